Context: an optimization exercise on an open-source flow, tuned for small area. The choices shown serve that exercise and are no tape-out recipe. RTL that was checked went through simulation tests only; none was proved equivalent to the original. Runs are listed by start time; runs that overlapped did not see each other's results, and the first one shown may already differ from the original design. Not every run is shown, and edits may drop behaviour that the tests do not exercise. The RTL of run 11 was laid out without a check of its function. The flow treats the clock pin as an ideal source, which a real chip does not have.

[flow/run.sh]
#!/bin/bash
# synth_recipe.tcl (not shown) runs the flow's synth.tcl, then flattens the netlist and writes it again
# the make line also repeats each setting of config.mk as NAME=value (left out here)
make -C /OpenROAD-flow-scripts/flow DESIGN_CONFIG=/design/flow/config.mk WORK_HOME=/design/flow/orfs CLKGATE_MAP_FILE= SYNTH_SCRIPT=/design/flow/synth_recipe.tcl finish
[flow/config.mk]
export PLATFORM = sky130hd
export DESIGN_NAME = top
export DESIGN_NICKNAME = top
export VERILOG_FILES = /design/flow/design.v
export SDC_FILE = /design/flow/constraint.sdc
export NUM_CORES = 4
export LEC_CHECK = 0
export CAP_MARGIN = 20
export CORE_MARGIN = 2
export CORE_UTILIZATION = 40
export SLEW_MARGIN = 20
[flow/constraint.sdc]
create_clock -name core_clock -period 40.0 [get_ports {clk}]
set_input_delay 8.0000 -clock core_clock [delete_from_list [all_inputs] [get_ports {clk}]]
set_output_delay 8.0000 -clock core_clock [all_outputs]
set_load 0.01 [all_outputs]
[flow/design.v]
module HorizontalCnt(vga_clk, reset, HcntValue, VcntEnable);
input vga_clk, reset;
output reg [9:0] HcntValue;
output reg VcntEnable;
always @(posedge vga_clk or posedge reset)
begin
	if (reset)
	begin
		HcntValue <= 0;
		VcntEnable <= 0;
	end
	else
		begin
			 if(HcntValue < 800)  
			 begin
				  HcntValue <= HcntValue + 1;
				  VcntEnable <= 0;
			 end
			 else
			 begin
				  HcntValue <= 0;
				  VcntEnable <=1;
			 end
		end
end
endmodule
module VerticalCnt(vga_clk, reset, VcntEnable, VcntValue);
input vga_clk, reset, VcntEnable;
output reg [8:0] VcntValue;
always @(posedge vga_clk or posedge reset) 
begin
	if (reset) 
	begin
	VcntValue <= 0;
	end
	else
		begin
		 if(VcntEnable == 1'b1)
			  begin
				if(VcntValue < 449)  
					begin
					 VcntValue <= VcntValue + 1;
					end
				else
					begin
					 VcntValue <= 0;
					end
				end
		end
end
endmodule
module kbd_protocol (reset, clk, ps2clk, ps2data, scancode, found);
  input        reset, clk, ps2clk, ps2data;
  output [7:0] scancode;
  output found;
  reg    [7:0] scancode;
  reg    [7:0] ps2clksamples;  
  reg found;
  always @(posedge clk or posedge reset)
    if (reset) ps2clksamples <= 8'd0;
      else ps2clksamples <= {ps2clksamples[7:0], ps2clk};
  wire fall_edge;  
  assign fall_edge = (ps2clksamples[7:4] == 4'hF) & (ps2clksamples[3:0] == 4'h0);
  reg    [9:0] shift;    
  reg    [3:0] cnt;      
  reg          f0;       
  always @(posedge clk or posedge reset)
    begin
    if (reset) 
      begin
        cnt      <= 4'd0;
        scancode <= 8'd0;
        shift    <= 10'd0;
        f0       <= 1'b0;
        found    <= 1'd0;
      end  
     else begin
      found <= 1'd0;
      if (fall_edge)
         begin
           if (cnt == 4'd10)  
             begin
               cnt <= 0;
               if ((shift[0] == 0) && (ps2data == 1) && (^shift[9:1]==1))  
                 begin
                   if (f0)  
                     begin
                       scancode <= shift[8:1];
                       f0       <= 0;
                       found    <= 1;
                     end
                    else if (shift[8:1] == 8'hF0) f0 <= 1'b1;
                 end  
             end
            else
             begin
               shift <= {ps2data, shift[9:1]};  
               cnt <= cnt+1;
             end
         end
      end
    end
endmodule
module vgasync(reset, clk25, HcntValue, VcntValue, hsync, vsync, red, green, blue, scancode, found);
input clk25, found, reset;
input [7:0] scancode;
input [9:0] HcntValue;
input [8:0] VcntValue;
output hsync, vsync;
output [2:0] red, green, blue;
integer counter;
wire [3:0] section;
reg [8:0] r_rgb1, r_rgb2, r_rgb3, r_rgb4, r_rgb5, r_rgb6, r_rgb7, r_rgb8, r_rgb9;
reg [4:0] zone;
reg flag;
assign hsync = (HcntValue > 15 && HcntValue < 112) ? 0:1;  
assign vsync = (VcntValue > 11 && VcntValue < 14) ? 1:0;  
assign section =	 ((HcntValue > 160 && HcntValue <= 373) && (VcntValue >  48 && VcntValue <= 182)) ? 4'd1 :																	
					 ((HcntValue > 373 && HcntValue <= 586) && (VcntValue >  48 && VcntValue <= 182)) ? 4'd2 : 
					 ((HcntValue > 586 && HcntValue <= 799) && (VcntValue >  48 && VcntValue <= 182)) ? 4'd3 : 
					 ((HcntValue > 160 && HcntValue <= 373) && (VcntValue > 182 && VcntValue <= 315)) ? 4'd4 : 
                	 ((HcntValue > 373 && HcntValue <= 586) && (VcntValue > 182 && VcntValue <= 315)) ? 4'd5 : 
					 ((HcntValue > 586 && HcntValue <= 799) && (VcntValue > 182 && VcntValue <= 315)) ? 4'd6 : 
					 ((HcntValue > 160 && HcntValue <= 373) && (VcntValue > 315 && VcntValue <= 448)) ? 4'd7 : 
					 ((HcntValue > 373 && HcntValue <= 586) && (VcntValue > 315 && VcntValue <= 448)) ? 4'd8 :
					 ((HcntValue > 586 && HcntValue <= 799) && (VcntValue > 315 && VcntValue <= 448)) ? 4'd9 : 4'd0;
always @(posedge clk25 or posedge reset) 
begin
	if(reset)
		begin
			zone<=0;
			flag<=1;
			counter=0;
			r_rgb1<=0; r_rgb2<=0; r_rgb3<=0;
			r_rgb4<=0; r_rgb5<=0; r_rgb6<=0;
			r_rgb7<=0; r_rgb8<=0; r_rgb9<=0;
		end
	else if(found)
	begin
		zone <=	 (scancode == 8'h15) ? 4'd0 :  
				 (scancode == 8'h16) ? 4'd1 :  
				 (scancode == 8'h1E) ? 4'd2 :  
				 (scancode == 8'h26) ? 4'd3 :  
				 (scancode == 8'h25) ? 4'd4 :  
				 (scancode == 8'h2E) ? 4'd5 :  
				 (scancode == 8'h36) ? 4'd6 :  
				 (scancode == 8'h3D) ? 4'd7 :  
				 (scancode == 8'h3E) ? 4'd8 :  
				 (scancode == 8'h46) ? 4'd9 :  
				 (scancode == 8'h35) ? 4'd10 :  
				 (scancode == 8'h3C) ? 4'd11 :  
				 (scancode == 8'h4B) ? 4'd12 : zone; 
		if(zone==1)
			begin
			r_rgb1<= 	(scancode == 8'h2d) ? 9'b111000000 :  
						(scancode == 8'h34) ? 9'b000111000 :  
						(scancode == 8'h24) ? 9'b000111111 :  
						(scancode == 8'h1D) ? 9'b111111111 :  
						(scancode == 8'h32) ? 9'b000000111 : r_rgb1;  
			end
		if(zone==2)
			begin
			r_rgb2<= 	(scancode == 8'h2d) ? 9'b111000000 :
						(scancode == 8'h34) ? 9'b000111000 :
						(scancode == 8'h24) ? 9'b000111111 :
						(scancode == 8'h1D) ? 9'b111111111 :
						(scancode == 8'h32) ? 9'b000000111 : r_rgb2;
			end
		if(zone==3) 
			begin
			r_rgb3<= 	(scancode == 8'h2d) ? 9'b111000000 :
						(scancode == 8'h34) ? 9'b000111000 :
						(scancode == 8'h24) ? 9'b000111111 :
						(scancode == 8'h1D) ? 9'b111111111 :
						(scancode == 8'h32) ? 9'b000000111 : r_rgb3;
			end
		if(zone==4) 
			begin
			r_rgb4<= 	(scancode == 8'h2d) ? 9'b111000000 :
						(scancode == 8'h34) ? 9'b000111000 :
						(scancode == 8'h24) ? 9'b000111111 :
						(scancode == 8'h1D) ? 9'b111111111 :
						(scancode == 8'h32) ? 9'b000000111 : r_rgb4;
			end
		if(zone==5) 
			begin
			r_rgb5<= 	(scancode == 8'h2d) ? 9'b111000000 :
						(scancode == 8'h34) ? 9'b000111000 :
						(scancode == 8'h24) ? 9'b000111111 :
						(scancode == 8'h1D) ? 9'b111111111 :
						(scancode == 8'h32) ? 9'b000000111 : r_rgb5;
			end
		if(zone==6) 
			begin
			r_rgb6<= 	(scancode == 8'h2d) ? 9'b111000000 :
						(scancode == 8'h34) ? 9'b000111000 :
						(scancode == 8'h24) ? 9'b000111111 :
						(scancode == 8'h1D) ? 9'b111111111 :
						(scancode == 8'h32) ? 9'b000000111 : r_rgb6;
			end
		if(zone==7) 
			begin
			r_rgb7<= 	(scancode == 8'h2d) ? 9'b111000000 :
						(scancode == 8'h34) ? 9'b000111000 :
						(scancode == 8'h24) ? 9'b000111111 :
						(scancode == 8'h1D) ? 9'b111111111 :
						(scancode == 8'h32) ? 9'b000000111 : r_rgb7;
			end
		if(zone==8) 
			begin
			r_rgb8<= 	(scancode == 8'h2d) ? 9'b111000000 :
						(scancode == 8'h34) ? 9'b000111000 :
						(scancode == 8'h24) ? 9'b000111111 :
						(scancode == 8'h1D) ? 9'b111111111 :
						(scancode == 8'h32) ? 9'b000000111 : r_rgb8;
			end
		if(zone==9) 
			begin
			r_rgb9<= 	(scancode == 8'h2d) ? 9'b111000000 :
						(scancode == 8'h34) ? 9'b000111000 :
						(scancode == 8'h24) ? 9'b000111111 :
						(scancode == 8'h1D) ? 9'b111111111 :
						(scancode == 8'h32) ? 9'b000000111 : r_rgb9;
			end
		if(zone == 0)  
			begin
				r_rgb1 <= 9'b000000000;
				r_rgb2 <= 9'b000000000;
				r_rgb3 <= 9'b000000000;
				r_rgb4 <= 9'b000000000;
				r_rgb5 <= 9'b000000000;
				r_rgb6 <= 9'b000000000;
				r_rgb7 <= 9'b000000000;
				r_rgb8 <= 9'b000000000;
				r_rgb9 <= 9'b000000000;
				flag <= 1;
			end
		if(zone == 10)  
			begin
				r_rgb1 <= 9'b111111111;
				r_rgb3 <= 9'b111111111;
				r_rgb7 <= 9'b111111111;
				r_rgb9 <= 9'b111111111;
				r_rgb2 <= 9'b000111111;
				r_rgb4 <= 9'b000111111;
				r_rgb5 <= 9'b000111111;
				r_rgb6 <= 9'b000111111;
				r_rgb8 <= 9'b000111111;
			end
		if(zone == 12)  
			begin
				flag <= 0;
			end
		if(zone == 11)  
		begin
				r_rgb1 <= 9'b111000000;
				r_rgb2 <= 9'b110000000;
				r_rgb3 <= 9'b101000000;
				r_rgb6 <= 9'b100000000;
				r_rgb9 <= 9'b011000000;
				r_rgb8 <= 9'b010000000;
				r_rgb7 <= 9'b001000000;
				r_rgb4 <= 9'b000000000;
		end
	end
		else if(flag==0)
					begin
					if(counter == 5499999)  
					begin
						counter = 0;  
						r_rgb1 <= r_rgb2;
						r_rgb2 <= r_rgb3;
						r_rgb3 <= r_rgb6;
						r_rgb6 <= r_rgb9;
						r_rgb9 <= r_rgb8;
						r_rgb8 <= r_rgb7;
						r_rgb7 <= r_rgb4;
						r_rgb4 <= r_rgb1;
					end
					else
					begin
						counter = counter + 1;
					end
					end
end
assign {red, green, blue} = 		 (section == 4'd1) ? r_rgb1 :
									 (section == 4'd2) ? r_rgb2 :
									 (section == 4'd3) ? r_rgb3 :
									 (section == 4'd4) ? r_rgb4 :
									 (section == 4'd5) ? r_rgb5 :
									 (section == 4'd6) ? r_rgb6 :
									 (section == 4'd7) ? r_rgb7 :
									 (section == 4'd8) ? r_rgb8 :
									 (section == 4'd9) ? r_rgb9 : {3'h0, 3'h0, 3'h0};
endmodule
module top(reset, clk, ps2clk, ps2data, hsync, vsync, red, green, blue);
input reset, clk;
input ps2clk, ps2data;
output hsync, vsync;
output [2:0] red, green, blue;
wire [9:0] Hcount;
wire [8:0] Vcount;
wire found;
wire Venable;
wire [7:0]scancode;
HorizontalCnt hcnt(clk, reset, Hcount, Venable);
VerticalCnt vcnt(clk, reset, Venable, Vcount);
kbd_protocol kbdp (reset, clk, ps2clk, ps2data, scancode, found);
vgasync vga(reset, clk, Hcount, Vcount, hsync, vsync, red, green, blue, scancode, found);
endmodule
==> summary.txt, run 1 <==
Final layout
  • Most common library cell in the layout ignoring fill and taps: dfrtp_1
  • Fraction of layout cells with a size suffix above 1: 0.0962
  • Nets: roughly 940
  • Ant diodes: 0
  • Commonest non-fill, non-tap cells in the layout: dfrtp_1 (162), nor2_1 (105), nand2b_1 (72), nand2_1 (72), a31oi_1 (53)
  • P&R area growth vs syn: 9.53%

STA
  • RSZ-0062 raised after global routing: false
  • Final setup TNS: 0 ns
  • Post-route setup slack: 28.15 ns
  • Slew Limit Fails: 0
  • FMAX: between 80 and 90 MHz
  • Post-layout minimum cycle time: about 12 ns
  • Setup violations, final: 0
  • Slew @ Worst Pin: 1.12 ns
  • Endpoints failing hold: 0
  • Relative slew slack: 0.253
  • Layout Skew: ~0.011 ns
  • Final Cycle Share: 0.296

Setup path
  • Worst-path fanout max: 9
  • Setup Crit Path Kind: reg -> out
  • Worst setup EP type: primary output
  • WP data required: 32.00 ns
  • Startpoint Class: register
  • Worst R2R Path Depth: 6
  • End of the worst register-to-register path: vga.r_rgb1[4]
  • Critical path arrival: 3.85 ns
  • Worst Setup SP: vcnt.VcntValue[0]
  • Worst R2R Start: kbdp.scancode[5]
  • FF-to-FF setup slack: 36.59 ns

Clocking
  • CTS-repair resized insts: 0
  • Clock insertion delay at the later pin of the skew report: roughly 0.43 ns
  • CTS clk-pin slew, worst paths: 0.07 ns
  • CTS Buf Count: 17
  • Worst-case clock buffer depth: 2
  • H-tree depth: 4
  • Hold_buf cts: 0
  • Postcts setup bufs: 0
  • CTS root buf: clkbuf_16
  • CTS tree: yes
  • Clk sink count: 164

Hold path
  • Hold path depth: 0
  • Worst hold path type: reg -> reg
  • Hold Path End: kbdp.ps2clksamples[6]
  • Worst Hold Launch: kbdp.ps2clksamples[5]

Yosys
  • EDFF count, synth: 0
  • Predominant post-synthesis flop cell: dfrtp_1
  • Share of the synthesized area in the top cell type: 0.461
  • Mean Syn Cell Area: 9.43 sq um
  • Post-synth top area cell: dfrtp_1
  • Post-Syn Instances: 939
  • Post-synthesis sequential area ratio: 0.464
  • Synth Cell Area: just under 9000 sq um
  • Synth cell types: 79
  • Asr flop ratio synth: 1.00
  • Syn nets: 953
  • Synth Register Bits: 164
  • Synth top area cells: dfrtp_1 (46%), nand2b_1 (5.1%), nor2_1 (4.5%), a31oi_1 (3.7%), mux2_2 (3.6%)
  • Yosys warns: 4

Global route
  • Tot GR Track Use: 0.178
  • Vias in the first global route: roughly 6,600
  • Initial antenna violation count: 0
  • Grt total ovfl: 0
  • Largest net degree at the start of global routing: 96
  • First-pass GRT wire length: 34.2 mm

Run status
  • Status: finished clean

Run
  • Max Cap Violations: 0

Die
  • I/O pin cnt: 15
  • Initial Util: 0.407
  • Rows: 54
  • Core ar.: 21,800 sq um
  • Die width: 153 um
  • Chip height: 153 um
  • Die area: around 23,000 sq um

Routing
  • DR vias/cell: 5.63
  • DRT Pass-1 Iters: 6
  • Final ANT Viol Nets: 0
  • DRC Markers: 0
  • Initial DRC count: 474
  • WL/cell: 16.3 um
  • Vias: 6,851
  • Routed wire length: 19.9 mm

Placement
  • Pre-CTS setup slack: between 20 and 30 ns
  • Routability cong.: 0.820
  • Final HPWL DP: 12.8 mm
  • Buffers on Ports: 14
==> cells by family after synthesis <==
group	Yosys count	share of synthesized area
flops	164	0.464
fa+ha+maj	10	0.0141
simple gates	374	0.219
mux	30	0.0379
compound gates	238	0.183
xor+xnor	44	0.0435
buf+inv	79	0.0383
==> critical path, stage by stage, from the launching register on <==
cell,delay (ns)
dfrtp_1,0.43
ha_1,0.27
nand3b_1,0.17
a221oi_1,0.44
or2b_1,0.32
nor2_2,0.42
a221oi_1,0.16
a2111o_1,0.41
a41oi_1,0.23
clkdlybuf4s50_1,0.57
==> worst max-delay path by stage <==
stage | to | cells past startpoint | slack, ns
floorplan | hcnt.HcntValue[0] | 1 | 27.57
global placement | blue[1] | 9 | 28.68
detailed placement | blue[1] | 9 | 28.59
CTS | blue[1] | 9 | 28.15
global route | blue[1] | 9 | 27.86
finish | blue[1] | 9 | 28.15
==> layer usage <==
layer	wire [um]	vias to the layer above	part of all wire	GRT usage
li1	-	3344	-	-
met1	9450	3345	0.48	0.257
met2	9130	140	0.46	0.275
met3	989	22	0.050	0.0350
met4	299	0	0.015	0.0467
met5	0	-	0	0
==> flip-flops by register name, indices dropped and copies added (netlist names), 3 cells and up <==
register,count
vga.r_rgb4,9
vga.r_rgb8,9
vga.r_rgb1,9
vcnt.VcntValue,9
hcnt.HcntValue,10
vga.counter,32
kbdp.ps2clksamples,8
vga.r_rgb6,9
vga.r_rgb2,9
vga.r_rgb5,3
kbdp.shift,10
vga.r_rgb7,9
kbdp.scancode,8
kbdp.cnt,4
vga.r_rgb9,9
vga.r_rgb3,9
vga.zone,4
==> stage by stage <==
step	cell area (sq um)	std cells	hold slack [ns]	utilization
floorplan	8850	939	0.347	-
global placement	9150	1184	0.353	0.420
detailed placement	9150	1184	0.359	0.420
CTS	9700	1216	0.380	0.446
global route	9700	1216	0.383	0.446
finish	9700	1216	0.375	0.446
==> synth_stat cells (4+ instances only) <==
cell type and n:
inv_1 24, nor2b_1 11, nor4_1 5, nor3_1 11
nand2_1 72, o21ai_0 50, ha_1 10, clkbuf_1 29
nor2_1 105, and2_1 9, a21o_1 20, a21oi_1 31
and4_1 5, buf_2 18, xor2_1 18, or3_1 7
o22ai_1 6, xnor2_1 26, nor4b_1 8, mux2_2 28
dfrtp_1 163, o211ai_1 6, or2_2 4, a211o_1 5
nand4_1 13, and3_1 5, a222oi_1 8, a221oi_1 11
o31ai_1 4, nand2b_1 72, nand3_1 25, a31oi_1 53
==> layout make-up <==
class                   count  area [sq um]
clock buffers              18           429
flip-flops and latches    164          4110
clock inverters            14           119
repair buffers             19           178
multi-input cells         696          4410
well taps                 280           350
fillers                  2101         12100
inverters                  25          98.8
Power of run 1 is not shown: the default activity estimate is doubtful for this run.
==> inputs of run 2 (changes only) <==
==> flow/design.v (replaced) <==
module top(reset, clk, ps2clk, ps2data, hsync, vsync, red, green, blue);
input reset, clk;
input ps2clk, ps2data;
output hsync, vsync;
output [2:0] red, green, blue;
reg [1:0] hs;
reg [7:0] hb;
reg [8:0] V;       
reg       ven;     
wire      hw = &hb;
always @(posedge clk or posedge reset)
  if (reset) begin
    hs <= 2'd0; hb <= 8'd95; ven <= 1'b0; V <= 9'd0;
  end else begin
    hb <= hw ? ((hs == 2'd3) ? 8'd94 : 8'd43) : hb + 8'd1;
    if (hw) hs <= hs + 2'd1;
    ven <= (hs == 2'd0) && (hb == 8'd94);
    if (ven) V <= (V == 9'd449) ? 9'd0 : V + 9'd1;
  end
assign hsync = ~(hs == 2'd0 && hb >= 8'd111 && hb <= 8'd206);    
assign vsync = (V == 9'd12) || (V == 9'd13);
wire r1 = V > 9'd48  && V <= 9'd182;
wire r2 = V > 9'd182 && V <= 9'd315;
wire r3 = V > 9'd315 && V <= 9'd448;
reg [3:0] ps;
wire fe = (ps == 4'd8);
always @(posedge clk or posedge reset)
  if (reset) ps <= 4'd0;
  else if (ps2clk) ps <= (ps < 4'd4) ? ps + 4'd1 : (ps == 4'd4) ? 4'd4 : 4'd1;
  else ps <= (ps >= 4'd4 && ps < 4'd8) ? ps + 4'd1 : 4'd0;
reg [8:0] shift;
reg [3:0] cnt;
reg       f0, found, p;
wire      stop = cnt == 4'd10;
wire      good = ~shift[0] & ps2data & p;
wire [7:0] code = shift[8:1];
always @(posedge clk)
  if (fe && cnt < 4'd9) shift <= {ps2data, shift[8:1]};
always @(posedge clk or posedge reset)
  if (reset) begin
    cnt <= 4'd0; f0 <= 1'b0; found <= 1'b0; p <= 1'b0;
  end else begin
    found <= 1'b0;
    if (fe) begin
      p <= stop ? 1'b0 : p ^ ps2data;
      if (stop) begin
        cnt <= 4'd0;
        if (good) begin
          if (f0) begin f0 <= 1'b0; found <= 1'b1; end
          else if (code == 8'hF0) f0 <= 1'b1;
        end
      end else cnt <= cnt + 4'd1;
    end
  end
reg [3:0] zone;
reg       flag;
reg [22:0] counter;
reg [2:0] k;
reg [2:0] s0, s1, s2, s3, s4, s5, s6, s7, cc;
reg       zk;
reg [3:0] zv;
always @* begin
  zk = 1'b1;
  case (code)
    8'h15: zv = 4'b1000;
    8'h16: zv = 4'b0000;
    8'h1E: zv = 4'b0001;
    8'h26: zv = 4'b0010;
    8'h25: zv = 4'b0111;
    8'h2E: zv = 4'b1001;
    8'h36: zv = 4'b0011;
    8'h3D: zv = 4'b0110;
    8'h3E: zv = 4'b0101;
    8'h46: zv = 4'b0100;
    8'h35: zv = 4'b1010;
    8'h3C: zv = 4'b1011;
    8'h4B: zv = 4'b1100;
    default: begin zv = 4'bxxxx; zk = 1'b0; end
  endcase
end
reg       hit;
reg [2:0] ncol;
always @*
  case (code)
    8'h2D: begin hit = 1'b1; ncol = 3'b100; end
    8'h34: begin hit = 1'b1; ncol = 3'b010; end
    8'h24: begin hit = 1'b1; ncol = 3'b011; end
    8'h1D: begin hit = 1'b1; ncol = 3'b111; end
    8'h32: begin hit = 1'b1; ncol = 3'b001; end
    default: begin hit = 1'b0; ncol = 3'bxxx; end
  endcase
wire zQ = zone == 4'b1000;
wire zC = zone == 4'b1001;
wire zY = zone == 4'b1010;
wire zU = zone == 4'b1011;
wire zL = zone == 4'b1100;
wire [2:0] wslot = zone[2:0] + k;
wire       wr    = found & hit & ~zone[3];
wire       ldall = found & (zQ | zY | zU);
wire [7:0] ld    = ({8{wr}} & (8'd1 << wslot)) | {8{ldall}};
wire [2:0] dE    = zQ ? 3'b000 : zY ? 3'b111 : zU ? 3'b101 : ncol;
wire [2:0] dO    = zQ ? 3'b000 : zY ? 3'b011 : zU ? 3'b101 : ncol;
wire       ldc   = found & (zQ | zY | (zC & hit));
wire [2:0] dc    = zQ ? 3'b000 : zY ? 3'b011 : ncol;
wire        en    = !found && !flag;
wire        step  = en && (counter == 23'h4691b0);
wire [22:0] cnext = {counter[21:0], ~(counter[22] ^ counter[17])};
always @(posedge clk or posedge reset)
  if (reset) begin
    zone <= 4'b1000; flag <= 1'b1; counter <= 23'd0; k <= 3'd0;
    s0 <= 3'd0; s1 <= 3'd0; s2 <= 3'd0; s3 <= 3'd0;
    s4 <= 3'd0; s5 <= 3'd0; s6 <= 3'd0; s7 <= 3'd0; cc <= 3'd0;
  end else begin
    if (found & zk) zone <= zv;
    if (found & zQ) flag <= 1'b1;
    if (found & zL) flag <= 1'b0;
    if (en) counter <= step ? 23'd0 : cnext;
    if (found & (zY | zU)) k <= 3'd0;
    else if (step) k <= k + 3'd1;
    if (ld[0]) s0 <= dE;
    if (ld[1]) s1 <= dO;
    if (ld[2]) s2 <= dE;
    if (ld[3]) s3 <= dO;
    if (ld[4]) s4 <= dE;
    if (ld[5]) s5 <= dO;
    if (ld[6]) s6 <= dE;
    if (ld[7]) s7 <= dO;
    if (ldc) cc <= dc;
  end
reg [2:0] rpos;    
always @*
  case ({r1, r2, r3, hs})
    5'b10001: rpos = 3'd0;
    5'b10010: rpos = 3'd1;
    5'b10011: rpos = 3'd2;
    5'b01011: rpos = 3'd3;
    5'b00111: rpos = 3'd4;
    5'b00110: rpos = 3'd5;
    5'b00101: rpos = 3'd6;
    default:  rpos = 3'd7;
  endcase
wire inarea = (r1 | r2 | r3) & (hs != 2'd0);
wire centre = r2 & (hs == 2'd2);
wire [2:0] rslot = rpos + k;
reg  [2:0] rc;
always @*
  case (rslot)
    3'd0: rc = s0; 3'd1: rc = s1; 3'd2: rc = s2; 3'd3: rc = s3;
    3'd4: rc = s4; 3'd5: rc = s5; 3'd6: rc = s6; default: rc = s7;
  endcase
wire [2:0] col = !inarea ? 3'd0 : centre ? cc : rc;
wire snake = col == 3'b101;
assign red   = snake ? ~rslot : {3{col[2]}};
assign green = {3{col[1]}};
assign blue  = {3{col[0] & ~snake}};
endmodule
--- a/flow/config.mk
+++ b/flow/config.mk
@@ -7,5 +7,6 @@
 export LEC_CHECK = 0
 export CAP_MARGIN = 20
 export CORE_MARGIN = 2
-export CORE_UTILIZATION = 40
+export CORE_UTILIZATION = 70
+export CTS_BUF_LIST = sky130_fd_sc_hd__clkbuf_4 sky130_fd_sc_hd__clkbuf_8
 export SLEW_MARGIN = 20
==> summary.txt, run 2 <==
Run status
  • Status: finished clean

Yosys
  • Syn nets: between 500 and 600
  • Synth Cell Area: 5440 sq um
  • Synth top area cells: dfrtp_1 (37%), nand2_1 (7.7%), mux2_2 (5.2%), edfxtp_1 (5.0%), dfstp_2 (3.9%)
  • Mean Syn Cell Area: 9.82 sq um
  • Predominant post-synthesis flop cell: dfrtp_1
  • EDFF count, synth: 9
  • Post-synthesis sequential area ratio: 0.461
  • Post-synth top area cell: dfrtp_1
  • Synth Register Bits: 98
  • Yosys warns: 1
  • Count leader, synth: nand2_1
  • Asr flop ratio synth: 0.908
  • Synth cell types: 70
  • Top cells by count, synth: nand2_1 (111), dfrtp_1 (81), nor2_1 (33), inv_1 (25), mux2_2 (25)
  • Post-Syn Instances: about 550
  • Share of the synthesized area in the top cell type: 0.372

STA
  • Post-layout minimum cycle time: 13.09 ns
  • Relative slew slack: 0.442
  • Slew Limit Fails: 0
  • Layout Skew: 0.0159 ns
  • RSZ-0062 raised after global routing: false
  • Setup violations, final: 0
  • Endpoints failing hold: 0
  • Final setup TNS: 0 ns
  • Slew @ Worst Pin: 0.835 ns
  • Final Cycle Share: 0.327
  • FMAX: 76.4 MHz

Setup path
  • Setup Crit Path Kind: reg -> out
  • Worst setup EP type: primary output
  • Critical path arrival: 5.09 ns
  • WP data required: between 30 and 40 ns
  • Startpoint Class: register
  • Worst-path fanout max: 10

Routing
  • DR vias/cell: 6.04
  • Final ANT Viol Nets: 0
  • Vias: 3,995
  • Initial DRC count: 195
  • WL/cell: 15.1 um
  • DRT Pass-1 Iters: 4
  • Routed wire length: around 10 mm
  • DRC Markers: 0

Final layout
  • Nets: about 570
  • Commonest non-fill, non-tap cells in the layout: nand2_1 (111), dfrtp_1 (81), nor2_1 (33), mux2_2 (25)
  • Most common library cell in the layout ignoring fill and taps: nand2_1
  • Number of flip-flops in the largest register: 23
  • Fraction of layout cells with a size suffix above 1: 0.134
  • Ant diodes: 0
  • P&R area growth vs syn: 6.18%

Global route
  • First-pass GRT wire length: 17.5 mm
  • Largest net degree at the start of global routing: 51
  • Tot GR Track Use: 0.258
  • Vias in the first global route: between 3,000 and 4,000
  • Initial antenna violation count: 0
  • Grt total ovfl: 0

Die
  • Initial Util: 0.712
  • Die area: 8500 sq um
  • Chip height: 92.2 um
  • Die width: 92.2 um
  • Rows: 32
  • Core ar.: 7650 sq um
  • I/O pin cnt: 15

Clocking
  • CTS clk-pin slew, worst paths: 0.09 ns
  • H-tree depth: 3
  • Postcts setup bufs: 0
  • CTS-repair resized insts: 0
  • Clk sink count: 98
  • CTS root buf: clkbuf_8
  • CTS Buf Count: 9
  • Clock insertion delay at the later pin of the skew report: 0.38 ns
  • Worst-case clock buffer depth: 2
  • CTS tree: yes
  • Hold_buf cts: 0

Placement
  • Final HPWL DP: around 7.1 mm
  • Buffers on Ports: 14
  • Routability cong.: 0.911

Hold path
  • Worst hold path type: reg -> reg

Run
  • Max Cap Violations: 0
[run 2: changes by cell type after synthesis, moves of 15 or more]
cell / before / now
o21ai_0: 50 / 24
a21o_1: 20 / 4
clkbuf_1: 29 / 14
dfrtp_1: 163 / 81
nand3_1: 25 / 10
nand2b_1: 72 / 8
a31oi_1: 53 / 18
nand2_1: 72 / 111
nor2_1: 105 / 33
[run 2: cells by family (layout without fill, tap and decap cells)]
family | Yosys count | after routing | synth area share
flops | 98 | 98 | 0.461
buf+inv | 53 | 58 | 0.0446
xor+xnor | 18 | 18 | 0.0290
simple gates | 228 | 228 | 0.206
mux | 38 | 38 | 0.0897
fa+ha+maj | 16 | 16 | 0.0395
compound gates | 103 | 103 | 0.131
[run 2: final timing paths]
kind,startpoint,end,slack [ns],cells after the start
max,V[2],blue[2],26.91,12
min,p,p,0.50,1
max reg2reg,shift[2],cc[0],37.32,7
min reg2reg,p,p,0.50,1
max in group asynchronous,reset,k[1],30.93,3
min in group asynchronous,reset,counter[7],8.01,2
[run 2: area by class of cell]
cell class              instances  area (sq um)
clock buffers                  11           151
flip-flops and latches         98          2510
repair buffers                 17           163
multi-input cells             403          2690
inverters                      25          95.1
well taps                     102           128
fillers                       529          1870
clock inverters                 5          42.5
[run 2: stage by stage]
step / utilization / area (sq um) / worst slack (ns) / hold slack [ns] / cells
5_1_grt: 0.756 / 5780 / 26.56 / 0.524 / 661
2_1_floorplan: - / 5440 / 28.00 / 0.435 / 554
6_report: 0.756 / 5780 / 26.91 / 0.499 / 661
3_5_place_dp: 0.730 / 5590 / 27.33 / 0.477 / 645
4_1_cts: 0.756 / 5780 / 26.90 / 0.504 / 661
3_3_place_gp: 0.730 / 5590 / 27.49 / 0.465 / 645
[run 2: worst max-delay path: stages, from the launching register on]
cell	delay [ns]
dfrtp_1	0.49
or4_1	0.60
or3_1	0.33
a31oi_1	0.23
nand2b_1	0.17
o21ai_0	0.10
a211oi_1	0.27
fa_1	0.65
mux4_2	0.51
and3_1	0.20
o31ai_2	0.39
o211a_1	0.22
clkdlybuf4s50_1	0.55
[run 2: layer usage]
metal / GRT usage / share of wire / up-vias
met5: 0 / 0 / -
met4: 0.0983 / 0.021 / 0
met1: 0.368 / 0.48 / 1935
li1: - / - / 1951
met2: 0.393 / 0.46 / 89
met3: 0.0534 / 0.043 / 20
Power of run 2 is not shown: the default activity estimate is doubtful for this run.
==> inputs of run 3 (changes only) <==
==> flow/flow/run.sh (new file) <==
#!/bin/bash
# Own layout flow: the standard flow with
#  - an area-oriented ABC script in synthesis (flow/synth.tcl, flow/area.abc),
#  - the smallest buffer on every port,
#  - clock tree synthesis without dummy loads.
set -euo pipefail
W=$PWD
export AREA_ABC_SCRIPT=$W/flow/area.abc
export FLOW_SYNTH_TCL=$W/synth_recipe.tcl
export BUFFER_PORTS_ARGS="-buffer_cell sky130_fd_sc_hd__buf_1"
export CTS_ARGS="-sink_clustering_enable -repair_clock_nets -dont_use_dummy_load -buf_list sky130_fd_sc_hd__clkbuf_8 -sink_clustering_size 25 -sink_clustering_max_diameter 60"
bash standard.sh SYNTH_SCRIPT=$W/flow/synth.tcl synth > $W/synth.log 2>&1
bash standard.sh SYNTH_SCRIPT=$W/flow/synth.tcl finish > $W/layout.log 2>&1
==> flow/flow/area.abc (new file) <==
strash
&get -n
&fraig -x
&put
scorr
dc2
strash
&get -n
&deepsyn -T 30
&put
strash
&get -n
&dch -f
&nf -a
&put
topo
dnsize
==> flow/flow/synth.tcl (new file) <==
# synth_recipe.tcl with an area-oriented ABC script for the technology mapping.
proc abc {args} {
  set new {}
  set i 0
  while {$i < [llength $args]} {
    set a [lindex $args $i]
    if {$a eq "-script"} {
      lappend new -script $::env(AREA_ABC_SCRIPT)
      incr i 2
    } elseif {$a eq "-D"} {
      lappend new -D 40000
      incr i 2
    } else {
      lappend new $a
      incr i
    }
  }
  yosys abc {*}$new
}
source $::env(FLOW_SYNTH_TCL)
==> flow/standard.sh (new file) <==
#!/bin/bash
# synth_recipe.tcl (not shown) runs the flow's synth.tcl, then flattens the netlist and writes it again
# the make line also repeats each setting of config.mk as NAME=value (left out here)
make -C /OpenROAD-flow-scripts/flow DESIGN_CONFIG=/design/flow/config.mk WORK_HOME=/design/flow/orfs CLKGATE_MAP_FILE= SYNTH_SCRIPT=/design/flow/synth_recipe.tcl "${@:-finish}"
--- a/flow/config.mk
+++ b/flow/config.mk
@@ -8,5 +8,4 @@
 export CAP_MARGIN = 20
 export CORE_MARGIN = 2
 export CORE_UTILIZATION = 70
-export CTS_BUF_LIST = sky130_fd_sc_hd__clkbuf_4 sky130_fd_sc_hd__clkbuf_8
 export SLEW_MARGIN = 20
removed: flow/run.sh
==> summary.txt, run 3 <==
Routing
  • Routed wire length: 8.76 mm
  • Vias: 3,452
  • Final ANT Viol Nets: 0
  • WL/cell: 15.7 um
  • DR vias/cell: 6.19
  • Initial DRC count: 192
  • DRT Pass-1 Iters: 4
  • DRC Markers: 0

Final layout
  • Most common library cell in the layout ignoring fill and taps: dfrtp_1
  • Nets: 500
  • Commonest non-fill, non-tap cells in the layout: dfrtp_1 (81), nor2_1 (66), nand2_1 (41), a21oi_1 (31), mux2_1 (30)
  • Final Non-Filler Cells: between 500 and 600
  • Ant diodes: 0
  • Number of flip-flops in the largest register: 23
  • Fraction of layout cells with a size suffix above 1: 0.0565
  • P&R area growth vs syn: 5.56%

Global route
  • Largest net degree at the start of global routing: 90
  • First-pass GRT wire length: 15.4 mm
  • Vias in the first global route: about 3,300
  • Tot GR Track Use: 0.257
  • Grt total ovfl: 0
  • Initial antenna violation count: 0

STA
  • RSZ-0062 raised after global routing: false
  • FMAX: 78.2 MHz
  • Post-route setup slack: 27.22 ns
  • Hold_ws: 0.487 ns
  • Slew @ Worst Pin: 0.947 ns
  • Final Cycle Share: 0.320
  • Relative slew slack: 0.366
  • Post-layout minimum cycle time: between 10 and 15 ns
  • Final setup TNS: 0 ns
  • Slew Limit Fails: 0
  • Endpoints failing hold: 0
  • Layout Skew: ~0.026 ns
  • Setup violations, final: 0

Setup path
  • Worst Setup SP: V[2]
  • Setup Crit Path Kind: reg -> out
  • End of the worst register-to-register path: s3[2]
  • Worst setup EP type: primary output
  • Worst-path fanout max: 7
  • CP Cell Sequence: and3_1 > a311o_1 > a311o_1 > a21oi_1 > nor2_1 > o21ai_0 > ha_1 > clkinv_1 > fa_1 > mux4_2 > mux2i_1 > a211oi_1 > a211oi_1 > a31o_1 > buf_1
  • Startpoint Class: register
  • WP data required: ~32 ns
  • CP Buf/Inv Count: 2
  • FF-to-FF setup slack: approximately 37 ns
  • Cell family with most CP delay: compound AO/OA/AOI/OAI gates
  • Slowest-stage cell, CP: fa_1
  • Critical path arrival: 4.78 ns
  • Worst R2R Start: shift[6]
  • Worst path max stage delay: 0.79 ns
  • Worst R2R Path Depth: 9

Die
  • Rows: 30
  • I/O pin cnt: 15
  • Core ar.: 6760 sq um
  • Die width: 87.5 um
  • Chip height: 87.5 um
  • Die area: 7660 sq um
  • Initial Util: 0.723

Yosys
  • Mean Syn Cell Area: 10.7 sq um
  • Post-synthesis sequential area ratio: 0.514
  • Post-synthesis xor/xnor area fraction: 0.0305
  • Share of the synthesized area in the top cell type: 0.415
  • Post-synth top area cell: dfrtp_1
  • Asr flop ratio synth: 0.908
  • Synth Area in Simple Gates: 0.179
  • Compound-Gate Fraction of Synth Area: 0.108
  • Mux share of post-synthesis cell area: 0.107
  • Yosys warns: 1
  • Largest family of logic cells by synthesized area: simple AND/OR/NAND/NOR gates
  • Syn nets: about 480
  • Count leader, synth: dfrtp_1
  • Synth top area cells: dfrtp_1 (42%), mux2_1 (6.9%), edfxtp_1 (5.5%), nor2_1 (5.1%), dfstp_2 (4.3%)
  • Post-Syn Instances: 457
  • Synth Cell Area: 4880 sq um
  • Post-Synth Adder-Cell Area: 0.0441
  • EDFF count, synth: 9
  • Synth Register Bits: 98
  • Synth cell types: 48
  • Top cells by count, synth: dfrtp_1 (81), nor2_1 (66), nand2_1 (41), a21oi_1 (31), mux2_1 (30)
  • Predominant post-synthesis flop cell: dfrtp_1

Placement
  • Placed cell count: 549
  • Final HPWL DP: about 6.3 mm
  • Pre-CTS setup slack: 27.65 ns
  • Buffers on Ports: 14
  • Routability cong.: 0.847

Run
  • Max Cap Violations: 0

Clocking
  • Clk sink count: 98
  • CTS clk-pin slew, worst paths: 0.09 ns
  • H-tree depth: 3
  • Postcts setup bufs: 0
  • CTS-repair resized insts: 0
  • Hold_buf cts: 0
  • CTS tree: yes
  • Clock insertion delay at the later pin of the skew report: around 0.37 ns
  • CTS root buf: clkbuf_8
  • Worst-case clock buffer depth: 2
  • CTS Buf Count: 9

Run status
  • Status: finished clean

Hold path
  • Worst hold path type: reg -> reg
  • Hold path depth: 2
  • Hold Path End: flag
  • Worst Hold Launch: flag
## run 3: worst max-delay path by stage
| stage | end | depth (start not counted) |
|---|---|---|
| global placement | red[1] | 15 |
| CTS | red[2] | 15 |
| global route | red[0] | 15 |
| finish | red[2] | 15 |
| floorplan | red[0] | 14 |
| detailed placement | red[2] | 15 |
## run 3: worst min-delay path: stages, from the launching register on
cell and delay [ns]:
dfstp_2 0.37, nand2_1 0.04, o21ai_0 0.07
## run 3: kinds of logic after synthesis
family                     count (synthesis)
and+or+nand+nor                          182
DFF                                       98
AOI/OAI and AO/OA                         83
muxes                                     41
buffers and inverters                     20
xor gates and xnor gates                  17
adders and majority gates                 16
## run 3: through the flow
stage,util,cell area (sq um)
2_1_floorplan,-,4880
3_3_place_gp,0.743,5020
3_5_place_dp,0.743,5020
4_1_cts,0.761,5140
5_1_grt,0.763,5150
6_report,0.763,5150
## run 3: layout make-up
class	count	area [sq um]
multi-input cells	339	2290
repair buffers	16	71.3
fillers	460	1600
well taps	80	100
flip-flops and latches	98	2510
inverters	16	61.3
clock buffers	9	124
## run 3: routing by layer
metal	track usage	vias to the layer above	wire (um)
li1	-	1675	-
met1	0.378	1692	4160
met2	0.393	72	4160
met3	0.0398	13	286
met4	0.0979	0	157
met5	0	-	0
Power of run 3 is not shown: the default activity estimate is doubtful for this run.
==> inputs of run 4 (changes only) <==
==> flow/flow/run.sh (replaced) <==
#!/bin/bash
# Own layout flow: the standard flow with
#  - an area-oriented ABC script in synthesis (flow/synth.tcl, flow/area.abc),
#  - the smallest buffer on every port,
#  - clock tree synthesis without dummy loads.
set -euo pipefail
W=$PWD
export AREA_ABC_SCRIPT=$W/flow/area.abc
export FLOW_SYNTH_TCL=$W/synth_recipe.tcl
export BUFFER_PORTS_ARGS="-buffer_cell sky130_fd_sc_hd__buf_1"
export CTS_ARGS="-sink_clustering_enable -repair_clock_nets -dont_use_dummy_load -buf_list sky130_fd_sc_hd__clkbuf_8 -sink_clustering_size 50 -sink_clustering_max_diameter 200"
bash standard.sh SYNTH_SCRIPT=$W/flow/synth.tcl synth > $W/synth.log 2>&1
bash standard.sh SYNTH_SCRIPT=$W/flow/synth.tcl finish > $W/layout.log 2>&1
==> summary.txt, run 4 <==
Clocking
  • Hold_buf cts: 0
  • CTS clk-pin slew, worst paths: 0.09 ns
  • Clock insertion delay at the later pin of the skew report: 0.37 ns
  • H-tree depth: 3
  • Postcts setup bufs: 0
  • CTS-repair resized insts: 0
  • CTS Buf Count: 9
  • Worst-case clock buffer depth: 2
  • CTS root buf: clkbuf_8
  • Clk sink count: 98
  • CTS tree: yes

Final layout
  • Most common library cell in the layout ignoring fill and taps: dfrtp_1
  • Post-route cell area: 5150 sq um
  • Fraction of layout cells with a size suffix above 1: 0.0565
  • P&R area growth vs syn: 5.56%
  • Nets: 500
  • Number of flip-flops in the largest register: 23
  • Fillers: 460
  • Commonest non-fill, non-tap cells in the layout: dfrtp_1 (81), nor2_1 (66), nand2_1 (41), a21oi_1 (31), mux2_1 (30)
  • Ant diodes: 0

Yosys
  • Predominant post-synthesis flop cell: dfrtp_1
  • Synth Register Bits: a little under 100
  • Syn nets: 477
  • Post-Syn Instances: ~460
  • Post-synth top area cell: dfrtp_1
  • Share of the synthesized area in the top cell type: 0.415
  • Synth cell types: 48
  • Synth Cell Area: 4880 sq um
  • Mean Syn Cell Area: 10.7 sq um
  • Yosys warns: 1
  • EDFF count, synth: 9
  • Top cells by count, synth: dfrtp_1 (81), nor2_1 (66), nand2_1 (41), a21oi_1 (31), mux2_1 (30)
  • Post-synthesis sequential area ratio: 0.514
  • Asr flop ratio synth: 0.908
  • Count leader, synth: dfrtp_1
  • Synth top area cells: dfrtp_1 (42%), mux2_1 (6.9%), edfxtp_1 (5.5%), nor2_1 (5.1%), dfstp_2 (4.3%)

STA
  • Endpoints failing hold: 0
  • Slew @ Worst Pin: 0.947 ns
  • Layout Skew: 0.0255 ns
  • Hold_ws: just under 0.5 ns
  • Post-layout minimum cycle time: between 10 and 15 ns
  • FMAX: slightly below 80 MHz
  • Slew Limit Fails: 0
  • Setup violations, final: 0
  • Final setup TNS: 0 ns
  • RSZ-0062 raised after global routing: false
  • Relative slew slack: 0.366
  • Final Cycle Share: 0.320

Setup path
  • Worst R2R Path Depth: 9
  • Worst R2R Start: shift[6]
  • Startpoint Class: register
  • FF-to-FF setup slack: 37.34 ns
  • Critical path arrival: 4.78 ns
  • WP data required: 32.00 ns
  • Setup Crit Path Kind: reg -> out
  • End of the worst register-to-register path: s3[2]
  • Worst Setup SP: V[2]
  • Worst setup EP type: primary output
  • Worst-path fanout max: 7

Hold path
  • Worst Hold Launch: flag
  • Hold path depth: 2
  • Hold Path End: flag
  • Worst hold path type: reg -> reg

Global route
  • Vias in the first global route: 3,303
  • Tot GR Track Use: 0.257
  • First-pass GRT wire length: 15.4 mm
  • Grt total ovfl: 0
  • Largest net degree at the start of global routing: 90
  • Initial antenna violation count: 0

Die
  • I/O pin cnt: 15
  • Core ar.: 6760 sq um
  • Die area: 7660 sq um
  • Initial Util: 0.723
  • Die width: about 90 um
  • Rows: 30
  • Chip height: between 80 and 90 um

Placement
  • Final HPWL DP: 6.26 mm
  • Routability cong.: roughly 0.85
  • Buffers on Ports: 14
  • DP Area: 5020 sq um

Routing
  • WL/cell: approximately 16 um
  • Routed wire length: 8.76 mm
  • Final ANT Viol Nets: 0
  • DR vias/cell: ~6.2
  • DRT Pass-1 Iters: 4
  • Initial DRC count: 192
  • DRC Markers: 0
  • Vias: 3,452

Run status
  • Status: finished clean

Run
  • Max Cap Violations: 0
==> run 4: cell counts after synthesis <==
Identical to the previous run, type by type.
==> run 4: logic make-up after synthesis <==
group	count (synthesis)	synth area share
AND/OR/NAND/NOR	182	0.179
AO/OA/AOI/OAI	83	0.108
buffers and inverters	20	0.0185
flip-flops	98	0.514
XOR/XNOR	17	0.0305
adder cells (fa/ha/maj)	16	0.0441
multiplexers	41	0.107
==> run 4: how the worst max path moves through the flow <==
stage                         to  cells after the start  slack (ns)
after global routing      red[0]                     15       26.93
after floorplan           red[0]                     14       28.13
after CTS                 red[2]                     15       27.25
final                     red[2]                     15       27.22
after detailed placement  red[2]                     15       27.65
after global placement    red[1]                     15       27.83
==> run 4: area by class of cell <==
class                      count  area, sq um  share of cell area
multi-input combinational    339         2290               0.444
sequential                    98         2510               0.487
inverter                      16         61.3              0.0119
tap                           80          100              0.0194
clock buffer                   9          124              0.0240
timing repair buffer          16         71.3              0.0138
==> run 4: stage by stage <==
stage	util	instances	worst slack [ns]
global route	0.763	558	26.93
floorplan	-	457	28.13
finish	0.763	558	27.22
CTS	0.761	558	27.25
detailed placement	0.743	549	27.65
global placement	0.743	549	27.83
==> run 4: critical path, cell delays in order (launching register included) <==
cell	delay [ns]
dfrtp_1	0.44
and3_1	0.25
a311o_1	0.38
a311o_1	0.37
a21oi_1	0.22
nor2_1	0.05
o21ai_0	0.08
ha_1	0.18
clkinv_1	0.07
fa_1	0.79
mux4_2	0.56
mux2i_1	0.16
a211oi_1	0.15
a211oi_1	0.42
a31o_1	0.16
buf_1	0.15
==> run 4: routing by layer <==
| layer | routed length (um) | track usage | part of all wire | up-vias |
|---|---|---|---|---|
| met5 | 0 | 0 | 0 | - |
| met4 | 157 | 0.0979 | 0.018 | 0 |
| met3 | 286 | 0.0398 | 0.033 | 13 |
| met2 | 4160 | 0.393 | 0.47 | 72 |
| met1 | 4160 | 0.378 | 0.47 | 1692 |
| li1 | - | - | - | 1675 |
Power of run 4 is not shown: the default activity estimate is doubtful for this run.
==> inputs of run 5 (changes only) <==
--- a/flow/design.v
+++ b/flow/design.v
@@ -5,23 +5,26 @@
 output [2:0] red, green, blue;
 reg [1:0] hs;
 reg [7:0] hb;
-reg [8:0] V;       
-reg       ven;     
+reg [1:0] vs;
+reg [7:0] vb;
 wire      hw = &hb;
+wire      vw = &vb;
 always @(posedge clk or posedge reset)
   if (reset) begin
-    hs <= 2'd0; hb <= 8'd95; ven <= 1'b0; V <= 9'd0;
+    hs <= 2'd0; hb <= 8'd95; vs <= 2'd0; vb <= 8'd206;
   end else begin
     hb <= hw ? ((hs == 2'd3) ? 8'd94 : 8'd43) : hb + 8'd1;
     if (hw) hs <= hs + 2'd1;
-    ven <= (hs == 2'd0) && (hb == 8'd94);
-    if (ven) V <= (V == 9'd449) ? 9'd0 : V + 9'd1;
+    if (hs == 2'd0 && hb == 8'd95) begin
+      vb <= vw ? ((vs == 2'd3) ? 8'd206 : (vs == 2'd0) ? 8'd122 : 8'd123) : vb + 8'd1;
+      if (vw) vs <= vs + 2'd1;
+    end
   end
-assign hsync = ~(hs == 2'd0 && hb >= 8'd111 && hb <= 8'd206);    
-assign vsync = (V == 9'd12) || (V == 9'd13);
-wire r1 = V > 9'd48  && V <= 9'd182;
-wire r2 = V > 9'd182 && V <= 9'd315;
-wire r3 = V > 9'd315 && V <= 9'd448;
+assign hsync = ~(hs == 2'd0 && hb >= 8'd111 && hb <= 8'd206);
+assign vsync = (vs == 2'd0) && (vb == 8'd219 || vb == 8'd220);
+wire r1 = vs == 2'd1;
+wire r2 = vs == 2'd2;
+wire r3 = vs == 2'd3;
 reg [3:0] ps;
 wire fe = (ps == 4'd8);
 always @(posedge clk or posedge reset)
@@ -30,7 +33,8 @@
   else ps <= (ps >= 4'd4 && ps < 4'd8) ? ps + 4'd1 : 4'd0;
 reg [8:0] shift;
 reg [3:0] cnt;
-reg       f0, found, p;
+reg       f0, p;
+wire      found = cnt == 4'd11;    
 wire      stop = cnt == 4'd10;
 wire      good = ~shift[0] & ps2data & p;
 wire [7:0] code = shift[8:1];
@@ -38,15 +42,15 @@
   if (fe && cnt < 4'd9) shift <= {ps2data, shift[8:1]};
 always @(posedge clk or posedge reset)
   if (reset) begin
-    cnt <= 4'd0; f0 <= 1'b0; found <= 1'b0; p <= 1'b0;
+    cnt <= 4'd0; f0 <= 1'b0; p <= 1'b0;
   end else begin
-    found <= 1'b0;
+    if (found) cnt <= 4'd0;
     if (fe) begin
       p <= stop ? 1'b0 : p ^ ps2data;
       if (stop) begin
         cnt <= 4'd0;
         if (good) begin
-          if (f0) begin f0 <= 1'b0; found <= 1'b1; end
+          if (f0) begin f0 <= 1'b0; cnt <= 4'd11; end
           else if (code == 8'hF0) f0 <= 1'b1;
         end
       end else cnt <= cnt + 4'd1;
==> flow/flow/run.sh (replaced) <==
#!/bin/bash
# Own layout flow: the standard flow with
#  - an area-oriented ABC script in synthesis (flow/synth.tcl, flow/area.abc),
#  - the smallest buffer on every port,
#  - clock tree synthesis without dummy loads.
set -euo pipefail
W=$PWD
export AREA_ABC_SCRIPT=$W/flow/area.abc
export FLOW_SYNTH_TCL=$W/synth_recipe.tcl
export BUFFER_PORTS_ARGS="-buffer_cell sky130_fd_sc_hd__buf_1"
export CTS_ARGS="-sink_clustering_enable -repair_clock_nets -dont_use_dummy_load -buf_list sky130_fd_sc_hd__clkbuf_8 -sink_clustering_size 25 -sink_clustering_max_diameter 60"
bash standard.sh SYNTH_SCRIPT=$W/flow/synth.tcl synth > $W/synth.log 2>&1
bash standard.sh SYNTH_SCRIPT=$W/flow/synth.tcl finish > $W/layout.log 2>&1
==> summary.txt, run 5 <==
Run status
  • Status: finished clean

Setup path
  • CP Cell Sequence: clkinv_1 > ha_1 > or3_1 > o21ai_0 > nor2_1 > o21ai_0 > ha_1 > clkinv_1 > fa_1 > xnor2_1 > xor2_1 > nand3_1 > nand4_1 > a31o_1 > nor2_1 > nor3_1 > buf_1
  • Setup Crit Path Kind: reg -> out
  • Critical path arrival: 4.50 ns
  • Worst path max stage delay: roughly 0.74 ns
  • Cell family with most CP delay: simple AND/OR/NAND/NOR gates
  • WP data required: 32.00 ns
  • Startpoint Class: register
  • Worst setup EP type: primary output
  • Worst-path fanout max: 13
  • CP Buf/Inv Count: 3
  • Slowest-stage cell, CP: xor2_1

Yosys
  • Post-synthesis sequential area ratio: 0.494
  • Share of the synthesized area in the top cell type: 0.373
  • Post-synth top area cell: dfrtp_1
  • Asr flop ratio synth: 0.907
  • Predominant post-synthesis flop cell: dfrtp_1
  • Synth Register Bits: 97
  • Mean Syn Cell Area: roughly 10 sq um
  • Count leader, synth: nand2_1
  • Synth Cell Area: 5040 sq um
  • Synth top area cells: dfrtp_1 (37%), dfstp_2 (6.8%), nand2_1 (6.6%), mux2_1 (5.8%), ha_1 (5.5%)
  • EDFF count, synth: 9
  • Post-Syn Instances: around 500
  • Yosys warns: 1
  • Synth cell types: 50
  • Top cells by count, synth: nand2_1 (88), dfrtp_1 (75), nor2_1 (33), a21oi_1 (31), nand3_1 (27)
  • Syn nets: 540

Final layout
  • Number of flip-flops in the largest register: 23
  • Fraction of layout cells with a size suffix above 1: 0.0469
  • P&R area growth vs syn: 5.64%
  • Nets: 563
  • Fillers: 455
  • Ant diodes: 0
  • Commonest non-fill, non-tap cells in the layout: nand2_1 (88), dfrtp_1 (75), nor2_1 (33), a21oi_1 (31), nand3_1 (27)
  • Multi-input logic area: 2430 sq um
  • Most common library cell in the layout ignoring fill and taps: nand2_1
  • Register area: between 2000 and 2500 sq um

Routing
  • Final ANT Viol Nets: 0
  • DRC Markers: 0
  • Top Layer Used: met4
  • Initial DRC count: 177
  • Routed wire length: around 9.5 mm
  • Vias: about 3,800
  • DRT Pass-1 Iters: 4
  • Routed met3 length: 293 um
  • WL/cell: between 15 and 20 um
  • DR vias/cell: 6.04
  • Met1 Wirelength: around 4.4 mm
  • Routed wl met2: approximately 4.6 mm

Clocking
  • Hold_buf cts: 0
  • Clock insertion delay at the later pin of the skew report: 0.36 ns
  • CTS-repair resized insts: 0
  • H-tree depth: 3
  • CTS Buf Count: 9
  • Clk sink count: 97
  • CTS tree: yes
  • CTS clk-pin slew, worst paths: ~0.060 ns
  • Postcts setup bufs: 0
  • Worst-case clock buffer depth: 2
  • CTS root buf: clkbuf_8

Global route
  • Largest net degree at the start of global routing: 89
  • Vias in the first global route: ~3,500
  • Initial antenna violation count: 0
  • First-pass GRT wire length: 16.0 mm
  • Tot GR Track Use: 0.261
  • Grt total ovfl: 0

STA
  • Final Cycle Share: 0.313
  • Relative slew slack: 0.309
  • Layout Skew: 0.0282 ns
  • Slew @ Worst Pin: 1.03 ns
  • FMAX: 80.0 MHz
  • Slew Limit Fails: 0
  • Endpoints failing hold: 0
  • Final setup TNS: 0 ns
  • Post-layout minimum cycle time: 12.50 ns
  • RSZ-0062 raised after global routing: false
  • Setup violations, final: 0

Die
  • Core ar.: around 6900 sq um
  • Initial Util: 0.733
  • Die width: slightly below 90 um
  • Die area: 7890 sq um
  • Chip height: 88.8 um
  • I/O pin cnt: 15
  • Rows: 30

Hold path
  • Worst hold path type: reg -> reg

Placement
  • Routability cong.: around 0.87
  • Buffers on Ports: 14
  • Final HPWL DP: 6.81 mm

Run
  • Max Cap Violations: 0
-- run 5: cell count changes in the layout (fill, tap and decap cells not counted), sizes merged, moves of 8 or more --
cell and delta:
clkinv +8, ha +8, nand2 +47, nand3 +12
nor2 -33, o21ai +8
-- run 5: final timing paths --
check,from,endpoint,slack (ns),depth (start not counted)
min in group asynchronous,reset,counter[4],7.79,3
max in group asynchronous,reset,s1[1],31.60,3
worst max register to register,shift[4],s5[1],37.12,8
worst min register to register,cc[2],cc[2],0.48,2
worst min-delay path,cc[2],cc[2],0.48,2
worst max-delay path,hs[0],blue[1],27.50,17
-- run 5: logic make-up (layout without fill, tap and decap cells) --
kind of cell    count (synthesis)  count (layout)  synth area share
simple gates                  229             229             0.224
flops                          97              97             0.494
compound gates                 90              90             0.107
buf+inv                        28              49            0.0238
mux                            26              26            0.0581
fa+ha+maj                      24              24            0.0626
xor+xnor                       18              18            0.0313
-- run 5: area by class of cell --
type	count	area share
Multi-Input combinational cell	387	0.456
Tap cell	96	0.0226
Timing Repair Buffer	16	0.0129
Clock buffer	9	0.0233
Sequential cell	97	0.468
Inverter	24	0.0172
-- run 5: per-stage QoR --
| step | cell area [sq um] | worst slack [ns] | util | hold slack [ns] | cells |
|---|---|---|---|---|---|
| 5_1_grt | 5320 | 27.13 | 0.775 | 0.510 | 629 |
| 6_report | 5320 | 27.50 | 0.775 | 0.480 | 629 |
| 3_5_place_dp | 5190 | 27.89 | 0.755 | 0.463 | 619 |
| 4_1_cts | 5310 | 27.52 | 0.773 | 0.483 | 628 |
| 2_1_floorplan | 5040 | 28.27 | - | 0.440 | 512 |
| 3_3_place_gp | 5190 | 28.17 | 0.755 | 0.454 | 619 |
-- run 5: layer usage --
| metal | vias up | global-route usage |
|---|---|---|
| li1 | 1856 | - |
| met2 | 73 | 0.424 |
| met1 | 1850 | 0.359 |
| met4 | 0 | 0.103 |
| met3 | 19 | 0.0373 |
| met5 | - | 0 |
-- run 5: tightest hold or removal path, delay by kind of cell (launching register included) --
kind             cells  cell delay [ns]
DFF                  1             0.35
and+or+nand+nor      2             0.10
Power of run 5 is not shown: the default activity estimate is doubtful for this run.
==> inputs of run 6 (changes only) <==
==> flow/flow/run.sh (replaced) <==
#!/bin/bash
# Own layout flow: the standard flow with
#  - an area-oriented ABC script in synthesis (flow/synth.tcl, flow/area.abc),
#    with adders left to ABC (no ORFS adder or Kogge-Stone carry mapping),
#  - the smallest buffer on every port,
#  - clock tree synthesis without dummy loads.
set -euo pipefail
W=$PWD
export AREA_ABC_SCRIPT=$W/flow/area.abc
export FLOW_SYNTH_TCL=$W/synth_recipe.tcl
export SYNTH_OPERATIONS_ARGS="-noshare"
export BUFFER_PORTS_ARGS="-buffer_cell sky130_fd_sc_hd__buf_1"
export CTS_ARGS="-sink_clustering_enable -repair_clock_nets -dont_use_dummy_load -buf_list sky130_fd_sc_hd__clkbuf_8 -sink_clustering_size 25 -sink_clustering_max_diameter 60"
bash standard.sh SYNTH_SCRIPT=$W/flow/synth.tcl ADDER_MAP_FILE= synth > $W/synth.log 2>&1
bash standard.sh SYNTH_SCRIPT=$W/flow/synth.tcl ADDER_MAP_FILE= finish > $W/layout.log 2>&1
==> flow/flow/area.abc (replaced) <==
strash
&get -n
&fraig -x
&put
scorr
dc2
strash
&get -n
&deepsyn -T 30
&put
strash
&get -n
&dch -f
&nf -a -F 10 -A 10
&put
mfs3 -ae -K 8 -H 6 -R 4
topo
dnsize
==> summary.txt, run 6 <==
Die
  • Chip height: 84.9 um
  • Die width: 84.9 um
  • I/O pin cnt: 15
  • Initial Util: 0.722
  • Rows: 29
  • Core ar.: 6350 sq um
  • Die area: 7210 sq um

Setup path
  • Critical path arrival: 4.26 ns
  • Setup Crit Path Kind: reg -> out
  • Worst-path fanout max: 7
  • Slowest-stage cell, CP: xnor2_1
  • CP Cell Sequence: and2_0 > nor2_1 > o21a_1 > or3_1 > nand2_1 > a21oi_1 > nor2_1 > nand2b_1 > a21oi_1 > xnor2_1 > a31oi_1 > a22oi_1 > clkinv_1 > o211ai_1 > o41ai_1 > buf_1
  • Worst setup EP type: primary output
  • CP Buf/Inv Count: 2
  • Startpoint Class: register
  • Cell family with most CP delay: simple AND/OR/NAND/NOR gates
  • WP data required: 32.00 ns
  • Worst path max stage delay: 0.44 ns

STA
  • Layout Skew: 0.0178 ns
  • FMAX: between 80 and 90 MHz
  • Slew @ Worst Pin: about 0.75 ns
  • Setup violations, final: 0
  • RSZ-0062 raised after global routing: false
  • Post-layout minimum cycle time: 12.26 ns
  • Relative slew slack: 0.498
  • Final Cycle Share: 0.307
  • Slew Limit Fails: 0
  • Final setup TNS: 0 ns
  • Endpoints failing hold: 0

Final layout
  • Final Non-Filler Cells: 557
  • Most common library cell in the layout ignoring fill and taps: nor2_1
  • P&R area growth vs syn: 5.84%
  • Ant diodes: 0
  • Final core occ: 0.764
  • Number of flip-flops in the largest register: 23
  • Fillers: 427
  • Nets: 486
  • Commonest non-fill, non-tap cells in the layout: nor2_1 (87), dfrtp_1 (75), nand2_1 (52), mux2_1 (30), o21ai_0 (25)
  • Fraction of layout cells with a size suffix above 1: 0.0542

Clocking
  • CTS-repair resized insts: 0
  • CTS root buf: clkbuf_8
  • Postcts setup bufs: 0
  • CTS Buf Count: 9
  • CTS tree: yes
  • Clk sink count: 97
  • CTS clk-pin slew, worst paths: ~0.07 ns
  • Worst-case clock buffer depth: 2
  • H-tree depth: 3
  • Clock insertion delay at the later pin of the skew report: 0.36 ns
  • Hold_buf cts: 0

Routing
  • Vias: 3,448
  • Initial DRC count: 203
  • DRC Markers: 0
  • Final ANT Viol Nets: 0
  • DRT Pass-1 Iters: 5
  • Routed wire length: 8.81 mm
  • DR vias/cell: 6.19
  • WL/cell: 15.8 um

Yosys
  • Post-synthesis sequential area ratio: 0.543
  • Top cells by count, synth: nor2_1 (87), dfrtp_1 (75), nand2_1 (52), mux2_1 (30), o21ai_0 (25)
  • Yosys warns: 1
  • Syn nets: 463
  • Synth Register Bits: 97
  • Post-synth top area cell: dfrtp_1
  • Mean Syn Cell Area: 9.99 sq um
  • EDFF count, synth: 9
  • Synth top area cells: dfrtp_1 (41%), dfstp_2 (7.4%), mux2_1 (7.4%), nor2_1 (7.1%), edfxtp_1 (5.9%)
  • Count leader, synth: nor2_1
  • Predominant post-synthesis flop cell: dfrtp_1
  • Synth Cell Area: 4590 sq um
  • Asr flop ratio synth: 0.907
  • Synth cell types: 40
  • Share of the synthesized area in the top cell type: 0.409
  • Post-Syn Instances: 459

Placement
  • Final HPWL DP: 6.21 mm
  • Routability cong.: between 0.9 and 1
  • Buffers on Ports: 14
  • Placed cell count: 548

Global route
  • Tot GR Track Use: 0.268
  • Grt total ovfl: 0
  • First-pass GRT wire length: about 15 mm
  • Vias in the first global route: 3,389
  • Initial antenna violation count: 0
  • Largest net degree at the start of global routing: 89

Run
  • Max Cap Violations: 0

Hold path
  • Worst hold path type: reg -> reg

Run status
  • Status: finished clean
run 6: cell types whose count changed in the layout (fill, tap and decap cells not counted), sizes merged, moves of 11 or more:
cell and delta:
a21oi -11, clkinv -14, ha -22, nand2 -36
nand3 -19, nor2 +54
run 6: cell type report:
class / instances / area [sq um] / area share
flip-flops and latches: 97 / 2490 / 0.513
multi-input cells: 348 / 2030 / 0.419
clock buffers: 9 / 124 / 0.0255
well taps: 77 / 96.3 / 0.0199
repair buffers: 16 / 71.3 / 0.0147
inverters: 10 / 38.8 / 0.00799
run 6: layer usage:
metal | vias up | part of all wire | GRT usage
li1 | 1674 | - | -
met1 | 1642 | 0.44 | 0.363
met2 | 107 | 0.49 | 0.422
met3 | 25 | 0.045 | 0.0457
met4 | 0 | 0.028 | 0.137
met5 | - | 0 | 0
run 6: worst paths after layout:
path | startpoint | to | slack, ns | cells past startpoint
max | hs[0] | red[1] | 27.74 | 16
min | s2[0] | s2[0] | 0.49 | 1
max reg2reg | hb[0] | vs[1] | 36.71 | 11
min reg2reg | s2[0] | s2[0] | 0.49 | 1
max in group asynchronous | reset | s2[1] | 31.66 | 3
min in group asynchronous | reset | vb[4] | 7.82 | 3
run 6: through the flow:
step           cell area (sq um)  hold slack [ns]  worst slack [ns]
6_report                    4850            0.489             27.74
5_1_grt                     4850            0.507             27.20
4_1_cts                     4840            0.490             27.78
3_5_place_dp                4720            0.477             28.18
3_3_place_gp                4720            0.471             28.38
2_1_floorplan               4590            0.451             28.55
run 6: cells by family after synthesis:
logic type / Yosys count / share of synthesized area
AND/OR/NAND/NOR: 207 / 0.203
flip-flops: 97 / 0.543
AO/OA/AOI/OAI: 90 / 0.125
multiplexers: 33 / 0.0802
XOR/XNOR: 18 / 0.0344
buffers and inverters: 14 / 0.0147
Power of run 6 is not shown: the default activity estimate is doubtful for this run.
==> inputs of run 7 (changes only) <==
--- a/flow/flow/area.abc
+++ b/flow/flow/area.abc
@@ -14,5 +14,18 @@
 &nf -a -F 10 -A 10
 &put
 mfs3 -ae -K 8 -H 6 -R 4
+strash
+&get -n
+&dch -f
+&nf -a -F 10 -A 10
+&put
+mfs3 -ae -K 8 -H 6 -R 4
+mfs3 -aer -K 8 -H 6 -R 4
+strash
+&get -n
+&dch -f
+&nf -a -F 10 -A 10
+&put
+mfs3 -ae -K 8 -H 6 -R 4
 topo
 dnsize
==> summary.txt, run 7 <==
Yosys
  • Yosys warns: 1

Run status
  • First Error: ERROR: ABC failed with status 6
  • Halt Stage: 1_2_yosys
  • Status: aborted with a tool error
==> inputs of run 8 (changes only) <==
--- a/flow/flow/run.sh
+++ b/flow/flow/run.sh
@@ -1,12 +1,13 @@
 #!/bin/bash
 # Own layout flow: the standard flow with
-#  - an area-oriented ABC script in synthesis (flow/synth.tcl, flow/area.abc),
+#  - area-oriented ABC scripts in synthesis, the smallest result kept
+#    (flow/synth.tcl, flow/area*.abc),
 #    with adders left to ABC (no ORFS adder or Kogge-Stone carry mapping),
 #  - the smallest buffer on every port,
 #  - clock tree synthesis without dummy loads.
 set -euo pipefail
 W=$PWD
-export AREA_ABC_SCRIPT=$W/flow/area.abc
+export AREA_ABC_SCRIPTS="$W/flow/area1.abc $W/flow/area2.abc $W/flow/area3.abc $W/flow/area4.abc"
 export FLOW_SYNTH_TCL=$W/synth_recipe.tcl
 export SYNTH_OPERATIONS_ARGS="-noshare"
 export BUFFER_PORTS_ARGS="-buffer_cell sky130_fd_sc_hd__buf_1"
==> flow/flow/area1.abc (new file) <==
strash
&get -n
&fraig -x
&put
scorr
dc2
strash
&get -n
&deepsyn -T 30
&put
strash
&get -n
&dch -f
&nf -a -F 10 -A 10
&put
mfs3 -ae -K 8 -H 6 -R 4
strash
&get -n
&dch -f
&nf -a -F 10 -A 10
&put
mfs3 -ae -K 8 -H 6 -R 4
strash
&get -n
&dch -f
&nf -a -F 10 -A 10
&put
mfs3 -ae -K 8 -H 6 -R 4
topo
dnsize
==> flow/flow/area2.abc (new file) <==
strash
&get -n
&fraig -x
&put
scorr
dc2
strash
&get -n
&deepsyn -T 60
&put
strash
&get -n
&dch -f
&nf -a -F 10 -A 10
&put
mfs3 -ae -K 8 -H 6 -R 4
strash
&get -n
&dch -f
&nf -a -F 10 -A 10
&put
mfs3 -ae -K 8 -H 6 -R 4
strash
&get -n
&dch -f
&nf -a -F 10 -A 10
&put
mfs3 -ae -K 8 -H 6 -R 4
strash
&get -n
&dch -f
&nf -a -F 10 -A 10
&put
mfs3 -ae -K 8 -H 6 -R 4
strash
&get -n
&dch -f
&nf -a -F 10 -A 10
&put
mfs3 -ae -K 8 -H 6 -R 4
topo
dnsize
==> flow/flow/area3.abc (new file) <==
strash
&get -n
&fraig -x
&put
scorr
dc2
strash
&get -n
&deepsyn -T 30
&put
strash
&get -n
&dch -f
&nf -a -F 10 -A 10
&put
mfs3 -ae -K 8 -H 6 -R 4
topo
dnsize
==> flow/flow/area4.abc (new file) <==
strash
&get -n
&fraig -x
&put
scorr
dc2
strash
&get -n
&deepsyn -T 30
&put
strash
&get -n
&dch -f
&nf -a
&put
topo
dnsize
==> flow/flow/synth.tcl (replaced) <==
# synth_recipe.tcl with area-oriented technology mapping. The logic that
# ORFS hands to ABC is saved, and ABC is run on it once per script in
# AREA_ABC_SCRIPTS, each in a yosys process of its own (a script that fails
# there is skipped). The smallest mapped result replaces the design; if
# every script fails, the standard ABC call runs instead.
proc abc {args} {
  set std $args
  set rest {}
  set i 0
  while {$i < [llength $args]} {
    set a [lindex $args $i]
    if {$a eq "-script" || $a eq "-D"} {
      incr i 2
    } else {
      lappend rest $a
      incr i
    }
  }
  set dir $::env(OBJECTS_DIR)/area_abc
  file mkdir $dir
  yosys write_rtlil $dir/pre.il
  set lib [lindex $::env(LIB_FILES) 0]
  set best ""
  set best_area 1e12
  set n 0
  foreach s $::env(AREA_ABC_SCRIPTS) {
    incr n
    set ys $dir/try$n.ys
    set fh [open $ys w]
    puts $fh "read_rtlil $dir/pre.il"
    puts $fh "abc -script $s -D 40000 [join $rest { }]"
    puts $fh "write_rtlil $dir/try$n.il"
    puts $fh "tee -q -o $dir/try$n.stat stat -liberty $lib"
    close $fh
    if {[catch {exec $::env(YOSYS_EXE) -q -l $dir/try$n.log -s $ys} err]} {
      puts "area abc: $s failed"
      continue
    }
    set fh [open $dir/try$n.stat r]
    set txt [read $fh]
    close $fh
    if {![regexp {Chip area for module [^:]*: ([0-9.]+)} $txt -> a]} {
      puts "area abc: $s gave no area"
      continue
    }
    puts "area abc: $s gives $a"
    if {$a < $best_area} {
      set best_area $a
      set best $dir/try$n.il
    }
  }
  if {$best eq ""} {
    yosys abc {*}$std
  } else {
    puts "area abc: keeping $best ($best_area)"
    yosys design -reset
    yosys read_rtlil $best
  }
}
source $::env(FLOW_SYNTH_TCL)
removed: flow/flow/area.abc
==> summary.txt, run 8 <==
Hold path
  • Worst Hold Launch: hb[0]
  • Worst hold path type: reg -> reg
  • Hold Path End: hb[0]
  • Hold path depth: 1

Die
  • Rows: 29
  • Die area: 7140 sq um
  • Core ar.: 6310 sq um
  • Chip height: 84.5 um
  • I/O pin cnt: 15
  • Die width: ~84 um
  • Initial Util: 0.718

Routing
  • Vias: 3,317
  • DRT Pass-1 Iters: 5
  • Final ANT Viol Nets: 0
  • DRC Markers: 0
  • Routed wire length: ~8.4 mm
  • Initial DRC count: 200
  • DR vias/cell: 6.27
  • WL/cell: 15.9 um

Clocking
  • Clk sink count: 97
  • Clock insertion delay at the later pin of the skew report: 0.35 ns
  • Postcts setup bufs: 0
  • CTS tree: yes
  • Hold_buf cts: 0
  • Worst-case clock buffer depth: 2
  • CTS root buf: clkbuf_8
  • CTS clk-pin slew, worst paths: 0.09 ns
  • H-tree depth: 3
  • CTS Buf Count: 9
  • CTS-repair resized insts: 0

Yosys
  • Top cells by count, synth: dfrtp_1 (75), nand2_1 (59), nor2_1 (40), mux2_1 (39)
  • Asr flop ratio synth: 0.907
  • Predominant post-synthesis flop cell: dfrtp_1
  • Post-synthesis sequential area ratio: 0.549
  • EDFF count, synth: 9
  • Post-synth top area cell: dfrtp_1
  • Yosys warns: 1
  • Share of the synthesized area in the top cell type: 0.414
  • Syn nets: 435
  • Synth cell types: 40
  • Count leader, synth: dfrtp_1
  • Synth Register Bits: between 90 and 100
  • Mean Syn Cell Area: 10.5 sq um
  • Post-Syn Instances: 431
  • Synth Cell Area: 4530 sq um
  • Synth top area cells: dfrtp_1 (41%), mux2_1 (9.7%), dfstp_2 (7.5%), edfxtp_1 (6.0%), nand2_1 (4.9%)

STA
  • Setup violations, final: 0
  • Final setup TNS: 0 ns
  • Post-layout minimum cycle time: 12.39 ns
  • RSZ-0062 raised after global routing: false
  • Relative slew slack: 0.325
  • Layout Skew: ~0.028 ns
  • Slew @ Worst Pin: approximately 1.0 ns
  • Final Cycle Share: 0.310
  • Endpoints failing hold: 0
  • Slew Limit Fails: 0
  • FMAX: 80.7 MHz

Setup path
  • CP Buf/Inv Count: 1
  • WP data required: 32.00 ns
  • Setup Crit Path Kind: reg -> out
  • Worst setup EP type: primary output
  • FF-to-FF setup slack: 36.55 ns
  • Cell family with most CP delay: simple AND/OR/NAND/NOR gates
  • Startpoint Class: register
  • Worst R2R Start: hb[0]
  • Worst path max stage delay: 0.73 ns
  • Worst R2R Path Depth: 12
  • Slowest-stage cell, CP: nor3_1
  • Critical path arrival: 4.39 ns
  • Crit path top cell by count: a21oi_1
  • End of the worst register-to-register path: vb[0]
  • CP Cell Sequence: a21oi_1 > or3_1 > a211o_1 > nand2_1 > nor2_1 > nor3_1 > a21oi_1 > xnor2_1 > mux2i_1 > mux2_1 > o211ai_1 > o31ai_1 > buf_1
  • Worst-path fanout max: 9

Final layout
  • P&R area growth vs syn: 5.91%
  • Number of flip-flops in the largest register: 23
  • Fillers: 438
  • Fraction of layout cells with a size suffix above 1: 0.0575
  • Multi-input logic area: 1990 sq um
  • Ant diodes: 0
  • Final core occ: 0.760
  • Most common library cell in the layout ignoring fill and taps: dfrtp_1
  • Register area: 2490 sq um
  • Commonest non-fill, non-tap cells in the layout: dfrtp_1 (75), nand2_1 (59), nor2_1 (40), mux2_1 (39)
  • Nets: 458

Run
  • Max Cap Violations: 0

Global route
  • Vias in the first global route: 3,175
  • Initial antenna violation count: 0
  • Tot GR Track Use: 0.258
  • First-pass GRT wire length: 14.7 mm
  • Largest net degree at the start of global routing: 89
  • Grt total ovfl: 0

Placement
  • Routability cong.: 0.945
  • Buffers on Ports: 14
  • Final HPWL DP: 6.06 mm

Run status
  • Status: finished clean
[run 8: layout make-up]
type                       count  area share
sequential                    97       0.518
multi-input combinational    322       0.414
clock buffer                   9      0.0258
tap                           77      0.0201
timing repair buffer          16      0.0149
inverter                       8     0.00652
[run 8: cells by family after synthesis]
logic type             Yosys count  share of synthesized area
AO/OA/AOI/OAI                   97                      0.134
XOR/XNOR                        18                     0.0348
buffers and inverters           12                     0.0132
flip-flops                      97                      0.549
multiplexers                    42                      0.104
AND/OR/NAND/NOR                165                      0.166
[run 8: per-stage QoR]
| step | setup slack (ns) | std cells | instance area, sq um | hold slack, ns |
|---|---|---|---|---|
| after floorplan | 28.52 | 431 | 4530 | 0.427 |
| after global placement | 28.25 | 520 | 4670 | 0.434 |
| after detailed placement | 28.07 | 520 | 4670 | 0.449 |
| after CTS | 27.67 | 529 | 4800 | 0.472 |
| after global routing | 27.25 | 529 | 4800 | 0.488 |
| final | 27.61 | 529 | 4800 | 0.464 |
[run 8: worst max path at each step]
stage / startpoint / to / slack [ns] / cells past startpoint
after CTS: hs[0] / red[2] / 27.67 / 13
final: hs[0] / red[1] / 27.61 / 13
after floorplan: vs[0] / green[1] / 28.52 / 12
after global routing: hs[0] / red[2] / 27.25 / 13
after global placement: vs[0] / red[1] / 28.25 / 13
after detailed placement: vs[0] / red[0] / 28.07 / 13
[run 8: layer usage]
metal	vias up	share of wire	routed length (um)	global-route usage
li1	1614	-	-	-
met1	1608	0.47	3940	0.349
met2	84	0.48	4020	0.431
met3	11	0.041	346	0.0531
met4	0	0.014	114	0.0678
met5	-	0	0	0
Power of run 8 is not shown: the default activity estimate is doubtful for this run.
==> inputs of run 9 (changes only) <==
--- a/flow/flow/run.sh
+++ b/flow/flow/run.sh
@@ -4,7 +4,8 @@
 #    (flow/synth.tcl, flow/area*.abc),
 #    with adders left to ABC (no ORFS adder or Kogge-Stone carry mapping),
 #  - the smallest buffer on every port,
-#  - clock tree synthesis without dummy loads.
+#  - clock tree synthesis without dummy loads, then clock buffers shrunk
+#    where the clock pin slew allows (flow/resize_clk.tcl).
 set -euo pipefail
 W=$PWD
 export AREA_ABC_SCRIPTS="$W/flow/area1.abc $W/flow/area2.abc $W/flow/area3.abc $W/flow/area4.abc"
@@ -13,4 +14,7 @@
 export BUFFER_PORTS_ARGS="-buffer_cell sky130_fd_sc_hd__buf_1"
 export CTS_ARGS="-sink_clustering_enable -repair_clock_nets -dont_use_dummy_load -buf_list sky130_fd_sc_hd__clkbuf_8 -sink_clustering_size 25 -sink_clustering_max_diameter 60"
 bash standard.sh SYNTH_SCRIPT=$W/flow/synth.tcl ADDER_MAP_FILE= synth > $W/synth.log 2>&1
+bash standard.sh SYNTH_SCRIPT=$W/flow/synth.tcl ADDER_MAP_FILE= cts > $W/cts.log 2>&1
+export RESULTS=$W/orfs/results/$FLOW_PLATFORM/top/base
+openroad -no_init -exit $W/flow/resize_clk.tcl > $W/resize_clk.log 2>&1
 bash standard.sh SYNTH_SCRIPT=$W/flow/synth.tcl ADDER_MAP_FILE= finish > $W/layout.log 2>&1
==> flow/flow/resize_clk.tcl (new file) <==
# Shrink clock-tree buffers after CTS: each buffer CTS made (clkbuf_*) is
# given the smallest of clkbuf_2 / clkbuf_4 that keeps every flip-flop
# clock pin's estimated slew under 110 ps; otherwise it keeps its size.
# The buffers keep their places, so the placement stays legal.
set P $::env(FLOW_HOME)/platforms/$::env(FLOW_PLATFORM)
set R $::env(RESULTS)
read_lef $P/lef/sky130_fd_sc_hd.tlef
read_lef $P/lef/sky130_fd_sc_hd_merged.lef
read_liberty $P/lib/sky130_fd_sc_hd__tt_025C_1v80.lib
read_db $R/4_cts.odb
read_sdc $R/4_cts.sdc
source $P/setRC.tcl
estimate_parasitics -placement
proc maxslew {} {
  set mx 0
  foreach pin [get_pins */CLK] {
    set s [get_property $pin slew_max]
    if {$s > $mx} { set mx $s }
  }
  return $mx
}
puts "clock pin slew before: [maxslew]"
foreach inst [get_cells clkbuf_*] {
  set old [get_property $inst ref_name]
  foreach cand {sky130_fd_sc_hd__clkbuf_2 sky130_fd_sc_hd__clkbuf_4} {
    if {$cand eq $old} { break }
    replace_cell $inst $cand
    estimate_parasitics -placement
    set m [maxslew]
    if {$m < 0.110} {
      puts "[get_property $inst name]: $old -> $cand, clock pin slew $m"
      set old $cand
      break
    }
    replace_cell $inst $old
  }
}
estimate_parasitics -placement
puts "clock pin slew after: [maxslew]"
write_db $R/4_cts.odb
==> summary.txt, run 9 <==
Routing
  • DRT Pass-1 Iters: 6
  • Vias: 3,319
  • DR vias/cell: 6.27
  • Routed wire length: roughly 8.4 mm
  • WL/cell: 15.9 um
  • Initial DRC count: between 150 and 200
  • Final ANT Viol Nets: 0
  • DRC Markers: 0

Die
  • Rows: 29
  • Chip height: roughly 84 um
  • Die area: 7140 sq um
  • I/O pin cnt: 15
  • Die width: 84.5 um
  • Core ar.: 6310 sq um
  • Initial Util: 0.718

STA
  • Setup violations, final: 0
  • Slew @ Worst Pin: 0.950 ns
  • Layout Skew: 0.0353 ns
  • RSZ-0062 raised after global routing: false
  • Slew Limit Fails: 0
  • FMAX: 80.1 MHz
  • Endpoints failing hold: 0
  • Final setup TNS: 0 ns
  • Post-layout minimum cycle time: 12.48 ns
  • Relative slew slack: 0.359
  • Final Cycle Share: 0.312

Clocking
  • Worst-case clock buffer depth: 2
  • CTS root buf: clkbuf_8
  • CTS clk-pin slew, worst paths: 0.10 ns
  • Hold_buf cts: 0
  • H-tree depth: 3
  • CTS Buf Count: 9
  • CTS tree: yes
  • CTS-repair resized insts: 0
  • Clock insertion delay at the later pin of the skew report: 0.51 ns
  • Clk sink count: 97
  • Postcts setup bufs: 0

Final layout
  • P&R area growth vs syn: 5.30%
  • Nets: 458
  • Commonest non-fill, non-tap cells in the layout: dfrtp_1 (75), nand2_1 (59), nor2_1 (40), mux2_1 (39)
  • Fillers: around 440
  • Most common library cell in the layout ignoring fill and taps: dfrtp_1
  • Number of flip-flops in the largest register: 23
  • Fraction of layout cells with a size suffix above 1: 0.0575
  • Ant diodes: 0

Setup path
  • Crit path top cell by count: a21oi_1
  • Worst-path fanout max: 9
  • Worst path max stage delay: 0.69 ns
  • Worst R2R Start: hb[0]
  • Startpoint Class: register
  • Worst R2R Path Depth: 12
  • CP Cell Sequence: a21oi_1 > or3_1 > a211o_1 > nand2_1 > nor2_1 > nor3_1 > a21oi_1 > xnor2_1 > mux2i_1 > mux2_1 > o211ai_1 > o21ai_0 > buf_1
  • Critical path arrival: around 4.5 ns
  • Worst setup EP type: primary output
  • End of the worst register-to-register path: vb[0]
  • Setup Crit Path Kind: reg -> out
  • WP data required: 32.00 ns
  • Slowest-stage cell, CP: nor3_1
  • FF-to-FF setup slack: 36.54 ns

Global route
  • Vias in the first global route: 3,172
  • Largest net degree at the start of global routing: between 80 and 90
  • First-pass GRT wire length: 14.7 mm
  • Grt total ovfl: 0
  • Tot GR Track Use: 0.257
  • Initial antenna violation count: 0

Yosys
  • Predominant post-synthesis flop cell: dfrtp_1
  • Post-Syn Instances: 431
  • Synth top area cells: dfrtp_1 (41%), mux2_1 (9.7%), dfstp_2 (7.5%), edfxtp_1 (6.0%), nand2_1 (4.9%)
  • Count leader, synth: dfrtp_1
  • EDFF count, synth: 9
  • Synth cell types: 40
  • Mean Syn Cell Area: 10.5 sq um
  • Share of the synthesized area in the top cell type: 0.414
  • Top cells by count, synth: dfrtp_1 (75), nand2_1 (59), nor2_1 (40), mux2_1 (39)
  • Synth Register Bits: 97
  • Asr flop ratio synth: 0.907
  • Post-synth top area cell: dfrtp_1
  • Synth Cell Area: 4530 sq um
  • Post-synthesis sequential area ratio: 0.549
  • Yosys warns: 1
  • Syn nets: 435

Hold path
  • Hold Path End: hb[0]
  • Hold path depth: 1
  • Worst hold path type: reg -> reg
  • Worst Hold Launch: hb[0]

Run status
  • Status: finished clean

Run
  • Max Cap Violations: 0

Placement
  • Final HPWL DP: 6.06 mm
  • Buffers on Ports: 14
  • Routability cong.: approximately 0.94
[run 9: routing by layer]
layer  global-route usage  share of wire
met4               0.0678          0.013
met3               0.0501          0.049
met2                0.431           0.47
met1                0.349           0.47
met5                    0              0
[run 9: per-stage QoR]
stage / utilization / cells / hold slack, ns / cell area (sq um) / setup slack (ns)
floorplan: - / 431 / 0.427 / 4530 / 28.52
global placement: 0.739 / 520 / 0.434 / 4670 / 28.25
detailed placement: 0.740 / 520 / 0.449 / 4670 / 28.07
CTS: 0.760 / 529 / 0.472 / 4800 / 27.67
global route: 0.756 / 529 / 0.488 / 4770 / 27.09
finish: 0.756 / 529 / 0.467 / 4770 / 27.52
[run 9: how the worst max path moves through the flow]
stage	start	endpoint	slack [ns]	depth (start not counted)
4_1_cts	hs[0]	red[2]	27.67	13
5_1_grt	hs[0]	red[2]	27.09	13
3_3_place_gp	vs[0]	red[1]	28.25	13
2_1_floorplan	vs[0]	green[1]	28.52	12
6_report	hs[0]	red[2]	27.52	13
3_5_place_dp	vs[0]	red[0]	28.07	13
[run 9: cells by family (layout without fill, tap and decap cells)]
kind of cell,after synthesis,in the layout,share of synthesized area
flops,97,97,0.549
compound gates,97,97,0.134
buf+inv,12,33,0.0132
simple gates,165,165,0.166
mux,42,42,0.104
xor+xnor,18,18,0.0348
[run 9: final cells by class]
type                            count  area (sq um)  area share
Sequential cell                    97          2490       0.521
Clock buffer                        9          96.3      0.0202
Tap cell                           77          96.3      0.0202
Inverter                            8          31.3     0.00655
Timing Repair Buffer               16          71.3      0.0149
Multi-Input combinational cell    322          1990       0.417
[run 9: critical path: cells and delay by family, from the launching register on]
kind	cells	cell delay [ns]
muxes	2	0.47
buffers and inverters	1	0.15
DFF	1	0.49
AOI/OAI and AO/OA	5	0.91
and+or+nand+nor	4	1.50
xor gates and xnor gates	1	0.47
Power of run 9 is not shown: the default activity estimate is doubtful for this run.
==> inputs of run 10 (changes only) <==
--- a/flow/config.mk
+++ b/flow/config.mk
@@ -7,5 +7,5 @@
 export LEC_CHECK = 0
 export CAP_MARGIN = 20
 export CORE_MARGIN = 2
-export CORE_UTILIZATION = 70
+export CORE_UTILIZATION = 85
 export SLEW_MARGIN = 20
==> summary.txt, run 10 <==
Global route
  • First-pass GRT wire length: 20.3 mm
  • Largest net degree at the start of global routing: 89
  • Initial antenna violation count: 1
  • Grt total ovfl: 0
  • Vias in the first global route: 3,933
  • Tot GR Track Use: 0.455

Routing
  • DRC Markers: 0
  • DRT Pass-1 Iters: 8
  • Routed wire length: 12.4 mm
  • Final ANT Viol Nets: 0
  • Vias: 3,925
  • WL/cell: 23.7 um
  • DR vias/cell: 7.52
  • Initial DRC count: 668

Setup path
  • Cell family with most CP delay: simple AND/OR/NAND/NOR gates
  • CP Buf/Inv Count: 1
  • Worst path max stage delay: 0.74 ns
  • Startpoint Class: register
  • Slowest-stage cell, CP: nor3_1
  • WP data required: 32.00 ns
  • Worst-path fanout max: 9
  • FF-to-FF setup slack: 36.34 ns
  • Worst setup EP type: primary output
  • Critical path arrival: 4.83 ns
  • CP Cell Sequence: and3_1 > or3_1 > a211o_1 > nand2_1 > nor2_1 > nor3_1 > a21oi_1 > xnor2_1 > mux2i_1 > mux2_1 > o211ai_1 > o21ai_0 > buf_1
  • Setup Crit Path Kind: reg -> out

Yosys
  • Compound-Gate Fraction of Synth Area: 0.134
  • Yosys warns: 1
  • Count leader, synth: dfrtp_1
  • EDFF count, synth: 9
  • Syn nets: between 400 and 500
  • Synth cell types: 40
  • Post-Syn Instances: 431
  • Synth Cell Area: roughly 4500 sq um
  • Mux share of post-synthesis cell area: 0.104
  • Post-synthesis sequential area ratio: 0.549
  • Synth Area in Simple Gates: 0.166
  • Mean Syn Cell Area: 10.5 sq um
  • Predominant post-synthesis flop cell: dfrtp_1
  • Synth top area cells: dfrtp_1 (41%), mux2_1 (9.7%), dfstp_2 (7.5%), edfxtp_1 (6.0%), nand2_1 (4.9%)
  • Top cells by count, synth: dfrtp_1 (75), nand2_1 (59), nor2_1 (40), mux2_1 (39)
  • Post-synth top area cell: dfrtp_1
  • Share of the synthesized area in the top cell type: 0.414
  • Largest family of logic cells by synthesized area: simple AND/OR/NAND/NOR gates
  • Asr flop ratio synth: 0.907
  • Post-Synth Adder-Cell Area: 0
  • Post-synthesis xor/xnor area fraction: 0.0348
  • Synth Register Bits: 97

Clocking
  • CTS Buf Count: 9
  • H-tree depth: 3
  • Clk sink count: 97
  • Worst-case clock buffer depth: 2
  • CTS clk-pin slew, worst paths: ~0.10 ns
  • CTS tree: yes
  • CTS root buf: clkbuf_8
  • Postcts setup bufs: 0
  • Clock insertion delay at the later pin of the skew report: between 0.5 and 0.6 ns
  • CTS-repair resized insts: 0
  • Hold_buf cts: 0

Die
  • Die area: between 5000 and 6000 sq um
  • I/O pin cnt: 15
  • Rows: 26
  • Initial Util: 0.882
  • Die width: 77.0 um
  • Chip height: approximately 77 um
  • Core ar.: 5140 sq um

Placement
  • Routability cong.: 0.882
  • Placed cell count: 513
  • Buffers on Ports: 14
  • Final HPWL DP: 7.35 mm

STA
  • RSZ-0062 raised after global routing: false
  • Slew Limit Fails: 0
  • Final setup TNS: 0 ns
  • Final Cycle Share: 0.321
  • Endpoints failing hold: 0
  • Relative slew slack: 0.277
  • Setup violations, final: 0
  • Layout Skew: approximately 0.028 ns
  • FMAX: 78.0 MHz
  • Slew @ Worst Pin: 1.07 ns
  • Post-layout minimum cycle time: 12.83 ns

Final layout
  • Final core occ: 0.929
  • Fraction of layout cells with a size suffix above 1: 0.0575
  • Ant diodes: 0
  • Nets: 458
  • P&R area growth vs syn: 5.38%
  • Multi-input logic area: 1990 sq um
  • Register area: 2490 sq um
  • Most common library cell in the layout ignoring fill and taps: dfrtp_1
  • Final Non-Filler Cells: 522
  • Commonest non-fill, non-tap cells in the layout: dfrtp_1 (75), nand2_1 (59), nor2_1 (40), mux2_1 (39)
  • Fillers: around 180
  • Number of flip-flops in the largest register: 23

Run status
  • Status: finished clean

Run
  • Max Cap Violations: 0

Hold path
  • Worst hold path type: reg -> reg
[run 10: cell counts after synthesis]
Identical to the previous run, type by type.
[run 10: layout make-up]
type                            instances  share of cell area
Sequential cell                        97               0.521
Multi-Input combinational cell        322               0.416
Clock buffer                            9              0.0228
Tap cell                               70              0.0183
Timing Repair Buffer                   16              0.0149
Inverter                                8             0.00655
[run 10: worst paths after layout]
path,end,from,depth (start not counted)
setup / recovery,red[0],vs[0],13
hold / removal,hb[0],hb[0],1
setup reg to reg,vs[1],hb[0],12
hold reg to reg,hb[0],hb[0],1
max in group asynchronous,s0[0],reset,3
min in group asynchronous,counter[5],reset,3
[run 10: kinds of logic after synthesis]
kind of cell	count (synthesis)
flops	97
simple gates	165
buf+inv	12
xor+xnor	18
compound gates	97
mux	42
[run 10: metal layers]
metal / up-vias / GRT usage / share of wire
met4: 2 / 0.263 / 0.062
li1: 1616 / - / -
met2: 351 / 0.740 / 0.49
met5: - / 0 / 0.00089
met1: 1851 / 0.558 / 0.35
met3: 105 / 0.114 / 0.11
[run 10: through the flow]
| stage | hold WS, ns | area [sq um] | setup WS (ns) |
|---|---|---|---|
| 2_1_floorplan | 0.427 | 4530 | 28.52 |
| 4_1_cts | 0.487 | 4780 | 27.48 |
| 6_report | 0.490 | 4780 | 27.17 |
| 3_5_place_dp | 0.465 | 4660 | 27.89 |
| 3_3_place_gp | 0.433 | 4660 | 28.30 |
| 5_1_grt | 0.505 | 4780 | 26.95 |
Power of run 10 is not shown: the default activity estimate is doubtful for this run.
==> inputs of run 11 (changes only) <==
--- a/flow/design.v
+++ b/flow/design.v
@@ -4,19 +4,21 @@
 output hsync, vsync;
 output [2:0] red, green, blue;
 reg [1:0] hs;
-reg [7:0] hb;
+reg [7:0] hbq;
 reg [1:0] vs;
-reg [7:0] vb;
+reg [7:0] vbq;
+wire [7:0] hb = hbq ^ 8'd95;
+wire [7:0] vb = vbq ^ 8'd206;
 wire      hw = &hb;
 wire      vw = &vb;
 always @(posedge clk or posedge reset)
   if (reset) begin
-    hs <= 2'd0; hb <= 8'd95; vs <= 2'd0; vb <= 8'd206;
+    hs <= 2'd0; hbq <= 8'd0; vs <= 2'd0; vbq <= 8'd0;
   end else begin
-    hb <= hw ? ((hs == 2'd3) ? 8'd94 : 8'd43) : hb + 8'd1;
+    hbq <= (hw ? ((hs == 2'd3) ? 8'd94 : 8'd43) : hb + 8'd1) ^ 8'd95;
     if (hw) hs <= hs + 2'd1;
     if (hs == 2'd0 && hb == 8'd95) begin
-      vb <= vw ? ((vs == 2'd3) ? 8'd206 : (vs == 2'd0) ? 8'd122 : 8'd123) : vb + 8'd1;
+      vbq <= (vw ? ((vs == 2'd3) ? 8'd206 : (vs == 2'd0) ? 8'd122 : 8'd123) : vb + 8'd1) ^ 8'd206;
       if (vw) vs <= vs + 2'd1;
     end
   end
@@ -56,8 +58,10 @@
       end else cnt <= cnt + 4'd1;
     end
   end
-reg [3:0] zone;
-reg       flag;
+reg [3:0] zq;      
+reg       run;     
+wire [3:0] zone = zq ^ 4'b1000;
+wire      flag = ~run;
 reg [22:0] counter;
 reg [2:0] k;
 reg [2:0] s0, s1, s2, s3, s4, s5, s6, s7, cc;
@@ -111,13 +115,13 @@
 wire [22:0] cnext = {counter[21:0], ~(counter[22] ^ counter[17])};
 always @(posedge clk or posedge reset)
   if (reset) begin
-    zone <= 4'b1000; flag <= 1'b1; counter <= 23'd0; k <= 3'd0;
+    zq <= 4'b0000; run <= 1'b0; counter <= 23'd0; k <= 3'd0;
     s0 <= 3'd0; s1 <= 3'd0; s2 <= 3'd0; s3 <= 3'd0;
     s4 <= 3'd0; s5 <= 3'd0; s6 <= 3'd0; s7 <= 3'd0; cc <= 3'd0;
   end else begin
-    if (found & zk) zone <= zv;
-    if (found & zQ) flag <= 1'b1;
-    if (found & zL) flag <= 1'b0;
+    if (found & zk) zq <= zv ^ 4'b1000;
+    if (found & zQ) run <= 1'b0;
+    if (found & zL) run <= 1'b1;
     if (en) counter <= step ? 23'd0 : cnext;
     if (found & (zY | zU)) k <= 3'd0;
     else if (step) k <= k + 3'd1;
--- a/flow/config.mk
+++ b/flow/config.mk
@@ -7,5 +7,5 @@
 export LEC_CHECK = 0
 export CAP_MARGIN = 20
 export CORE_MARGIN = 2
-export CORE_UTILIZATION = 85
+export CORE_UTILIZATION = 70
 export SLEW_MARGIN = 20
==> summary.txt, run 11 <==
Yosys
  • Compound-Gate Fraction of Synth Area: 0.126
  • Mean Syn Cell Area: approximately 10 sq um
  • Post-Synth Adder-Cell Area: 0
  • Yosys warns: 1
  • Synth Area in Simple Gates: 0.167
  • Synth cell types: 46
  • Synth Cell Area: 4540 sq um
  • Post-synthesis xor/xnor area fraction: 0.0270
  • Synth Register Bits: 97
  • Share of the synthesized area in the top cell type: 0.485
  • Syn nets: 439
  • Post-synthesis sequential area ratio: 0.544
  • Asr flop ratio synth: 0.907
  • Top cells by count, synth: dfrtp_1 (88), nand2_1 (68), nor2_1 (51), mux2_1 (44), a21oi_1 (30)
  • Mux share of post-synthesis cell area: 0.121
  • EDFF count, synth: 9
  • Synth top area cells: dfrtp_1 (48%), mux2_1 (11%), edfxtp_1 (5.9%), nand2_1 (5.6%), nor2_1 (4.2%)
  • Largest family of logic cells by synthesized area: simple AND/OR/NAND/NOR gates
  • Post-synth top area cell: dfrtp_1
  • Post-Syn Instances: about 440
  • Count leader, synth: dfrtp_1
  • Predominant post-synthesis flop cell: dfrtp_1

Global route
  • Vias in the first global route: 3,185
  • Tot GR Track Use: 0.251
  • Initial antenna violation count: 0
  • First-pass GRT wire length: 14.3 mm
  • Grt total ovfl: 0
  • Largest net degree at the start of global routing: 89

Routing
  • Routed wl met2: 4.01 mm
  • Vias: 3,266
  • WL/cell: around 16 um
  • Top Layer Used: met4
  • DRC Markers: 0
  • Initial DRC count: between 150 and 200
  • DR vias/cell: around 6.1
  • Routed met3 length: approximately 210 um
  • DRT Pass-1 Iters: 5
  • Final ANT Viol Nets: 0
  • Routed wire length: roughly 8.4 mm
  • Met1 Wirelength: 3.99 mm

Setup path
  • FF-to-FF setup slack: between 30 and 40 ns
  • Worst setup EP type: primary output
  • Worst-path fanout max: 14
  • Slowest-stage cell, CP: xor2_1
  • Critical path arrival: a little over 4 ns
  • Worst path max stage delay: between 0.7 and 0.8 ns
  • Setup Crit Path Kind: reg -> out
  • CP Cell Sequence: nand2_1 > nand2_1 > xor2_1 > xor2_1 > nor2_1 > a21oi_1 > xnor2_1 > nor2_1 > a311o_1 > a222oi_1 > a31oi_1 > buf_1
  • WP data required: 32.00 ns
  • Startpoint Class: register

STA
  • Final Cycle Share: 0.304
  • Endpoints failing hold: 0
  • Final setup TNS: 0 ns
  • FMAX: 82.4 MHz
  • Slew @ Worst Pin: between 0.9 and 1 ns
  • Post-layout minimum cycle time: 12.14 ns
  • Relative slew slack: 0.363
  • Slew Limit Fails: 0
  • Setup violations, final: 0
  • Layout Skew: about 0.033 ns
  • Post-route setup slack: 27.86 ns
  • RSZ-0062 raised after global routing: false

Clocking
  • CTS tree: yes
  • Hold_buf cts: 0
  • CTS clk-pin slew, worst paths: 0.08 ns
  • Postcts setup bufs: 0
  • H-tree depth: 3
  • CTS-repair resized insts: 0
  • Worst-case clock buffer depth: 2
  • Clk sink count: 97
  • CTS Buf Count: 9
  • Clock insertion delay at the later pin of the skew report: 0.54 ns
  • CTS root buf: clkbuf_8

Die
  • I/O pin cnt: 15
  • Core ar.: roughly 6300 sq um
  • Initial Util: 0.720
  • Chip height: 84.6 um
  • Die area: 7150 sq um
  • Rows: 29
  • Die width: approximately 85 um

Final layout
  • Commonest non-fill, non-tap cells in the layout: dfrtp_1 (88), nand2_1 (68), nor2_1 (51), mux2_1 (44), a21oi_1 (30)
  • P&R area growth vs syn: 5.32%
  • Fraction of layout cells with a size suffix above 1: 0.0307
  • Ant diodes: 0
  • Nets: 462
  • Number of flip-flops in the largest register: 23
  • Most common library cell in the layout ignoring fill and taps: dfrtp_1

Placement
  • Routability cong.: 0.909
  • Pre-CTS setup slack: ~29 ns
  • Buffers on Ports: 14
  • Final HPWL DP: between 5 and 6 mm

Run status
  • Status: finished clean

Hold path
  • Worst hold path type: reg -> reg

Run
  • Max Cap Violations: 0
[run 11: cell count changes after synthesis, moves of 4 or more]
cell / change
and3_1: -7
nand2b_1: -5
a222oi_1: -5
dfstp_2: -13
nor2_1: +11
xnor2_1: -7
o21ai_0: -8
dfrtp_1: +13
nand2_1: +9
nor3_1: -4
mux2_1: +5
a21boi_0: -5
[run 11: area by class of cell]
type                            instances  area [sq um]
Clock buffer                            9           103
Fill cell                             438          1530
Tap cell                               77          96.3
Timing Repair Buffer                   16          71.3
Sequential cell                        97          2470
Multi-Input combinational cell        324          2000
Inverter                               10          38.8
[run 11: worst paths after layout]
kind                               to  depth (start not counted)    from
min in group asynchronous  counter[8]                          3   reset
setup reg to reg                vs[1]                         13  hbq[1]
hold / removal                 hbq[0]                          1  hbq[0]
hold reg to reg                hbq[0]                          1  hbq[0]
setup / recovery               red[0]                         12   vs[0]
max in group asynchronous       cc[1]                          3   reset
[run 11: layer usage]
layer,vias up,global-route usage
met5,-,0
met4,0,0.105
met3,17,0.0374
met2,59,0.402
met1,1580,0.346
li1,1610,-
[run 11: through the flow]
| stage | std cells | area [sq um] | utilization | hold slack, ns |
|---|---|---|---|---|
| floorplan | 435 | 4540 | - | 0.422 |
| global placement | 524 | 4680 | 0.741 | 0.437 |
| detailed placement | 524 | 4680 | 0.741 | 0.445 |
| CTS | 533 | 4800 | 0.761 | 0.454 |
| global route | 533 | 4780 | 0.758 | 0.492 |
| finish | 533 | 4780 | 0.758 | 0.455 |
[run 11: kinds of logic (layout without fill, tap and decap cells)]
| kind of cell | after synthesis | count (layout) |
|---|---|---|
| multiplexers | 47 | 47 |
| AND/OR/NAND/NOR | 173 | 173 |
| XOR/XNOR | 14 | 14 |
| buffers and inverters | 14 | 35 |
| AO/OA/AOI/OAI | 90 | 90 |
| flip-flops | 97 | 97 |
[run 11: critical path: cells and delay by family, from the launching register on]
family,cells,cell delay [ns]
buffers and inverters,1,0.15
flip-flops,1,0.50
AND/OR/NAND/NOR,4,0.60
AO/OA/AOI/OAI,4,1.14
XOR/XNOR,3,1.23
Power of run 11 is not shown: the default activity estimate is doubtful for this run.
==> inputs of run 12 (changes only) <==
--- a/flow/design.v
+++ b/flow/design.v
@@ -4,21 +4,19 @@
 output hsync, vsync;
 output [2:0] red, green, blue;
 reg [1:0] hs;
-reg [7:0] hbq;
+reg [7:0] hb;
 reg [1:0] vs;
-reg [7:0] vbq;
-wire [7:0] hb = hbq ^ 8'd95;
-wire [7:0] vb = vbq ^ 8'd206;
+reg [7:0] vb;
 wire      hw = &hb;
 wire      vw = &vb;
 always @(posedge clk or posedge reset)
   if (reset) begin
-    hs <= 2'd0; hbq <= 8'd0; vs <= 2'd0; vbq <= 8'd0;
+    hs <= 2'd0; hb <= 8'd95; vs <= 2'd0; vb <= 8'd206;
   end else begin
-    hbq <= (hw ? ((hs == 2'd3) ? 8'd94 : 8'd43) : hb + 8'd1) ^ 8'd95;
+    hb <= hw ? ((hs == 2'd3) ? 8'd94 : 8'd43) : hb + 8'd1;
     if (hw) hs <= hs + 2'd1;
     if (hs == 2'd0 && hb == 8'd95) begin
-      vbq <= (vw ? ((vs == 2'd3) ? 8'd206 : (vs == 2'd0) ? 8'd122 : 8'd123) : vb + 8'd1) ^ 8'd206;
+      vb <= vw ? ((vs == 2'd3) ? 8'd206 : (vs == 2'd0) ? 8'd122 : 8'd123) : vb + 8'd1;
       if (vw) vs <= vs + 2'd1;
     end
   end
@@ -58,10 +56,8 @@
       end else cnt <= cnt + 4'd1;
     end
   end
-reg [3:0] zq;      
-reg       run;     
-wire [3:0] zone = zq ^ 4'b1000;
-wire      flag = ~run;
+reg [3:0] zone;
+reg       flag;
 reg [22:0] counter;
 reg [2:0] k;
 reg [2:0] s0, s1, s2, s3, s4, s5, s6, s7, cc;
@@ -115,13 +111,13 @@
 wire [22:0] cnext = {counter[21:0], ~(counter[22] ^ counter[17])};
 always @(posedge clk or posedge reset)
   if (reset) begin
-    zq <= 4'b0000; run <= 1'b0; counter <= 23'd0; k <= 3'd0;
+    zone <= 4'b1000; flag <= 1'b1; counter <= 23'd0; k <= 3'd0;
     s0 <= 3'd0; s1 <= 3'd0; s2 <= 3'd0; s3 <= 3'd0;
     s4 <= 3'd0; s5 <= 3'd0; s6 <= 3'd0; s7 <= 3'd0; cc <= 3'd0;
   end else begin
-    if (found & zk) zq <= zv ^ 4'b1000;
-    if (found & zQ) run <= 1'b0;
-    if (found & zL) run <= 1'b1;
+    if (found & zk) zone <= zv;
+    if (found & zQ) flag <= 1'b1;
+    if (found & zL) flag <= 1'b0;
     if (en) counter <= step ? 23'd0 : cnext;
     if (found & (zY | zU)) k <= 3'd0;
     else if (step) k <= k + 3'd1;
--- a/flow/config.mk
+++ b/flow/config.mk
@@ -5,7 +5,8 @@
 export SDC_FILE = /design/flow/constraint.sdc
 export NUM_CORES = 4
 export LEC_CHECK = 0
-export CAP_MARGIN = 20
+export CAP_MARGIN = 0
 export CORE_MARGIN = 2
 export CORE_UTILIZATION = 70
-export SLEW_MARGIN = 20
+export GPL_TIMING_DRIVEN = 0
+export SLEW_MARGIN = 0
==> summary.txt, run 12 <==
Setup path
  • Worst-path fanout max: 9
  • Startpoint Class: register
  • CP Cell Sequence: and3_1 > or3_1 > a211o_1 > nand2_1 > nor2_1 > nor3_1 > a21oi_1 > xnor2_1 > mux2i_1 > mux2i_1 > nor3_1 > buf_4 > buf_1
  • Worst setup EP type: primary output
  • Setup Crit Path Kind: reg -> out
  • Critical path arrival: slightly below 5 ns
  • Slowest-stage cell, CP: nor3_1
  • WP data required: 32.00 ns
  • Worst path max stage delay: 0.85 ns

Routing
  • WL/cell: 15.8 um
  • Vias: 3,319
  • DRT Pass-1 Iters: 5
  • Final ANT Viol Nets: 0
  • DRC Markers: 0
  • Routed wire length: 8.39 mm
  • Initial DRC count: roughly 240
  • DR vias/cell: 6.25

Yosys
  • Post-synthesis sequential area ratio: 0.549
  • Share of the synthesized area in the top cell type: 0.414
  • Predominant post-synthesis flop cell: dfrtp_1
  • Synth Register Bits: 97
  • Synth top area cells: dfrtp_1 (41%), mux2_1 (9.7%), dfstp_2 (7.5%), edfxtp_1 (6.0%), nand2_1 (4.9%)
  • Post-Syn Instances: 431
  • Synth cell types: 40
  • Synth Cell Area: 4530 sq um
  • Count leader, synth: dfrtp_1
  • Post-synth top area cell: dfrtp_1
  • Yosys warns: 1
  • Mean Syn Cell Area: 10.5 sq um
  • Syn nets: 435
  • Top cells by count, synth: dfrtp_1 (75), nand2_1 (59), nor2_1 (40), mux2_1 (39)
  • EDFF count, synth: 9
  • Asr flop ratio synth: 0.907

Die
  • Core ar.: 6310 sq um
  • Chip height: 84.5 um
  • Rows: 29
  • I/O pin cnt: 15
  • Die area: 7140 sq um
  • Initial Util: 0.718
  • Die width: 84.5 um

Global route
  • Grt total ovfl: 0
  • Vias in the first global route: about 3,100
  • Initial antenna violation count: 0
  • Largest net degree at the start of global routing: 89
  • First-pass GRT wire length: 14.3 mm
  • Tot GR Track Use: 0.252

Run status
  • Status: finished clean

Final layout
  • P&R area growth vs syn: 5.74%
  • Nets: 460
  • Number of flip-flops in the largest register: 23
  • Final Non-Filler Cells: 531
  • Most common library cell in the layout ignoring fill and taps: dfrtp_1
  • Commonest non-fill, non-tap cells in the layout: dfrtp_1 (75), nand2_1 (59), nor2_1 (40), mux2_1 (39), o21ai_0 (27)
  • Fraction of layout cells with a size suffix above 1: 0.0617
  • Ant diodes: 0

STA
  • FMAX: 77.4 MHz
  • Slew Limit Fails: 0
  • Endpoints failing hold: 0
  • Slew @ Worst Pin: 1.17 ns
  • RSZ-0062 raised after global routing: false
  • Final setup TNS: 0 ns
  • Relative slew slack: 0.213
  • Setup violations, final: 0
  • Layout Skew: 0.0260 ns
  • Post-route setup slack: 27.08 ns
  • Post-layout minimum cycle time: ~13 ns
  • Final Cycle Share: 0.323

Clocking
  • CTS root buf: clkbuf_8
  • H-tree depth: 3
  • Worst-case clock buffer depth: 2
  • Clk sink count: 97
  • CTS-repair resized insts: 0
  • CTS tree: yes
  • Postcts setup bufs: 0
  • CTS Buf Count: 9
  • CTS clk-pin slew, worst paths: 0.09 ns
  • Hold_buf cts: 0
  • Clock insertion delay at the later pin of the skew report: 0.53 ns

Placement
  • Routability cong.: 0.836
  • Placed cell count: 522
  • Pre-CTS setup slack: 27.67 ns
  • Buffers on Ports: 14
  • Final HPWL DP: 5.88 mm

Run
  • Max Cap Violations: 0

Hold path
  • Worst hold path type: reg -> reg
[run 12: cell types whose count changed after synthesis, sizes merged, moves of 7 or more]
cell   change
and3       +7
o21ai      +8
dfrtp     -13
nand2      -9
nor2      -11
dfstp     +13
xnor2      +7
[run 12: per-layer routing]
metal  track usage  vias to the layer above  share of wire
met3        0.0442                       15          0.039
met1         0.352                     1609           0.47
met5             0                        -              0
met4        0.0952                        0          0.016
li1              -                     1612              -
met2         0.402                       83           0.47
[run 12: final cells by class]
class | instances | area, sq um
buffer | 4 | 30.0
timing repair buffer | 14 | 52.6
inverter | 8 | 35.0
multi-input combinational | 322 | 1990
tap | 77 | 96.3
clock buffer | 9 | 103
sequential | 97 | 2490
fill | 457 | 1520
[run 12: cell families after synthesis]
group                  count (synthesis)  share of synthesized area
buffers and inverters                 12                     0.0132
AND/OR/NAND/NOR                      165                      0.166
XOR/XNOR                              18                     0.0348
multiplexers                          42                      0.104
AO/OA/AOI/OAI                         97                      0.134
flip-flops                            97                      0.549
[run 12: stage by stage]
step	instance area (sq um)	utilization	hold slack [ns]
floorplan	4530	-	0.427
finish	4790	0.759	0.484
global route	4790	0.759	0.493
global placement	4680	0.742	0.435
CTS	4810	0.763	0.487
detailed placement	4690	0.743	0.467
[run 12: critical path: cells and delay by family, from the launching register on]
| family | cells | cell delay (ns) |
|---|---|---|
| flip-flops | 1 | 0.48 |
| XOR/XNOR | 1 | 0.51 |
| AO/OA/AOI/OAI | 2 | 0.44 |
| buffers and inverters | 2 | 0.31 |
| multiplexers | 2 | 0.43 |
| AND/OR/NAND/NOR | 6 | 2.22 |
[run 12: worst paths after layout]
kind	from	to	slack [ns]	cells after the start
hold reg to reg	hb[0]	hb[0]	0.48	1
setup / recovery	vs[0]	green[1]	27.08	13
max in group asynchronous	reset	ps[0]	31.90	2
setup reg to reg	hb[0]	vs[1]	36.59	12
min in group asynchronous	reset	hs[1]	7.59	2
hold / removal	hb[0]	hb[0]	0.48	1
Power of run 12 is not shown: the default activity estimate is doubtful for this run.
==> inputs of run 13 (changes only) <==
--- a/flow/config.mk
+++ b/flow/config.mk
@@ -8,5 +8,4 @@
 export CAP_MARGIN = 0
 export CORE_MARGIN = 2
 export CORE_UTILIZATION = 70
-export GPL_TIMING_DRIVEN = 0
 export SLEW_MARGIN = 0
==> summary.txt, run 13 <==
STA
  • Setup violations, final: 0
  • Endpoints failing hold: 0
  • Final setup TNS: 0 ns
  • Relative slew slack: 0.173
  • Slew @ Worst Pin: 1.23 ns
  • Final Cycle Share: 0.312
  • Slew Limit Fails: 0
  • FMAX: approximately 80 MHz
  • Layout Skew: 0.0354 ns
  • RSZ-0062 raised after global routing: false
  • Post-layout minimum cycle time: about 12 ns

Yosys
  • Syn nets: ~440
  • Compound-Gate Fraction of Synth Area: 0.134
  • Post-synth top area cell: dfrtp_1
  • Mux share of post-synthesis cell area: 0.104
  • Synth top area cells: dfrtp_1 (41%), mux2_1 (9.7%), dfstp_2 (7.5%), edfxtp_1 (6.0%), nand2_1 (4.9%)
  • Post-synthesis sequential area ratio: 0.549
  • Post-Syn Instances: 431
  • Asr flop ratio synth: 0.907
  • Synth cell types: 40
  • Share of the synthesized area in the top cell type: 0.414
  • Yosys warns: 1
  • Mean Syn Cell Area: 10.5 sq um
  • Post-synthesis xor/xnor area fraction: 0.0348
  • Predominant post-synthesis flop cell: dfrtp_1
  • Largest family of logic cells by synthesized area: simple AND/OR/NAND/NOR gates
  • EDFF count, synth: 9
  • Synth Register Bits: 97
  • Synth Cell Area: between 4000 and 5000 sq um
  • Post-Synth Adder-Cell Area: 0
  • Synth Area in Simple Gates: 0.166
  • Top cells by count, synth: dfrtp_1 (75), nand2_1 (59), nor2_1 (40), mux2_1 (39)
  • Count leader, synth: dfrtp_1

Setup path
  • Startpoint Class: register
  • Critical path arrival: 4.48 ns
  • Worst R2R Start: hb[0]
  • Crit path top cell by count: a21oi_1
  • Setup Crit Path Kind: reg -> out
  • WP data required: 32.00 ns
  • Worst-path fanout max: 9
  • Worst setup EP type: primary output
  • Slowest-stage cell, CP: nor3_1
  • FF-to-FF setup slack: 36.54 ns
  • CP Cell Sequence: a21oi_1 > or3_1 > a211o_1 > nand2_1 > nor2_1 > nor3_1 > a21oi_1 > xnor2_1 > mux2i_1 > mux2_1 > o211ai_1 > o21ai_0 > buf_1
  • Worst path max stage delay: 0.67 ns
  • Worst R2R Path Depth: 12
  • End of the worst register-to-register path: vb[0]

Routing
  • Final ANT Viol Nets: 0
  • WL/cell: 15.8 um
  • Vias: 3,364
  • Initial DRC count: 276
  • DR vias/cell: about 6.4
  • DRT Pass-1 Iters: 6
  • DRC Markers: 0
  • Routed wire length: 8.36 mm

Global route
  • Initial antenna violation count: 0
  • Vias in the first global route: 3,207
  • Grt total ovfl: 0
  • Tot GR Track Use: 0.255
  • First-pass GRT wire length: approximately 15 mm
  • Largest net degree at the start of global routing: 89

Clocking
  • H-tree depth: 3
  • CTS tree: yes
  • CTS root buf: clkbuf_8
  • Clock insertion delay at the later pin of the skew report: 0.49 ns
  • CTS Buf Count: 9
  • CTS-repair resized insts: 0
  • CTS clk-pin slew, worst paths: 0.10 ns
  • Postcts setup bufs: 0
  • Hold_buf cts: 0
  • Clk sink count: 97
  • Worst-case clock buffer depth: 2

Die
  • Core ar.: between 6000 and 7000 sq um
  • I/O pin cnt: 15
  • Die area: 7140 sq um
  • Initial Util: 0.718
  • Die width: 84.5 um
  • Chip height: 84.5 um
  • Rows: 29

Final layout
  • Fillers: ~440
  • Commonest non-fill, non-tap cells in the layout: dfrtp_1 (75), nand2_1 (59), nor2_1 (40), mux2_1 (39)
  • Most common library cell in the layout ignoring fill and taps: dfrtp_1
  • Number of flip-flops in the largest register: 23
  • Fraction of layout cells with a size suffix above 1: 0.0553
  • Ant diodes: 0
  • Nets: 458
  • Multi-input logic area: 1980 sq um
  • Register area: 2490 sq um
  • P&R area growth vs syn: 5.11%

Hold path
  • Worst hold path type: reg -> reg
  • Hold Path End: ps[1]
  • Worst Hold Launch: ps[3]
  • Hold path depth: 1

Placement
  • Routability cong.: around 0.94
  • Final HPWL DP: 5.98 mm
  • Buffers on Ports: 14

Run
  • Max Cap Violations: 0

Run status
  • Status: finished clean
==> run 13: cell counts after synthesis <==
Identical to the previous run, type by type.
==> run 13: worst max path at each step <==
stage / start / to / slack, ns / cells past startpoint
floorplan: vs[0] / green[1] / 28.52 / 12
global placement: vs[0] / red[1] / 28.25 / 13
detailed placement: hs[0] / red[2] / 28.04 / 13
CTS: hs[0] / red[2] / 27.67 / 13
global route: hs[0] / red[2] / 27.04 / 13
finish: hs[0] / red[2] / 27.52 / 13
==> run 13: cell type report <==
type | instances | share of cell area
inverters | 8 | 0.00657
repair buffers | 16 | 0.0142
multi-input cells | 322 | 0.416
clock buffers | 9 | 0.0202
well taps | 77 | 0.0202
flip-flops and latches | 97 | 0.522
==> run 13: metrics by stage <==
stage | instance area, sq um | util | std cells | hold slack, ns | setup slack, ns
2_1_floorplan | 4530 | - | 431 | 0.427 | 28.52
3_3_place_gp | 4670 | 0.739 | 520 | 0.434 | 28.25
3_5_place_dp | 4670 | 0.739 | 520 | 0.448 | 28.04
4_1_cts | 4790 | 0.759 | 529 | 0.464 | 27.67
5_1_grt | 4760 | 0.755 | 529 | 0.479 | 27.04
6_report | 4760 | 0.755 | 529 | 0.460 | 27.52
==> run 13: logic make-up after synthesis <==
| group | Yosys count |
|---|---|
| mux | 42 |
| xor+xnor | 18 |
| flops | 97 |
| simple gates | 165 |
| compound gates | 97 |
| buf+inv | 12 |
==> run 13: metal layers <==
metal  track usage  wire, um  part of all wire  vias up
met1         0.352      3850              0.46     1649
met4        0.0823       123             0.015        0
met2         0.427      4070              0.49       88
met5             0         0                 0        -
li1              -         -                 -     1616
met3        0.0344       313             0.037       11
==> run 13: worst max-delay path: cells and delay by family, from the launching register on <==
| family | cells | cell delay [ns] |
|---|---|---|
| flip-flops | 1 | 0.50 |
| AND/OR/NAND/NOR | 4 | 1.48 |
| multiplexers | 2 | 0.48 |
| AO/OA/AOI/OAI | 5 | 0.92 |
| XOR/XNOR | 1 | 0.47 |
| buffers and inverters | 1 | 0.15 |
Power of run 13 is not shown: the default activity estimate is doubtful for this run.
==> inputs of run 14 (changes only) <==
--- a/flow/flow/resize_clk.tcl
+++ b/flow/flow/resize_clk.tcl
@@ -1,6 +1,7 @@
-# Shrink clock-tree buffers after CTS: each buffer CTS made (clkbuf_*) is
-# given the smallest of clkbuf_2 / clkbuf_4 that keeps every flip-flop
-# clock pin's estimated slew under 110 ps; otherwise it keeps its size.
+# Shrink clock-tree buffers after CTS: each buffer CTS made (clkbuf_*),
+# leaf buffers first and the root last, is given the smallest of
+# clkbuf_1 / clkbuf_2 / clkbuf_4 that keeps every flip-flop clock pin's
+# estimated slew under 115 ps; otherwise it keeps its size.
 # The buffers keep their places, so the placement stays legal.
 set P $::env(FLOW_HOME)/platforms/$::env(FLOW_PLATFORM)
 set R $::env(RESULTS)
@@ -20,14 +21,18 @@
   return $mx
 }
 puts "clock pin slew before: [maxslew]"
-foreach inst [get_cells clkbuf_*] {
+set bufs [get_cells clkbuf_*]
+set order {}
+foreach inst $bufs { if {[get_property $inst name] ne "clkbuf_0_clk"} { lappend order $inst } }
+foreach inst $bufs { if {[get_property $inst name] eq "clkbuf_0_clk"} { lappend order $inst } }
+foreach inst $order {
   set old [get_property $inst ref_name]
-  foreach cand {sky130_fd_sc_hd__clkbuf_2 sky130_fd_sc_hd__clkbuf_4} {
+  foreach cand {sky130_fd_sc_hd__clkbuf_1 sky130_fd_sc_hd__clkbuf_2 sky130_fd_sc_hd__clkbuf_4} {
     if {$cand eq $old} { break }
     replace_cell $inst $cand
     estimate_parasitics -placement
     set m [maxslew]
-    if {$m < 0.110} {
+    if {$m < 0.115} {
       puts "[get_property $inst name]: $old -> $cand, clock pin slew $m"
       set old $cand
       break
==> summary.txt, run 14 <==
Run status
  • Status: finished clean

Clocking
  • CTS root buf: clkbuf_8
  • CTS clk-pin slew, worst paths: 0.10 ns
  • CTS tree: yes
  • Clk sink count: 97
  • Clock insertion delay at the later pin of the skew report: 0.48 ns
  • CTS Buf Count: 9
  • Postcts setup bufs: 0
  • H-tree depth: 3
  • Worst-case clock buffer depth: 2
  • CTS-repair resized insts: 0
  • Hold_buf cts: 0

STA
  • Slew @ Worst Pin: 1.23 ns
  • RSZ-0062 raised after global routing: false
  • Layout Skew: 0.0332 ns
  • Slew Limit Fails: 0
  • Post-layout minimum cycle time: 12.48 ns
  • Final Cycle Share: 0.312
  • Setup violations, final: 0
  • Endpoints failing hold: 0
  • Relative slew slack: 0.171
  • FMAX: 80.1 MHz
  • Post-route setup slack: ~28 ns
  • Hold_ws: 0.459 ns
  • Final setup TNS: 0 ns

Yosys
  • Yosys warns: 1
  • Synth Register Bits: 97
  • Synth cell types: 40
  • Count leader, synth: dfrtp_1
  • Post-synth top area cell: dfrtp_1
  • Synth top area cells: dfrtp_1 (41%), mux2_1 (9.7%), dfstp_2 (7.5%), edfxtp_1 (6.0%), nand2_1 (4.9%)
  • Compound-Gate Fraction of Synth Area: 0.134
  • Synth Area in Simple Gates: 0.166
  • Post-synthesis sequential area ratio: 0.549
  • Synth Cell Area: 4530 sq um
  • Post-Syn Instances: 431
  • Post-synthesis xor/xnor area fraction: 0.0348
  • Share of the synthesized area in the top cell type: 0.414
  • Mux share of post-synthesis cell area: 0.104
  • Asr flop ratio synth: 0.907
  • Predominant post-synthesis flop cell: dfrtp_1
  • Top cells by count, synth: dfrtp_1 (75), nand2_1 (59), nor2_1 (40), mux2_1 (39)
  • Largest family of logic cells by synthesized area: simple AND/OR/NAND/NOR gates
  • Syn nets: 435
  • EDFF count, synth: 9
  • Mean Syn Cell Area: ~11 sq um
  • Post-Synth Adder-Cell Area: 0

Setup path
  • Cell family with most CP delay: simple AND/OR/NAND/NOR gates
  • Startpoint Class: register
  • Worst Setup SP: hs[0]
  • CP Cell Sequence: a21oi_1 > or3_1 > a211o_1 > nand2_1 > nor2_1 > nor3_1 > a21oi_1 > xnor2_1 > mux2i_1 > mux2_1 > o211ai_1 > o21ai_0 > buf_1
  • Worst setup EP type: primary output
  • Worst R2R Start: hb[0]
  • Critical path arrival: between 4 and 5 ns
  • Worst path max stage delay: 0.68 ns
  • Crit path top cell by count: a21oi_1
  • Worst-path fanout max: 9
  • Worst R2R Path Depth: 12
  • FF-to-FF setup slack: 36.54 ns
  • WP data required: 32.00 ns
  • Slowest-stage cell, CP: nor3_1
  • CP Buf/Inv Count: 1
  • Setup Crit Path Kind: reg -> out
  • End of the worst register-to-register path: vb[0]

Final layout
  • Commonest non-fill, non-tap cells in the layout: dfrtp_1 (75), nand2_1 (59), nor2_1 (40), mux2_1 (39)
  • Number of flip-flops in the largest register: 23
  • Register area: 2490 sq um
  • Fillers: 437
  • Nets: between 400 and 500
  • Ant diodes: 0
  • P&R area growth vs syn: 4.97%
  • Multi-input logic area: 1980 sq um
  • Most common library cell in the layout ignoring fill and taps: dfrtp_1
  • Fraction of layout cells with a size suffix above 1: 0.0553

Routing
  • Final ANT Viol Nets: 0
  • Routed wire length: 8.38 mm
  • DRT Pass-1 Iters: 5
  • DR vias/cell: 6.34
  • Vias: 3,353
  • Initial DRC count: roughly 270
  • DRC Markers: 0
  • WL/cell: roughly 16 um

Hold path
  • Worst Hold Launch: ps[3]
  • Hold path depth: 1
  • Hold Path End: ps[1]
  • Worst hold path type: reg -> reg

Die
  • Die width: 84.5 um
  • Initial Util: 0.718
  • I/O pin cnt: 15
  • Core ar.: 6310 sq um
  • Chip height: ~84 um
  • Rows: 29
  • Die area: 7140 sq um

Placement
  • Routability cong.: 0.945
  • Pre-CTS setup slack: 28.04 ns
  • Buffers on Ports: 14
  • Final HPWL DP: 5.98 mm

Global route
  • Vias in the first global route: 3,207
  • Tot GR Track Use: 0.255
  • Largest net degree at the start of global routing: 89
  • First-pass GRT wire length: 14.7 mm
  • Initial antenna violation count: 0
  • Grt total ovfl: 0

Run
  • Max Cap Violations: 0
[run 14: cell counts after synthesis]
No cell type changed its count.
[run 14: area by class of cell]
type | count | area share
repair buffers | 16 | 0.0142
clock buffers | 9 | 0.0189
well taps | 77 | 0.0202
multi-input cells | 322 | 0.417
inverters | 8 | 0.00657
flip-flops and latches | 97 | 0.523
[run 14: cell families after synthesis]
family,count (synthesis)
AND/OR/NAND/NOR,165
AO/OA/AOI/OAI,97
flip-flops,97
multiplexers,42
XOR/XNOR,18
buffers and inverters,12
[run 14: stage by stage]
stage                     cells  utilization  instance area, sq um
final                       529        0.754                  4760
after global routing        529        0.754                  4760
after CTS                   529        0.759                  4790
after detailed placement    520        0.739                  4670
after global placement      520        0.739                  4670
after floorplan             431            -                  4530
[run 14: worst register-to-register path: stages, from the launching register on]
cell      delay [ns]
dfstp_2         0.55
nand2_1         0.07
xor2_1          0.19
and3_1          0.26
and2_0          0.28
nand3_1         0.11
nor3_1          0.42
and3_1          0.28
and3_1          0.21
and3_1          0.27
nand4_1         0.27
nand2b_1        0.30
o21ai_0         0.19
[run 14: worst max path at each step]
stage	end	slack (ns)	cells after the start
detailed placement	red[2]	28.04	13
floorplan	green[1]	28.52	12
global route	red[2]	27.05	13
finish	red[2]	27.52	13
CTS	red[2]	27.67	13
global placement	red[1]	28.25	13
[run 14: per-layer routing]
metal	track usage	part of all wire	vias up
li1	-	-	1612
met1	0.352	0.46	1653
met2	0.427	0.49	77
met3	0.0344	0.036	11
met4	0.0823	0.015	0
met5	0	0	-
Power of run 14 is not shown: the default activity estimate is doubtful for this run.

[separate check: timing with driven ports]
How much do the figures lean on ideal ports? The routed layouts below were timed once more, with nothing changed but the port constraints.
Step 1 (the two cells are an assumption about what drives the block):
set clk [get_ports {clk}]
set_driving_cell -lib_cell sky130_fd_sc_hd__clkbuf_16 $clk
set_driving_cell -lib_cell sky130_fd_sc_hd__buf_2 [delete_from_list [all_inputs] $clk]
Step 2 also shifts input and output timing later by t, the mid clock arrival at the registers, as if the neighbouring blocks saw the same clock.
a / b / c = ideal / step 1 / step 2; a / b = the first two.
run	t (ns)	setup WS [ns]	clock arrival spread, ns	slew at the worst register clock pin (ns)
run 1	0.466	28.151 / 28.109 / 28.575	0.013 / 0.013	0.07 / 0.07
run 2	0.401	26.907 / 26.875 / 27.277	0.016 / 0.017	0.10 / 0.10
run 3	0.381	27.218 / 27.188 / 27.569	0.030 / 0.030	0.10 / 0.10
run 4	0.381	27.218 / 27.188 / 27.569	0.030 / 0.030	0.10 / 0.10
run 5	0.373	27.497 / 27.469 / 27.842	0.029 / 0.028	0.10 / 0.10
run 6	0.380	27.738 / 27.707 / 28.087	0.018 / 0.018	0.09 / 0.09
run 8	0.368	27.606 / 27.574 / 27.943	0.029 / 0.029	0.09 / 0.09
run 9	0.520	27.520 / 27.491 / 28.011	0.035 / 0.035	0.11 / 0.11
run 10	0.593	27.172 / 27.143 / 27.736	0.028 / 0.028	0.10 / 0.10
run 11	0.554	27.860 / 27.831 / 28.385	0.033 / 0.034	0.11 / 0.11
run 12	0.548	27.082 / 27.054 / 27.602	0.027 / 0.027	0.10 / 0.10
run 13	0.502	27.518 / 27.491 / 27.992	0.035 / 0.035	0.10 / 0.10
run 14	0.493	27.521 / 27.493 / 27.987	0.034 / 0.033	0.11 / 0.11
After both steps every run listed still meets setup and hold.
